Context: an optimization exercise on an open-source flow, tuned for a short achievable clock period and few clock cycles. The choices shown serve that exercise and are no tape-out recipe. Function was checked by simulation only, so behaviour that the tests miss may differ from the original. Order is by start time. A run may have started before the one above it ended, and the first run may already hold edits. Not every run is shown, and edits may drop behaviour that the tests do not exercise.

==> design.v <==
package rv32i_types;
typedef enum bit [6:0] {
    op_lui   = 7'b0110111,  
    op_auipc = 7'b0010111,  
    op_jal   = 7'b1101111,  
    op_jalr  = 7'b1100111,  
    op_br    = 7'b1100011,  
    op_load  = 7'b0000011,  
    op_store = 7'b0100011,  
    op_imm   = 7'b0010011,  
    op_reg   = 7'b0110011,  
    op_csr   = 7'b1110011   
} rv32i_opcode;
typedef enum bit [2:0] {
    beq  = 3'b000,
    bne  = 3'b001,
    blt  = 3'b100,
    bge  = 3'b101,
    bltu = 3'b110,
    bgeu = 3'b111
} branch_funct3_t;
typedef enum bit [2:0] {
    lb  = 3'b000,
    lh  = 3'b001,
    lw  = 3'b010,
    lbu = 3'b100,
    lhu = 3'b101
} load_funct3_t;
typedef enum bit [2:0] {
    sb = 3'b000,
    sh = 3'b001,
    sw = 3'b010
} store_funct3_t;
typedef enum bit [2:0] {
    add  = 3'b000,  
    sll  = 3'b001,
    slt  = 3'b010,
    sltu = 3'b011,
    axor = 3'b100,
    sr   = 3'b101,  
    aor  = 3'b110,
    aand = 3'b111
} arith_funct3_t;
typedef enum bit [2:0] {
    alu_add = 3'b000,
    alu_sll = 3'b001,
    alu_sra = 3'b010,
    alu_sub = 3'b011,
    alu_xor = 3'b100,
    alu_srl = 3'b101,
    alu_or  = 3'b110,
    alu_and = 3'b111
} alu_ops;
typedef logic [31:0] rv32i_word;
typedef logic [4:0] rv32i_reg;
typedef logic [3:0] rv32i_mem_wmask;
typedef struct packed {
    rv32i_word curr_pc;
    rv32i_word pc_plus4;
    rv32i_opcode opcode;
	 logic [2:0] funct3;
    alu_ops aluop;
    branch_funct3_t cmpop;
    logic [2:0] regfilemux_sel;
    logic alumux1_sel;
    logic [2:0] alumux2_sel;
    logic marmux_sel;
    logic [2:0] mdrmux_sel;
    logic cmpmux_sel;
	logic [1:0] pc_branch_jump_sel;
    logic load_regfile;
    logic mem_read;
    logic mem_write;
    logic [2:0] mem_byte_enable;
    logic [4:0] source_reg1;
    logic [4:0] source_reg2;
    logic [4:0] dest_reg;
} rv32i_ctrl_word;
endpackage : rv32i_types
module alu
(
    input rv32i_types::alu_ops aluop,
    input [31:0] a, b,
    output logic [31:0] f
);
always_comb
begin
    case (aluop)
        rv32i_types::alu_add:  f = a + b;
        rv32i_types::alu_sll:  f = a << b[4:0];
        rv32i_types::alu_sra:  f = $signed(a) >>> b[4:0];
        rv32i_types::alu_sub:  f = a - b;
        rv32i_types::alu_xor:  f = a ^ b;
        rv32i_types::alu_srl:  f = a >> b[4:0];
        rv32i_types::alu_or:   f = a | b;
        rv32i_types::alu_and:  f = a & b;
    endcase
end
endmodule
module cmp
(
	input logic[2:0] cmpop,
	input logic[31:0] a, b,
	output logic cmp_out
);
logic eq_bit, lt_bit, ltu_bit, cmpinternalmux_out;
always_comb
begin
	eq_bit = (a==b);
	lt_bit = ($signed(a)<$signed(b));
	ltu_bit = (a<b);
end
mux4 #(.width(1)) cmpinternalmux
(
	.sel(cmpop[2:1]),
	.a  (eq_bit),
	.b  (1'b0),  
	.c  (lt_bit),
	.d  (ltu_bit),
	.f  (cmpinternalmux_out)
);
assign cmp_out = cmpinternalmux_out ^ cmpop[0];
endmodule
module mux2 #(parameter width = 32)
(
	input sel,
	input [width-1:0] a,b,
	output logic [width-1:0] f
);
always_comb
begin
	if(sel == 0)
		f = a;
	else
		f = b;
end
endmodule
module mux4 #(parameter width = 32)
(
	input logic[1:0] sel,
	input logic[width-1:0] a,b,c,d,
	output logic[width-1:0] f
);
always_comb
begin
	case(sel)
		0 : f = a;
		1 : f = b;
		2 : f = c;
		3 : f = d;
	endcase  
end
endmodule
module mux8 #(parameter width = 32)
(
	input logic[2:0] sel,
	input logic[width-1:0] a,b,c,d,e,f,g,h,
	output logic[width-1:0] res
);
always_comb
begin
	case(sel)
		0: res = a;
		1: res = b;
		2: res = c;
		3: res = d;
		4: res = e;
		5: res = f;
		6: res = g;
		7: res = h;
	endcase
end
endmodule
module zext #(parameter width = 32)
(
	input logic in,
	output logic [width-1:0] out
);
assign out = {{(width-1){1'b0}}, in};
endmodule
module zext_32 #(parameter in_width = 16)
(
	input logic[in_width-1 :0] in,
	output logic[31:0] out
);
assign out = {{(32-in_width){1'b0}}, in};
endmodule
module register #(parameter width = 32)
(
    input clk,
    input rst,
    input load,
	input flush,
    input [width-1:0] in,
    output logic [width-1:0] out
);
logic [width-1:0] data;
always_ff @(posedge clk)
begin
	if (rst | flush)
	begin
		data <= 0;
	end
    else if (load)
    begin
        data <= in;
    end
	else 
	begin
		 ;
	end
end
always_comb
begin
    out = flush ? {width{1'b0}} : data;
end
endmodule
module control_reg
(
	input logic clk,
	input logic rst,
	input logic load,
    input logic flush,
	input rv32i_types::rv32i_ctrl_word in,
	output rv32i_types::rv32i_ctrl_word out
);
rv32i_types::rv32i_ctrl_word data;
always_ff @(posedge clk)
begin
    if(rst | flush)
        data <= 0;
	else if(load)
		data <= in;
	else  ;
end
always_comb
begin
    out = flush ? rv32i_types::rv32i_ctrl_word'(0) : data;
end
endmodule 
module ir
(
    input clk,
    input rst,
	input flush,
    input load,
    input [31:0] in,
    output [2:0] funct3,
    output [6:0] funct7,
    output rv32i_types::rv32i_opcode opcode,
    output [31:0] i_imm,
    output [31:0] s_imm,
    output [31:0] b_imm,
    output [31:0] u_imm,
    output [31:0] j_imm,
    output [4:0] rs1,
    output [4:0] rs2,
    output [4:0] rd
);
logic [31:0] data, q;
assign q = flush ? 32'h0 : data;
assign funct3 = q[14:12];
assign funct7 = q[31:25];
assign opcode = rv32i_types::rv32i_opcode'(q[6:0]);
assign i_imm = {{21{q[31]}}, q[30:20]};
assign s_imm = {{21{q[31]}}, q[30:25], q[11:7]};
assign b_imm = {{20{q[31]}}, q[7], q[30:25], q[11:8], 1'b0};
assign u_imm = {q[31:12], 12'h000};
assign j_imm = {{12{q[31]}}, q[19:12], q[20], q[30:21], 1'b0};
assign rs1 = q[19:15];
assign rs2 = q[24:20];
assign rd = q[11:7];
always_ff @(posedge clk)
begin
	if(rst | flush)
	begin
		data <= 0;
	end
    else if (load == 1)
    begin
        data <= in;
    end
	else 
	begin
		 ;
	end
end
endmodule
module pc_register #(parameter width = 32)
(
    input clk,
    input rst,
    input load,
    input [width-1:0] in,
    output logic [width-1:0] out
);
logic [width-1:0] data;
always_ff @(posedge clk)
begin
    if (rst)
    begin
        data <= 32'h00000060;
    end
    else if (load)
    begin
        data <= in;
    end
	else  ;
end
always_comb
begin
    out = data;
end
endmodule
module regfile
(
    input clk,
    input load,
    input [31:0] in,
    input [4:0] src_a, src_b, dest,
    output logic [31:0] reg_a, reg_b
);
logic [31:0] data [32]  ;
always_ff @(posedge clk)
begin
    if (load && dest)
    begin
        data[dest] <= in;
    end
	else
	begin
		 ;
	end
end
always_comb
begin
    reg_a = src_a ? data[src_a] : 0;
    reg_b = src_b ? data[src_b] : 0;
end
endmodule
module fetch_latch
(
	input logic clk,
	input logic rst,
	input logic flush,
	input logic latch_enable,
	input rv32i_types::rv32i_word pc_plus4_in,
	input rv32i_types::rv32i_word pc_in, 
	output rv32i_types::rv32i_word curr_pc_out,
	output rv32i_types::rv32i_word pc_plus4_out,
	input rv32i_types::rv32i_word i_rdata,
	output [2:0] funct3,
    output [6:0] funct7,
    output rv32i_types::rv32i_opcode opcode,
    output [31:0] i_imm,
    output [31:0] s_imm,
    output [31:0] b_imm,
    output [31:0] u_imm,
    output [31:0] j_imm,
    output [4:0] rs1,
    output [4:0] rs2,
    output [4:0] rd 
);
logic load_ir;
logic load_pc;
logic load_pcp4;
assign load_ir = latch_enable;
assign load_pc = latch_enable;
assign load_pcp4 = latch_enable;
register PC_Plus4
(
	.clk  (clk),
	.rst  (rst),
	.flush(flush),
	.load (load_pcp4),
	.in   (pc_plus4_in),
	.out  (pc_plus4_out)
);
register PC
(
	.clk  (clk),
	.rst  (rst),
	.flush(flush),
	.load (load_pc),
	.in   (pc_in),
	.out  (curr_pc_out)
);
ir IR
(
	.clk   (clk),
	.rst  (rst),
	.flush (flush),
	.load  (load_ir),
	.in    (i_rdata),
	.funct3(funct3),
	.funct7(funct7),
	.opcode(opcode),
	.i_imm (i_imm),
	.s_imm (s_imm),
	.b_imm (b_imm),
	.u_imm (u_imm),
	.j_imm (j_imm),
	.rs1   (rs1),
	.rs2   (rs2),
	.rd    (rd)
);
endmodule 
module decode_latch
(
	input logic clk,
	input logic rst,
				latch_enable,
                flush,
	input rv32i_types::rv32i_word rs1_data,
					 rs2_data,
	input rv32i_types::rv32i_word i_imm,
					 b_imm,
					 u_imm,
					 j_imm,
					 s_imm,
	input rv32i_types::rv32i_ctrl_word ctrl_word,
	output rv32i_types::rv32i_ctrl_word ctrl_word_out,
	output rv32i_types::rv32i_word rs1_data_out,
					  rs2_data_out,
	output rv32i_types::rv32i_word i_imm_out,
					  b_imm_out,
					  u_imm_out,
					  j_imm_out,
					  s_imm_out
);
register I_imm
(
	.clk  (clk),
	.rst  (rst),
	.flush(flush),
	.load (latch_enable),
	.in   (i_imm),
	.out  (i_imm_out)
);
register B_imm
(
	.clk (clk),
	.rst  (rst),
	.flush(flush),
	.load(latch_enable),
	.in  (b_imm),
	.out (b_imm_out)
);
register U_imm
(
	.clk (clk),
	.rst  (rst),
	.flush(flush),
	.load(latch_enable),
	.in  (u_imm),
	.out (u_imm_out)
);
register J_imm
(
	.clk (clk),
	.rst  (rst),
	.flush(flush),
	.load(latch_enable),
	.in  (j_imm),
	.out (j_imm_out)
);
register S_imm
(
	.clk (clk),
	.rst  (rst),
	.flush(flush),
	.load(latch_enable),
	.in  (s_imm),
	.out (s_imm_out)
);
register RS1_data
(
	.clk (clk),
	.rst  (rst),
	.flush(flush),
	.load(latch_enable),
	.in  (rs1_data),
	.out (rs1_data_out)
);
register RS2_data
(
	.clk (clk),
	.rst  (rst),
	.flush(flush),
	.load(latch_enable),
	.in  (rs2_data),
	.out (rs2_data_out)
);
control_reg ctrl_reg
(
	.clk (clk),
	.rst  (rst),
	.load(latch_enable),
    .flush(flush),
	.in  (ctrl_word),
	.out (ctrl_word_out)
);
endmodule 
module exec_latch
(
	input logic clk,
	input logic rst,
				latch_enable,
                flush,
	input rv32i_types::rv32i_word rs2_data,
					 alu_data,
	input logic [2:0] control_sel_br_en, 
	input rv32i_types::rv32i_word u_imm,
	input rv32i_types::rv32i_ctrl_word ctrl_word,
	output rv32i_types::rv32i_ctrl_word ctrl_word_out,
	output rv32i_types::rv32i_word rs2_data_out,
	output rv32i_types::rv32i_word u_imm_out,
	output rv32i_types::rv32i_word alu_data_out,
	output logic [2:0] control_sel_br_en_out
);
register RS2_data
(
	.clk (clk),
	.rst  (rst),
	.flush(1'b0),
	.load(latch_enable),
	.in  (rs2_data),
	.out (rs2_data_out)
);
register ALU_data
(
	.clk (clk),
	.rst  (rst),
	.flush(1'b0),
	.load(latch_enable),
	.in  (alu_data),
	.out (alu_data_out)
);
register U_imm
(
	.clk (clk),
	.rst  (rst),
	.flush(1'b0),
	.load(latch_enable),
	.in  (u_imm),
	.out (u_imm_out)
);
register #(3) Control_sel_br_en
(
	.clk (clk),
	.rst  (rst),
	.flush(1'b0),
	.load(latch_enable),
	.in  (control_sel_br_en),
	.out (control_sel_br_en_out)
);
control_reg ctrl_reg
(
	.clk (clk),
	.rst  (rst),
	.load(latch_enable),
    .flush(flush),
	.in  (ctrl_word),
	.out (ctrl_word_out)
);
endmodule
module mem_latch
(
	input logic clk,
	input logic rst,
	input logic latch_enable,
	input rv32i_types::rv32i_ctrl_word ctrl_word,
	input rv32i_types::rv32i_word mdr_in,
					 u_imm,
					 br_en_zext,
					 alu_data,
	output rv32i_types::rv32i_word mdr_out,
					  u_imm_out,
					  br_en_zext_out,
					  alu_data_out,
	output rv32i_types::rv32i_ctrl_word ctrl_word_out
);
register U_imm
(
	.clk (clk),
	.rst  (rst),
	.flush(1'b0),
	.load(latch_enable),
	.in  (u_imm),
	.out (u_imm_out)
);
register BR_en_zext
(
	.clk (clk),
	.rst  (rst),
	.flush(1'b0),
	.load(latch_enable),
	.in  (br_en_zext),
	.out (br_en_zext_out)
);
register mdr
(
	.clk (clk),
	.rst  (rst),
	.flush(1'b0),
	.load(latch_enable),
	.in  (mdr_in),
	.out (mdr_out)
);
control_reg ctrl_reg
(
	.clk (clk),
	.rst  (rst),
	.load(latch_enable),
    .flush(1'b0),
	.in  (ctrl_word),
	.out (ctrl_word_out)
);
register ALU_data
(
	.clk (clk),
	.rst  (rst),
	.flush(1'b0),
	.load(latch_enable),
	.in  (alu_data),
	.out (alu_data_out)
);
endmodule 
module staller
(
    input logic exec_regld,
                mem_regld,
					 decode_regld,
    input logic [4:0] decode_rs1,
                      decode_rs2,
							 fetch_rs1,
							 fetch_rs2,
                      exec_rd,
                      mem_rd,
							 decode_rd,
    input rv32i_types::rv32i_opcode fetch_opcode,
					   decode_opcode,
					   exec_opcode,
                       mem_opcode,
	input logic[2:0] exec_funct3,
					 mem_funct3,
    input logic [31:0] exec_alu_out,
					   exec_zext_br_en_out,
					   exec_u_imm_out,
                       mem_alu_out,
					   mem_zext_br_en_out,
                       mem_rdata_out,
					   mem_u_imm_out,
    output logic rs2_fwd_sel,
                 rs1_fwd_sel,
                 hazard_stall_signal,
					  regwr_hazard_signal,
    output logic [31:0] rs1_data_forward,
                        rs2_data_forward
);
always_comb begin
hazard_stall_signal = 1'b1;
regwr_hazard_signal = 1'b1;
rs1_fwd_sel = 1'b0;
rs2_fwd_sel = 1'b0;
rs1_data_forward = 32'b0;
rs2_data_forward = 32'b0;
	if ((fetch_rs1 == mem_rd) 
	    & ((fetch_rs1 != exec_rd) | !exec_regld)
		& ((fetch_rs1 != decode_rd) | !decode_regld)
		& mem_rd != 5'd0 & mem_regld == 1'b1)
	begin
		 regwr_hazard_signal = 0;
	end
	else  ;
	if ((fetch_rs2 == mem_rd) 
	    & ((fetch_rs2 != exec_rd) | !exec_regld)
		& ((fetch_rs2 != decode_rd) | !decode_regld)
		& mem_rd != 5'd0 & mem_regld == 1'b1 & fetch_opcode != rv32i_types::op_imm)
	begin	
		regwr_hazard_signal = 0;
	end
	else  ;
	if (((fetch_rs1 == exec_rd & fetch_rs2 == decode_rd) |
	    (fetch_rs1 == decode_rd & fetch_rs2 == exec_rd)) 
		& (decode_rd != exec_rd) & exec_regld & decode_regld 
		& decode_opcode == rv32i_types::op_load & exec_rd != 5'b0)
	begin
		regwr_hazard_signal = 0;
	end
	else  ;
    if (exec_opcode == rv32i_types::op_load & (decode_rs1 == exec_rd | decode_rs2 == exec_rd ) & exec_rd != 5'd0)
        hazard_stall_signal = 0;
	else  ;
    if (exec_regld & decode_rs1 == exec_rd & exec_rd != 5'd0 
		& ((exec_opcode == rv32i_types::op_imm & exec_funct3 != 3'b010 & exec_funct3 != 3'b011)
		| (exec_opcode == rv32i_types::op_reg & exec_funct3 != 3'b010 & exec_funct3 != 3'b011)
        | exec_opcode == rv32i_types::op_auipc)) 
	begin
        rs1_data_forward = exec_alu_out;
        rs1_fwd_sel = 1;
    end
	else  ;
    if (exec_regld & decode_rs1 == exec_rd & exec_rd != 5'd0 & exec_opcode == rv32i_types::op_lui) 
	begin
        rs1_data_forward = exec_u_imm_out;
        rs1_fwd_sel = 1;
    end
	else  ;
    if (exec_regld & decode_rs2 == exec_rd & exec_rd != 5'd0
		& ((exec_opcode == rv32i_types::op_imm & exec_funct3 != 3'b010 & exec_funct3 != 3'b011)
		| (exec_opcode == rv32i_types::op_reg & exec_funct3 != 3'b010 & exec_funct3 != 3'b011)
        | exec_opcode == rv32i_types::op_lui | exec_opcode == rv32i_types::op_auipc) 
		& decode_opcode != rv32i_types::op_imm) 
	begin
        rs2_data_forward = exec_alu_out;
        rs2_fwd_sel = 1;
    end
	else  ;
    if (exec_regld & decode_rs2 == exec_rd & exec_rd != 5'd0 & exec_opcode == rv32i_types::op_lui & decode_opcode != rv32i_types::op_imm) 
	begin
        rs2_data_forward = exec_u_imm_out;
        rs2_fwd_sel = 1;
	end
	else  ;
    if (exec_regld & decode_rs1 == exec_rd & exec_rd != 5'd0 
		& ((exec_opcode == rv32i_types::op_imm & (exec_funct3 == 3'b010 | exec_funct3 == 3'b011))
		| (exec_opcode == rv32i_types::op_reg & (exec_funct3 == 3'b010 | exec_funct3 == 3'b011)))) 
	begin
        rs1_data_forward = exec_zext_br_en_out;
        rs1_fwd_sel = 1;
    end
	else  ;
    if (exec_regld & decode_rs2 == exec_rd & exec_rd != 5'd0 
		& ((exec_opcode == rv32i_types::op_imm & (exec_funct3 == 3'b010 | exec_funct3 == 3'b011))
		| (exec_opcode == rv32i_types::op_reg & (exec_funct3 == 3'b010 | exec_funct3 == 3'b011)))
		& decode_opcode != rv32i_types::op_imm) 
	begin
        rs2_data_forward = exec_zext_br_en_out;
        rs2_fwd_sel = 1;
    end
	else  ;
    if (mem_regld & decode_rs1 == mem_rd & mem_rd != 5'd0 & (mem_opcode == rv32i_types::op_load | mem_opcode == rv32i_types::op_store)
        & (decode_rs1 != exec_rd | ~exec_regld)) 
	begin
        rs1_data_forward = mem_rdata_out;
        rs1_fwd_sel = 1;
    end
	else  ;
    if (mem_regld & decode_rs2 == mem_rd & mem_rd != 5'd0 & (mem_opcode == rv32i_types::op_load | mem_opcode == rv32i_types::op_store)
        & (decode_rs2 != exec_rd | ~exec_regld)) 
	begin
        rs2_data_forward = mem_rdata_out;
        rs2_fwd_sel = 1;
    end
	else  ;
    if (mem_regld & decode_rs1 == mem_rd & mem_rd != 5'd0 
		& ((mem_opcode == rv32i_types::op_imm & mem_funct3 != 3'b010 & mem_funct3 != 3'b011) 
		| (mem_opcode == rv32i_types::op_reg & mem_funct3 != 3'b010 & mem_funct3 != 3'b011)
        | mem_opcode == rv32i_types::op_lui | mem_opcode == rv32i_types::op_auipc) 
		& (decode_rs1 != exec_rd | ~exec_regld)) 
	begin
        rs1_data_forward = mem_alu_out;
        rs1_fwd_sel = 1;
    end
	else  ;
    if (mem_regld & decode_rs1 == mem_rd & mem_rd != 5'd0 & mem_opcode == rv32i_types::op_lui 
		& (decode_rs1 != exec_rd | ~exec_regld)) 
	begin
        rs1_data_forward = mem_u_imm_out;
        rs1_fwd_sel = 1;
    end
	else  ;
    if (mem_regld & decode_rs2 == mem_rd & mem_rd != 5'd0 
		& ((mem_opcode == rv32i_types::op_imm & mem_funct3 != 3'b010 & mem_funct3 != 3'b011) 
		| (mem_opcode == rv32i_types::op_reg & mem_funct3 != 3'b010 & mem_funct3 != 3'b011)
        | mem_opcode == rv32i_types::op_lui | mem_opcode == rv32i_types::op_auipc) 
		& (decode_rs2 != exec_rd | ~exec_regld) & decode_opcode != rv32i_types::op_imm) 
	begin
        rs2_data_forward = mem_alu_out;
        rs2_fwd_sel = 1;
    end
	else  ;
    if (mem_regld & decode_rs2 == mem_rd & mem_rd != 5'd0 & mem_opcode == rv32i_types::op_lui 
		& (decode_rs2 != exec_rd | ~exec_regld) & decode_opcode != rv32i_types::op_imm) 
	begin
        rs2_data_forward = mem_u_imm_out;
        rs2_fwd_sel = 1;
    end
	else  ;
    if (mem_regld & decode_rs1 == mem_rd & mem_rd != 5'd0 
		& ((mem_opcode == rv32i_types::op_imm & (mem_funct3 == 3'b010 | mem_funct3 == 3'b011))
		| (mem_opcode == rv32i_types::op_reg & (mem_funct3 == 3'b010 | mem_funct3 == 3'b011)))
		& (decode_rs1 != exec_rd | ~exec_regld)) 
	begin
        rs1_data_forward = mem_zext_br_en_out;
        rs1_fwd_sel = 1;
    end
	else  ;
    if (mem_regld & decode_rs2 == mem_rd & mem_rd != 5'd0 
		& ((mem_opcode == rv32i_types::op_imm & (mem_funct3 == 3'b010 | mem_funct3 == 3'b011))
		| (mem_opcode == rv32i_types::op_reg & (mem_funct3 == 3'b010 | mem_funct3 == 3'b011)))
		& (decode_rs2 != exec_rd | ~exec_regld) & decode_opcode != rv32i_types::op_imm) 
	begin
        rs2_data_forward = mem_zext_br_en_out;
        rs2_fwd_sel = 1;
    end
	else  ;
end
endmodule
module control_rom
(
	input rv32i_types::rv32i_opcode opcode,
	input logic[2:0] funct3,
	input logic[6:0] funct7,
	input logic[4:0] src_reg1,
					 src_reg2,
					 dest_reg,
	input rv32i_types::rv32i_word curr_pc,
					 pc_plus4,
	output rv32i_types::rv32i_ctrl_word ctrl_word
);
always_comb
begin
	ctrl_word.curr_pc = curr_pc;
    ctrl_word.pc_plus4 = pc_plus4;
    ctrl_word.opcode = opcode;
	 ctrl_word.funct3 = funct3;
    ctrl_word.aluop = rv32i_types::alu_ops'(funct3);
    ctrl_word.cmpop = rv32i_types::branch_funct3_t'(funct3);
    ctrl_word.regfilemux_sel = 3'b0;
    ctrl_word.alumux1_sel = 1'b0;
    ctrl_word.alumux2_sel = 3'b0;
    ctrl_word.marmux_sel = 1'b0;
    ctrl_word.mdrmux_sel = 3'b0;
    ctrl_word.cmpmux_sel = 1'b0;
	 ctrl_word.pc_branch_jump_sel = 2'b00;
    ctrl_word.load_regfile = 1'b0;
    ctrl_word.mem_read = 1'b0;
    ctrl_word.mem_write = 1'b0;
    ctrl_word.mem_byte_enable = 2'b00;
    ctrl_word.source_reg1 = src_reg1;
    ctrl_word.source_reg2 = src_reg2;
    ctrl_word.dest_reg = dest_reg;
    case(opcode)
    	rv32i_types::op_auipc :
    		begin
    			ctrl_word.load_regfile = 1'b1;
    			ctrl_word.alumux1_sel = 1'b1;
    			ctrl_word.alumux2_sel = 3'b001;
    			ctrl_word.aluop = rv32i_types::alu_add;
				ctrl_word.source_reg1 = 5'h0;
				ctrl_word.source_reg2 = 5'h0;
    		end
    	rv32i_types::op_lui :
    		begin 
    			ctrl_word.load_regfile = 1'b1;
    			ctrl_word.regfilemux_sel = 3'd2;
				ctrl_word.source_reg1 = 5'h0;
				ctrl_word.source_reg2 = 5'h0;
    		end
    	rv32i_types::op_imm :
    		begin
    			if(funct3 == 3'b010)  
    			begin : SLTI
    				ctrl_word.load_regfile = 1'b1;
    				ctrl_word.cmpop = rv32i_types::branch_funct3_t'(rv32i_types::blt);
    				ctrl_word.regfilemux_sel = 3'b001;
    				ctrl_word.cmpmux_sel = 1'b1;
					ctrl_word.source_reg2 = 5'h0;
    			end
    			else if(funct3 == 3'b011)  
    			begin : SLTIU
    				ctrl_word.load_regfile = 1'b1;
    				ctrl_word.cmpop = rv32i_types::branch_funct3_t'(rv32i_types::bltu);
    				ctrl_word.regfilemux_sel = 3'b001;
    				ctrl_word.cmpmux_sel = 1'b1;
					ctrl_word.source_reg2 = 5'h0;
    			end
    			else if ((funct3 == 3'b101) &&(funct7[5] == 1'b1))  
    			begin : SRAI
    				ctrl_word.load_regfile = 1'b1;
    				ctrl_word.aluop = rv32i_types::alu_sra; 
					ctrl_word.source_reg2 = 5'h0;
    			end
    			else  
    			begin : OTHER_IMM
    				ctrl_word.load_regfile = 1'b1;
    				ctrl_word.aluop = rv32i_types::alu_ops'(funct3);
					ctrl_word.source_reg2 = 5'h0;
    			end
    		end
    	rv32i_types::op_reg :
    		begin
    			if((funct3 == 3'b000) && (funct7[5] == 1'b1))  
    			begin : SUB
    				ctrl_word.load_regfile = 1'b1;
    				ctrl_word.alumux2_sel = 3'd5;
    				ctrl_word.aluop = rv32i_types::alu_sub;
    			end
    			else if((funct3 == 3'b101) && (funct7[5] == 1'b1))  
    			begin : SRA
    				ctrl_word.load_regfile = 1'b1;
    				ctrl_word.alumux2_sel = 3'd5;
    				ctrl_word.aluop = rv32i_types::alu_sra;
    			end
    			else if(funct3 == 3'b010)  
    			begin : SLT
    				ctrl_word.load_regfile = 1'b1;
    				ctrl_word.cmpop = rv32i_types::branch_funct3_t'(rv32i_types::blt);
    				ctrl_word.regfilemux_sel = 3'b001;
    			end
    			else if(funct3 == 3'b011)  
    			begin : SLTU
    				ctrl_word.load_regfile = 1'b1;
    				ctrl_word.cmpop = rv32i_types::branch_funct3_t'(rv32i_types::bltu);
    				ctrl_word.regfilemux_sel = 3'b001;
    			end
    			else  
    			begin : OTHER_REG
    				ctrl_word.load_regfile = 1'b1;
    				ctrl_word.alumux2_sel = 3'd5;
    				ctrl_word.aluop = rv32i_types::alu_ops'(funct3);
    			end
    		end
    	rv32i_types::op_load :
    		begin
				if(funct3 == rv32i_types::load_funct3_t'(rv32i_types::lw))  
				begin : LW
					ctrl_word.aluop = rv32i_types::alu_add;
					ctrl_word.marmux_sel = 1'b1;
					ctrl_word.mem_read = 1'b1;
					ctrl_word.regfilemux_sel = 3'd3;
					ctrl_word.load_regfile = 1'b1;
				end
				else if(funct3 == rv32i_types::load_funct3_t'(rv32i_types::lh))  
				begin : LH
					ctrl_word.aluop = rv32i_types::alu_add;
					ctrl_word.marmux_sel = 1'b1;
					ctrl_word.mem_read = 1'b1;
					ctrl_word.regfilemux_sel = 3'd3;
					ctrl_word.load_regfile = 1'b1;
					ctrl_word.mdrmux_sel = 3'd1;
				end
            else if(funct3 == rv32i_types::load_funct3_t'(rv32i_types::lhu))  
				begin : LHU
					ctrl_word.aluop = rv32i_types::alu_add;
					ctrl_word.marmux_sel = 1'b1;
					ctrl_word.mem_read = 1'b1;
					ctrl_word.regfilemux_sel = 3'd3;
					ctrl_word.load_regfile = 1'b1;
					ctrl_word.mdrmux_sel = 3'd2;
				end
            else if(funct3 == rv32i_types::load_funct3_t'(rv32i_types::lb))  
				begin : LB
					ctrl_word.aluop = rv32i_types::alu_add;
					ctrl_word.marmux_sel = 1'b1;
					ctrl_word.mem_read = 1'b1;
					ctrl_word.regfilemux_sel = 3'd3;
					ctrl_word.load_regfile = 1'b1;
					ctrl_word.mdrmux_sel = 3'd3;
				end
            else 
				begin : LBU  
					ctrl_word.aluop = rv32i_types::alu_add;
					ctrl_word.marmux_sel = 1'b1;
					ctrl_word.mem_read = 1'b1;
					ctrl_word.regfilemux_sel = 3'd3;
					ctrl_word.load_regfile = 1'b1;
					ctrl_word.mdrmux_sel = 3'd4;
				end
    		end
    	rv32i_types::op_store :
    		begin
				if(funct3 == rv32i_types::store_funct3_t'(rv32i_types::sw))  
            begin : SW
					ctrl_word.aluop = rv32i_types::alu_add;
					ctrl_word.marmux_sel = 1'b1;
					ctrl_word.alumux2_sel = 3'd3;
					ctrl_word.mem_write = 1'b1;
					ctrl_word.mem_byte_enable = 2'b00;
				end
            else if(funct3 == rv32i_types::store_funct3_t'(rv32i_types::sh))  
            begin : SH
					ctrl_word.aluop = rv32i_types::alu_add;
					ctrl_word.marmux_sel = 1'b1;
					ctrl_word.alumux2_sel = 3'd3;
					ctrl_word.mem_write = 1'b1;
					ctrl_word.mem_byte_enable = 2'b01;
				end
            else  
            begin : SB
					ctrl_word.aluop = rv32i_types::alu_add;
					ctrl_word.marmux_sel = 1'b1;
					ctrl_word.alumux2_sel = 3'd3;
					ctrl_word.mem_write = 1'b1;
					ctrl_word.mem_byte_enable = 2'b10;
				end	
    		end
    	rv32i_types::op_br : 
    		begin
				ctrl_word.pc_branch_jump_sel = 2'b11;
    			ctrl_word.alumux1_sel = 1'b1;
    			ctrl_word.alumux2_sel = 3'd2;
    			ctrl_word.aluop = rv32i_types::alu_add;
				ctrl_word.dest_reg = 5'h0;
    		end
    	rv32i_types::op_jal : 
    		begin
    			ctrl_word.alumux1_sel = 1'b1;
    			ctrl_word.alumux2_sel = 3'd4;
    			ctrl_word.pc_branch_jump_sel = 2'b01;
    			ctrl_word.load_regfile = 1'b1;
    			ctrl_word.aluop = rv32i_types::alu_add;
    			ctrl_word.regfilemux_sel = 3'd4;
				ctrl_word.source_reg1 = 5'h0;
				ctrl_word.source_reg2 = 5'h0;
    		end
    	rv32i_types::op_jalr : 
    		begin
    			ctrl_word.pc_branch_jump_sel = 2'd2;
    			ctrl_word.load_regfile = 1'b1;
    			ctrl_word.aluop = rv32i_types::alu_add;
    			ctrl_word.regfilemux_sel = 3'd4;
				ctrl_word.source_reg2 = 5'h0;
    		end
    	default : 
    			begin
    				ctrl_word = 0;
    			end
    endcase
end
endmodule  
module cpu_datapath
(
	input logic clk,
	input logic rst,
	input logic mem_resp_i,
				mem_resp_d,
	input logic [31:0] mem_rdata_i,
					   mem_rdata_d,
	output logic mem_read_i,
				 mem_read_d,
				 mem_write_i,
				 mem_write_d,
	output logic [3:0] mem_byte_enable_i,
					   mem_byte_enable_d,
	output logic [31:0] mem_wdata_i,
					    mem_wdata_d,
						mem_address_i,
						mem_address_d
);
rv32i_types::rv32i_word alumux1_out, alumux2_out, regfilemux_out, cmpmux_out, marmux_out, alu_out, mdrmux_out, br_en_zext_out;
logic cmp_out,exec_br_en_out, reserved_addr_space;
logic latch_en, fetch_latch_en, decode_latch_en, exec_latch_en, mem_latch_en;
logic flush_fetch, flush_decode, flush_exec;
logic [2:0] exec_control_sel_br_en_out, execbubbleflushmux_out;
logic[2:0] funct3;
logic[6:0] funct7;
logic [1:0] pcmux_sel, alignment;
logic [31:0] rs2_data;
logic [31:0] rs1_data_forward, rs2_data_forward, fwdrs1mux_out, fwdrs2mux_out;
logic fwd_rs1_mux_sel, fwd_rs2_mux_sel;
rv32i_types::rv32i_word reg1_data_out, reg2_data_out, 
		   decode_rs1_data_out, decode_rs2_data_out,
		   exec_rs2_data_out, exec_alu_data_out,
		   mem_mdr_out, mem_br_en_zext_out, mem_alu_data_out;
rv32i_types::rv32i_word pc_out, pc_plus4, pcmux_out;
rv32i_types::rv32i_word fetch_curr_pc_out, fetch_pc_plus4_out;
rv32i_types::rv32i_word mem_rdata_d_lh, mem_rdata_d_lhu, mem_rdata_d_lb, mem_rdata_d_lbu;
rv32i_types::rv32i_opcode fetch_opcode;
rv32i_types::rv32i_ctrl_word decode_ctrl, decode_ctrl_out, exec_ctrl_out, mem_ctrl_out, execbubblemux_out, decodebubblemux_out;
logic[4:0] fetch_source_reg1, fetch_source_reg2, fetch_dest_reg;
rv32i_types::rv32i_word fetch_i_imm,fetch_j_imm, fetch_b_imm, fetch_s_imm, fetch_u_imm,
		   decode_i_imm, decode_j_imm, decode_b_imm, decode_s_imm, decode_u_imm,
		   decode_i_imm_out, decode_j_imm_out, decode_b_imm_out, decode_s_imm_out, decode_u_imm_out,
		   exec_u_imm_out,
		   mem_u_imm_out;
logic hazard_stall_signal, regwr_hazard_signal;
staller staller
(
	.decode_regld		(decode_ctrl_out.load_regfile),
    .exec_regld			(exec_ctrl_out.load_regfile),
    .mem_regld			(mem_ctrl_out.load_regfile),
    .decode_rs1			(decode_ctrl_out.source_reg1),
    .decode_rs2			(decode_ctrl_out.source_reg2),
	.fetch_rs1			(fetch_source_reg1),
	.fetch_rs2			(fetch_source_reg2),
	.decode_rd			(decode_ctrl_out.dest_reg),
    .exec_rd			(exec_ctrl_out.dest_reg),
    .mem_rd				(mem_ctrl_out.dest_reg),
	.fetch_opcode		(fetch_opcode),
	.decode_opcode		(decode_ctrl_out.opcode),
    .exec_opcode		(exec_ctrl_out.opcode),
    .mem_opcode			(mem_ctrl_out.opcode),
	.exec_funct3		(exec_ctrl_out.funct3),
	.mem_funct3			(mem_ctrl_out.funct3),
    .exec_alu_out		(exec_alu_data_out),
	.exec_zext_br_en_out(br_en_zext_out),
	.exec_u_imm_out		(exec_u_imm_out),
    .mem_alu_out		(mem_alu_data_out),
	.mem_zext_br_en_out(mem_br_en_zext_out),
    .mem_rdata_out		(mem_mdr_out),
	.mem_u_imm_out		(mem_u_imm_out),
    .rs2_fwd_sel		(fwd_rs2_mux_sel),
    .rs1_fwd_sel		(fwd_rs1_mux_sel),
    .hazard_stall_signal(hazard_stall_signal),
	.regwr_hazard_signal(regwr_hazard_signal),
    .rs1_data_forward	(rs1_data_forward),
    .rs2_data_forward	(rs2_data_forward)
);
assign mem_read_d = exec_ctrl_out.mem_read;  
assign mem_write_d = exec_ctrl_out.mem_write;  
assign latch_en = ~((mem_read_d | mem_write_d) & ~mem_resp_d);
assign fetch_latch_en = mem_resp_i & latch_en & hazard_stall_signal & regwr_hazard_signal;
assign pc_plus4 = pc_out + 4;
assign mem_address_i = pc_out;
assign mem_write_i = 1'b0;
assign mem_read_i = 1'b1;
assign mem_byte_enable_i = 4'b0000;
assign mem_wdata_i = 32'h0;
assign flush_fetch = (pcmux_sel != 2'b00);
mux4 pcmux
(
	.sel(pcmux_sel), 
	.a  (pc_plus4),
	.b  (exec_alu_data_out),  
	.c  ((exec_alu_data_out & 32'hFFFFFFFE)),  
	.d  (32'h0),
	.f  (pcmux_out)
);
mux4 #(.width(2)) pcmuxselmux 
(
	.sel(exec_control_sel_br_en_out[2:1]),
	.a(2'b00),
	.b(2'b01),
	.c(2'b10),
	.d({1'b0,exec_control_sel_br_en_out[0]}),
	.f(pcmux_sel)
);
pc_register PC
(
	.clk (clk),
	.rst (rst),
	.load(fetch_latch_en),
	.in  (pcmux_out),
	.out (pc_out)
);
fetch_latch REG_fetch
(
	.clk         (clk),
	.rst (rst),
	.flush		 (flush_fetch),
	.latch_enable(fetch_latch_en),
	.pc_plus4_in (pc_plus4),
	.pc_in       (pc_out),
	.curr_pc_out (fetch_curr_pc_out),
	.pc_plus4_out(fetch_pc_plus4_out),
	.i_rdata     (mem_rdata_i),
	.funct3      (funct3),
	.funct7      (funct7),
	.opcode      (fetch_opcode),
	.i_imm       (fetch_i_imm),
	.s_imm       (fetch_s_imm),
	.b_imm       (fetch_b_imm),
	.u_imm       (fetch_u_imm),
	.j_imm       (fetch_j_imm),
	.rs1         (fetch_source_reg1),
	.rs2         (fetch_source_reg2),
	.rd          (fetch_dest_reg)
);
assign decode_latch_en = mem_resp_i & latch_en & hazard_stall_signal;
assign flush_decode = (pcmux_sel != 2'b00);
control_rom decode_block
(
	.opcode   (fetch_opcode),
	.funct3   (funct3),
	.funct7   (funct7),
	.src_reg1 (fetch_source_reg1),
	.src_reg2 (fetch_source_reg2),
	.dest_reg (fetch_dest_reg),
	.curr_pc  (fetch_curr_pc_out),
	.pc_plus4 (fetch_pc_plus4_out),
	.ctrl_word(decode_ctrl)
);
regfile Regfile
(
	.clk  (clk),
	.load (mem_ctrl_out.load_regfile), 
	.in   (regfilemux_out),
	.src_a(fetch_source_reg1),
	.src_b(fetch_source_reg2),
	.dest (mem_ctrl_out.dest_reg), 
	.reg_a(reg1_data_out),
	.reg_b(reg2_data_out)
);
mux2 #(.width($bits(decode_ctrl))) decodebubblemux
(
	.sel(regwr_hazard_signal),
	.a  (0),
	.b  (decode_ctrl),
	.f  (decodebubblemux_out)
);
decode_latch REG_decode
(
	.clk          (clk),
	.rst (rst),
	.latch_enable (decode_latch_en),
    .flush        (flush_decode),
	.rs1_data     (reg1_data_out),
	.rs2_data     (reg2_data_out),
	.i_imm        (fetch_i_imm),
	.b_imm        (fetch_b_imm),
	.u_imm        (fetch_u_imm),
	.j_imm        (fetch_j_imm),
	.s_imm        (fetch_s_imm),
	.ctrl_word    (decodebubblemux_out),
	.ctrl_word_out(decode_ctrl_out),
	.rs1_data_out (decode_rs1_data_out),
	.rs2_data_out (decode_rs2_data_out),
	.i_imm_out    (decode_i_imm_out),
	.b_imm_out    (decode_b_imm_out),
	.u_imm_out    (decode_u_imm_out),
	.j_imm_out    (decode_j_imm_out),
	.s_imm_out    (decode_s_imm_out)
);
assign exec_latch_en = mem_resp_i & latch_en;
assign flush_exec = 0;
mux2 fwdrs1mux
(
    .sel(fwd_rs1_mux_sel),
    .a  (decode_rs1_data_out),
    .b  (rs1_data_forward),
    .f  (fwdrs1mux_out)
);
mux2 fwdrs2mux
(
    .sel(fwd_rs2_mux_sel),
    .a  (decode_rs2_data_out),
    .b  (rs2_data_forward),
    .f  (fwdrs2mux_out)
);
mux2 alumux1
(
	.sel(decode_ctrl_out.alumux1_sel),
	.a  (fwdrs1mux_out),
	.b  (decode_ctrl_out.curr_pc),
	.f  (alumux1_out)
);
mux8 alumux2
(
	.sel(decode_ctrl_out.alumux2_sel),
	.a  (decode_i_imm_out),
	.b  (decode_u_imm_out),
	.c  (decode_b_imm_out),
	.d  (decode_s_imm_out),
	.e  (decode_j_imm_out),
	.f  (fwdrs2mux_out),
	.g  (32'h0),
	.h  (32'h0),
	.res(alumux2_out)
);
mux2 cmpmux
(
	.sel(decode_ctrl_out.cmpmux_sel),
	.a  (fwdrs2mux_out),
	.b  (decode_i_imm_out),
	.f  (cmpmux_out)
);
alu ALU
(
	.aluop(decode_ctrl_out.aluop),
	.a    (alumux1_out),
	.b    (alumux2_out),
	.f    (alu_out)
);
cmp CMP
(
	.cmpop  (decode_ctrl_out.cmpop),
	.a      (fwdrs1mux_out),
	.b      (cmpmux_out),
	.cmp_out(cmp_out)
);
mux2 #(.width($bits(decode_ctrl))) execbubblemux
(
	.sel(hazard_stall_signal),
	.a  (0),
	.b  (decode_ctrl_out),
	.f  (execbubblemux_out)
);
mux2 #(3) execbubbleflushmux
(
	.sel(hazard_stall_signal),
	.a	(3'b000),
	.b	({decode_ctrl_out.pc_branch_jump_sel, cmp_out}),
	.f	(execbubbleflushmux_out)
);
exec_latch REG_exec
(
	.clk          (clk),
	.rst (rst),
	.latch_enable (exec_latch_en),
    .flush        (flush_exec),
	.rs2_data     (fwdrs2mux_out),
	.alu_data     (alu_out),
	.control_sel_br_en        (execbubbleflushmux_out),
	.u_imm        (decode_u_imm_out),
	.ctrl_word    (execbubblemux_out),
	.ctrl_word_out(exec_ctrl_out),
	.rs2_data_out (exec_rs2_data_out),
	.u_imm_out    (exec_u_imm_out),
	.alu_data_out (exec_alu_data_out),
	.control_sel_br_en_out	  (exec_control_sel_br_en_out)
);
assign mem_latch_en = mem_resp_i & latch_en;  
assign mem_wdata_d = exec_rs2_data_out;
assign mem_byte_enable_d = exec_ctrl_out.mem_byte_enable;  
assign alignment = mem_address_d[1:0];
mux2 marmux
(
	.sel(exec_ctrl_out.marmux_sel),
	.a  (exec_ctrl_out.curr_pc),
	.b  (exec_alu_data_out),
	.f  (mem_address_d)
);
mux2 lh_align_mux
(
	.sel(alignment != 0),
	.a	({{16{mem_rdata_d[15]}}, mem_rdata_d[15:0]}),
	.b	({{16{mem_rdata_d[31]}}, mem_rdata_d[31:16]}),
	.f	(mem_rdata_d_lh)
);
mux2 lhu_align_mux
(
	.sel(alignment != 0),
	.a	({{16{1'b0}}, mem_rdata_d[15:0]}),
	.b	({{16{1'b0}}, mem_rdata_d[31:16]}),
	.f	(mem_rdata_d_lhu)
);
mux4 lb_align_mux
(
	.sel(alignment),
	.a	({{24{mem_rdata_d[7]}}, mem_rdata_d[7:0]}),
	.b	({{24{mem_rdata_d[15]}}, mem_rdata_d[15:8]}),
	.c	({{24{mem_rdata_d[23]}}, mem_rdata_d[23:16]}),
	.d	({{24{mem_rdata_d[31]}}, mem_rdata_d[31:24]}),
	.f	(mem_rdata_d_lb)
);
mux4 lbu_align_mux
(
	.sel(alignment),
	.a	({{24{1'b0}}, mem_rdata_d[7:0]}),
	.b	({{24{1'b0}}, mem_rdata_d[15:8]}),
	.c	({{24{1'b0}}, mem_rdata_d[23:16]}),
	.d	({{24{1'b0}}, mem_rdata_d[31:24]}),
	.f	(mem_rdata_d_lbu)
);
mux8 mdrmux 
(
	.sel(exec_ctrl_out.mdrmux_sel),
	.a  (mem_rdata_d),
	.b	(mem_rdata_d_lh),
	.c  (mem_rdata_d_lhu),
	.d  (mem_rdata_d_lb),
	.e  (mem_rdata_d_lbu),
	.f  (32'h0),
	.g  (32'h0),
	.h  (32'h0),
	.res(mdrmux_out)
);
zext #(.width(32)) br_en_zext
(
	.in(exec_control_sel_br_en_out[0]),
	.out(br_en_zext_out)
);
mem_latch REG_mem
(
	.clk           (clk),
	.rst (rst),
	.latch_enable	(mem_latch_en),
	.ctrl_word     (exec_ctrl_out),
	.mdr_in        (mdrmux_out),
	.u_imm         (exec_u_imm_out),
	.alu_data      (exec_alu_data_out),
	.br_en_zext    (br_en_zext_out),
	.mdr_out       (mem_mdr_out),
	.u_imm_out     (mem_u_imm_out),
	.br_en_zext_out(mem_br_en_zext_out),
	.alu_data_out  (mem_alu_data_out),
	.ctrl_word_out (mem_ctrl_out)
);
mux8 regfilemux
(
	.sel(mem_ctrl_out.regfilemux_sel),
	.a  (mem_alu_data_out),
	.b  (mem_br_en_zext_out),
	.c  (mem_u_imm_out),
	.d  (mem_mdr_out),
	.e  (mem_ctrl_out.pc_plus4),
	.f  (32'h0),
	.g  (32'h0),
	.h  (32'h0),
	.res(regfilemux_out)
);
endmodule
==> run.sh <==
#!/bin/bash
# synth_recipe.tcl (not shown) runs the flow's synth.tcl, then flattens the netlist and writes it again
# the make line also repeats each setting of config.mk as NAME=value (left out here)
make -C /OpenROAD-flow-scripts/flow DESIGN_CONFIG=/design/flow/config.mk WORK_HOME=/design/flow/orfs CLKGATE_MAP_FILE= SYNTH_SCRIPT=/design/flow/synth_recipe.tcl finish
==> config.mk <==
export PLATFORM = sky130hd
export DESIGN_NAME = cpu_datapath
export DESIGN_NICKNAME = cpu_datapath
export VERILOG_FILES = /design/flow/design.v
export SDC_FILE = /design/flow/constraint.sdc
export NUM_CORES = 4
export LEC_CHECK = 0
export CAP_MARGIN = 20
export CORE_MARGIN = 2
export CORE_UTILIZATION = 40
export SLEW_MARGIN = 20
==> constraint.sdc <==
create_clock -name core_clock -period 9.0 [get_ports {clk}]
set_input_delay 1.8000 -clock core_clock [delete_from_list [all_inputs] [get_ports {clk}]]
set_output_delay 1.8000 -clock core_clock [all_outputs]
set_load 0.01 [all_outputs]
==> out/metrics.csv, run 1 <==
stage,metric,value,unit
yosys,share of flip-flops with an asynchronous set or reset,0,
cts,clk root buf,clkbuf_16,
grt,initial antenna violation count,21,
yosys,Synth Register Bits,1660,
yosys,most frequent cells after synthesis,"nor2_1 (1077), edfxtp_1 (1024), a21oi_1 (914)",
cts,Worst-path clk slew,70,ps
timing,Tmin final,8418,ps
setup_path,Critical Path Stages,26,
floorplanning,# IOs,208,
yosys,Synth Cell Area,0.09085,mm2
cts,postcts setup bufs,0,
layout,final layout net count,9354,
cts,Skew-Pair Late Insertion Delay,890,ps
setup_path,kind of critical path,flip-flop to flip-flop,
outcome,run status,timing/DRC/antenna clean,
timing,period utilization,0.9353,
cts,CTS Hold Buffers Added,0,
setup_path,Required @ worst endpoint,9760,ps
routing,Wirelength per Cell,35.68,um
setup_path,reg2reg path depth,26,
setup_path,worst setup path start,REG_exec.Control_sel_br_en.data[1],
timing,relative slew slack,0.1561,
grt,gr usage total,0.3662,
yosys,"area leader, netlist",edfxtp_1,
yosys,largest cells by area after synthesis,"edfxtp_1 (34%), dfxtp_1 (14%), mux2i_1 (9.3%), a21oi_1 (5.0%), nor2_1 (4.4%)",
timing,post-route setup TNS,0,ps
layout,synthesis-to-layout area growth,12.98,%
run,max-cap violations,0,
routing,Via density,6.714,
setup_path,crit path max-delay cell type,dfxtp_1,
timing,Max Clk Rate,118.8,MHz
setup_path,Critical path destination,REG_exec.ALU_data.data[31],
yosys,Unique masters post-synth,113,
layout,FILL cells,21076,
routing,ANT nets after route,0,
grt,vias in the first global route,77804,
yosys,post-synthesis sequential area ratio,0.4786,
grt,first-pass GRT wire length,604600,um
routing,DRT iter0 DRCs,12326,
cts,Num CTS Buffers,181,
timing,count of pins over their slew limit,0,
cts,TritonCTS clock tree,yes,
timing,hold_ws,452.7,ps
setup_path,Top delay family on crit path,compound AO/OA/AOI/OAI gates,
cts,H-tree depth,4,
setup_path,reg2reg end,REG_exec.ALU_data.data[31],
routing,total routed wirelength,439600,um
yosys,Post-synth EDFFs,1024,
grt,GR Overflow Total,0,
cts,CTS Sinks,1660,
yosys,Mapped Cells,9285,
timing,final hold vios,0,
layout,layout cells sized above 1,0.1032,
grt,largest net degree at the start of global routing,145,
layout,multi-input logic area,0.04427,mm2
floorplanning,starting density of the core,0.4032,
yosys,top cell type's share of synthesized area,0.3385,
setup_path,crit path capture type,flip-flop,
placed_design,Post-DP HPWL,288500,um
worst_hold_path,hold depth,2,
timing,worst slew pin tran,1263,ps
floorplanning,row cnt,174,
cts,CTS resizes,0,
floorplanning,die height,480.6,um
timing,RSZ-0062 raised after global routing,no,
timing,Finish-stage setup viols,0,
routing,first drt pass iteration count,9,
setup_path,"Buf+Inv Stages, Crit Path",1,
setup_path,Setup crit start kind,flip-flop,
setup_path,"reg-to-reg slack, setup",580,ps
floorplanning,die width,480.6,um
layout,register area,0.04351,mm2
routing,Vias,82712,
setup_path,Critical Path Max Stage Delay,710,ps
setup_path,Critical Path AT,9180,ps
timing,Clock Skews,80.22,ps
setup_path,Crit Path Max Fanout,28,
placed_design,PortBufs,167,
floorplanning,Die Area,0.2309,mm2
yosys,synth warn,19,
setup_path,Reg2Reg Launch Point,REG_exec.Control_sel_br_en.data[1],
yosys,Main synth FF type,edfxtp_1,
yosys,"Avg Cell Area, Syn",9.784,um2
floorplanning,Core Box Area,0.2253,mm2
placed_design,GPL Wtd Cong,1.067,
worst_hold_path,Hold WC Path Type,flip-flop to flip-flop,
cts,Clock Path Buffers,3,
yosys,most instantiated library cell after synthesis,nor2_1,
routing,# DRC,0,
[tightest hold or removal path, cell delays in order (launching register included)]
cell,delay (ps)
dfxtp_1,310
nand2_1,60
a21oi_1,50
[per-stage QoR]
stage	area, um2	util	std cells	setup WS, ps
final	102600	0.4555	12320	581.9
after global routing	102600	0.4554	12310	97.98
after global placement	96290	0.4273	11961	788.6
after detailed placement	96310	0.4274	11962	768.3
after CTS	102600	0.4552	12304	743.2
after floorplan	91110	-	9355	2076
[layer usage]
metal	part of all wire	global-route usage	vias up
li1	-	-	34882
met1	0.38	0.4657	41078
met2	0.44	0.5607	5429
met3	0.10	0.07923	1307
met5	0.00048	0.003935	-
met4	0.076	0.2400	16
[cell families (layout without fill, tap and decap cells)]
| logic type | after synthesis | in the layout | share of synthesized area |
|---|---|---|---|
| AO/OA/AOI/OAI | 2749 | 2749 | 0.2075 |
| multiplexers | 982 | 982 | 0.1116 |
| buffers and inverters | 1004 | 963 | 0.04469 |
| XOR/XNOR | 123 | 123 | 0.01194 |
| other | 2 | 86 | 0.00008267 |
| AND/OR/NAND/NOR | 2633 | 2633 | 0.1273 |
| flip-flops | 1660 | 1660 | 0.4786 |
| adder cells (fa/ha/maj) | 132 | 132 | 0.01823 |
[layout make-up]
type | instances | share of cell area
multi-input combinational | 6691 | 0.4313
sequential | 1660 | 0.4239
clock buffer | 241 | 0.04913
timing repair buffer | 498 | 0.04250
tap | 2992 | 0.03647
clock inverter | 101 | 0.01181
inverter | 123 | 0.004510
antenna | 14 | 0.0003413
[flip-flops by register name, indices dropped and copies added (netlist names), 50 cells and up]
| register | cells |
|---|---|
| REG_decode.ctrl_reg.data | 111 |
| Regfile.data | 1024 |
| REG_exec.ctrl_reg.data | 89 |
| REG_mem.ctrl_reg.data | 50 |
[worst min path at each step]
stage | startpoint | to | slack, ps
2_1_floorplan | REG_decode.ctrl_reg.data[16] | REG_decode.ctrl_reg.data[16] | 430
3_3_place_gp | REG_fetch.PC.data[29] | REG_fetch.PC.data[29] | 440
3_5_place_dp | REG_exec.ctrl_reg.data[55] | REG_mem.ctrl_reg.data[55] | 440
4_1_cts | REG_exec.ctrl_reg.data[62] | REG_mem.ctrl_reg.data[62] | 450
5_1_grt | REG_fetch.IR.data[28] | REG_decode.S_imm.data[8] | 460
6_report | REG_exec.ctrl_reg.data[33] | REG_mem.ctrl_reg.data[33] | 450
[layout by cell type (no fill, tap or decap), types with 224 or more instances in the layout]
cell / n
a21oi_1: 913
a22oi_1: 244
buf_4: 315
dfxtp_1: 628
edfxtp_1: 1024
mux2i_1: 842
nand2_1: 757
nand3_1: 224
nor2_1: 1017
o21ai_0: 266
Testbench counts, summed over its fixed seeds: cycles 141,862.
Power of run 1 is not shown: the default activity estimate is doubtful for this run.
==> run 2, diff against run 1 <==
==> design.v (replaced) <==
module cpu_datapath
(
	input  logic        clk,
	input  logic        rst,
	input  logic        mem_resp_i,
	                    mem_resp_d,
	input  logic [31:0] mem_rdata_i,
	                    mem_rdata_d,
	output logic        mem_read_i,
	                    mem_read_d,
	                    mem_write_i,
	                    mem_write_d,
	output logic [3:0]  mem_byte_enable_i,
	                    mem_byte_enable_d,
	output logic [31:0] mem_wdata_i,
	                    mem_wdata_d,
	                    mem_address_i,
	                    mem_address_d
);
localparam int QD = 4;           
localparam int QW = 2;           
localparam int IC = 16;          
localparam int ICW = 4;
localparam logic [4:0] OP_LUI   = 5'b01101;
localparam logic [4:0] OP_AUIPC = 5'b00101;
localparam logic [4:0] OP_JAL   = 5'b11011;
localparam logic [4:0] OP_JALR  = 5'b11001;
localparam logic [4:0] OP_BR    = 5'b11000;
localparam logic [4:0] OP_LOAD  = 5'b00000;
localparam logic [4:0] OP_STORE = 5'b01000;
localparam logic [4:0] OP_IMM   = 5'b00100;
localparam logic [4:0] OP_REG   = 5'b01100;
assign mem_read_i        = 1'b1;
assign mem_write_i       = 1'b0;
assign mem_byte_enable_i = 4'b0000;
assign mem_wdata_i       = 32'h0;
logic        e_redirect;
logic [31:0] e_target;
logic        adv;
logic [31:0] pc_f;
assign mem_address_i = pc_f;
logic [31:0]  ic_data [IC];
logic [7:0]   ic_tag  [IC];
logic [IC-1:0] ic_valid;
logic [ICW-1:0] ic_idx;
logic         ic_hit;
assign ic_idx = pc_f[ICW+1:2];
assign ic_hit = ic_valid[ic_idx] && (ic_tag[ic_idx] == pc_f[13:6]);
logic [31:0] f_word;
logic        f_got, f_pred;
assign f_word = ic_hit ? ic_data[ic_idx] : mem_rdata_i;
assign f_got  = ic_hit | mem_resp_i;
assign f_pred = (f_word[6:2] == OP_JAL) | ((f_word[6:2] == OP_BR) & f_word[31]);
logic [31:0] q_instr [QD];
logic [31:0] q_pc    [QD];
logic        q_pred  [QD];
logic [QW-1:0] q_head, q_tail;
logic [QW:0]   q_count;
logic          q_full;
assign q_full = (q_count == QD[QW:0]);
logic        pd_pending;
logic [31:0] pd_pc, pd_instr, pd_target, pd_imm;
assign pd_imm = (pd_instr[6:2] == OP_JAL)
              ? {{12{pd_instr[31]}}, pd_instr[19:12], pd_instr[20], pd_instr[30:21], 1'b0}
              : {{20{pd_instr[31]}}, pd_instr[7], pd_instr[30:25], pd_instr[11:8], 1'b0};
assign pd_target = pd_pc + pd_imm;
logic pd_redirect, push, pop;
assign pd_redirect = pd_pending & ~e_redirect;
assign push = f_got & ~q_full & ~e_redirect & ~pd_redirect;
always_ff @(posedge clk) begin
	if (rst) begin
		pc_f <= 32'h0000_0060;
		pd_pending <= 1'b0;
	end else begin
		if (e_redirect)        pc_f <= e_target;
		else if (pd_redirect)  pc_f <= pd_target;
		else if (push)         pc_f <= pc_f + 32'd4;
		pd_pending <= push & f_pred;
	end
	if (push) begin
		pd_pc <= pc_f;
		pd_instr <= f_word;
	end
end
always_ff @(posedge clk) begin
	if (rst) ic_valid <= '0;
	else if (mem_resp_i & ~ic_hit) ic_valid[ic_idx] <= 1'b1;
	if (mem_resp_i & ~ic_hit) begin
		ic_data[ic_idx] <= mem_rdata_i;
		ic_tag[ic_idx]  <= pc_f[13:6];
	end
end
always_ff @(posedge clk) begin
	if (rst | e_redirect) begin
		q_head <= '0;
		q_tail <= '0;
		q_count <= '0;
	end else begin
		if (push) q_tail <= q_tail + 1'b1;
		if (pop)  q_head <= q_head + 1'b1;
		q_count <= q_count + {{QW{1'b0}}, push} - {{QW{1'b0}}, pop};
	end
	if (push) begin
		q_instr[q_tail] <= f_word;
		q_pc[q_tail]    <= pc_f;
		q_pred[q_tail]  <= f_pred;
	end
end
logic        d_valid;
logic [31:0] d_instr, d_pc;
logic        d_pred;
assign d_valid = (q_count != '0);
assign d_instr = q_instr[q_head];
assign d_pc    = q_pc[q_head];
assign d_pred  = q_pred[q_head];
logic [4:0] d_op, d_rd, d_rs1, d_rs2;
logic [2:0] d_f3;
assign d_op  = d_instr[6:2];
assign d_rd  = d_instr[11:7];
assign d_f3  = d_instr[14:12];
assign d_rs1 = d_instr[19:15];
assign d_rs2 = d_instr[24:20];
logic d_lui, d_auipc, d_jal, d_jalr, d_br, d_load, d_store, d_imm_op, d_reg_op;
assign d_lui    = d_op == OP_LUI;
assign d_auipc  = d_op == OP_AUIPC;
assign d_jal    = d_op == OP_JAL;
assign d_jalr   = d_op == OP_JALR;
assign d_br     = d_op == OP_BR;
assign d_load   = d_op == OP_LOAD;
assign d_store  = d_op == OP_STORE;
assign d_imm_op = d_op == OP_IMM;
assign d_reg_op = d_op == OP_REG;
logic d_use1, d_use2, d_wr;
assign d_use1 = d_jalr | d_br | d_load | d_store | d_imm_op | d_reg_op;
assign d_use2 = d_br | d_store | d_reg_op;
assign d_wr   = (d_lui | d_auipc | d_jal | d_jalr | d_load | d_imm_op | d_reg_op) & (d_rd != 5'd0);
logic [31:0] d_i_imm, d_s_imm, d_b_imm, d_u_imm;
assign d_i_imm = {{21{d_instr[31]}}, d_instr[30:20]};
assign d_s_imm = {{21{d_instr[31]}}, d_instr[30:25], d_instr[11:7]};
assign d_b_imm = {{20{d_instr[31]}}, d_instr[7], d_instr[30:25], d_instr[11:8], 1'b0};
assign d_u_imm = {d_instr[31:12], 12'h000};
logic [31:0] rf [1:31];
logic [31:0] rf_a, rf_b;
assign rf_a = (d_rs1 == 5'd0) ? 32'h0 : rf[d_rs1];
assign rf_b = (d_rs2 == 5'd0) ? 32'h0 : rf[d_rs2];
logic        e_valid, e_wr, e_load, e_store, e_br, e_jalr, e_pred, e_done;
logic [4:0]  e_rd;
logic [2:0]  e_f3;
logic        e_alt, e_bimm, e_const_sel;
logic [31:0] e_a, e_b, e_imm, e_const, e_alt_target;
logic        e_fa_m, e_fa_w, e_fb_m, e_fb_w;
logic        m_valid, m_wr, m_load, m_store;
logic [4:0]  m_rd;
logic [2:0]  m_f3;
logic [31:0] m_result, m_wdata;
logic        w_valid, w_wr;
logic [4:0]  w_rd;
logic [31:0] w_result;
logic [31:0] d_a, d_b;
assign d_a = (w_valid & w_wr & (w_rd == d_rs1)) ? w_result : rf_a;
assign d_b = (w_valid & w_wr & (w_rd == d_rs2)) ? w_result : rf_b;
logic d_stall;
assign d_stall = e_valid & e_load & e_wr &
                 ((d_use1 & (e_rd == d_rs1)) | (d_use2 & (e_rd == d_rs2)));
assign pop = d_valid & adv & ~d_stall & ~e_redirect;
logic [31:0] d_pc4, d_br_target;
assign d_pc4 = d_pc + 32'd4;
assign d_br_target = d_pc + d_b_imm;
always_ff @(posedge clk) begin
	if (rst) begin
		e_valid <= 1'b0;
		e_done  <= 1'b0;
	end else if (adv) begin
		e_valid <= pop;
		e_done  <= 1'b0;
	end else if (e_redirect) begin
		e_done  <= 1'b1;
	end
	if (adv) begin
		e_wr    <= d_wr & pop;
		e_load  <= d_load & pop;
		e_store <= d_store & pop;
		e_br    <= d_br & pop;
		e_jalr  <= d_jalr & pop;
		e_pred  <= d_pred;
		e_rd    <= d_rd;
		e_f3    <= (d_imm_op | d_reg_op | d_br | d_load | d_store) ? d_f3 : 3'b000;
		e_alt   <= (d_reg_op & d_instr[30] & ((d_f3 == 3'b000) | (d_f3 == 3'b101)))
		         | (d_imm_op & d_instr[30] & (d_f3 == 3'b101));
		e_bimm  <= ~(d_reg_op | d_br);
		e_imm   <= d_store ? d_s_imm : d_i_imm;
		e_const_sel <= d_lui | d_auipc | d_jal | d_jalr;
		e_const <= d_lui ? d_u_imm : d_auipc ? (d_pc + d_u_imm) : d_pc4;
		e_alt_target <= d_pred ? d_pc4 : d_br_target;
		e_a     <= d_a;
		e_b     <= d_b;
		e_fa_m  <= e_valid & e_wr & (e_rd == d_rs1);
		e_fb_m  <= e_valid & e_wr & (e_rd == d_rs2);
		e_fa_w  <= m_valid & m_wr & (m_rd == d_rs1);
		e_fb_w  <= m_valid & m_wr & (m_rd == d_rs2);
	end
end
logic [31:0] x_a, x_b_reg, x_b;
assign x_a     = e_fa_m ? m_result : e_fa_w ? w_result : e_a;
assign x_b_reg = e_fb_m ? m_result : e_fb_w ? w_result : e_b;
assign x_b     = e_bimm ? e_imm : x_b_reg;
logic [31:0] x_sum, x_diff, x_res, x_alu;
logic        x_eq, x_lt, x_ltu;
logic [31:0] x_sra;
assign x_sra = $signed(x_a) >>> x_b[4:0];
assign x_sum  = x_a + x_b;
assign x_diff = x_a - x_b;
assign x_eq   = (x_a == x_b);
assign x_lt   = ($signed(x_a) < $signed(x_b));
assign x_ltu  = (x_a < x_b);
always_comb begin
	case (e_f3)
		3'b000: x_alu = e_alt ? x_diff : x_sum;
		3'b001: x_alu = x_a << x_b[4:0];
		3'b010: x_alu = {31'b0, x_lt};
		3'b011: x_alu = {31'b0, x_ltu};
		3'b100: x_alu = x_a ^ x_b;
		3'b101: x_alu = e_alt ? x_sra : (x_a >> x_b[4:0]);
		3'b110: x_alu = x_a | x_b;
		default: x_alu = x_a & x_b;
	endcase
end
assign x_res = e_const_sel ? e_const : x_alu;
logic x_taken;
always_comb begin
	case (e_f3[2:1])
		2'b00:   x_taken = x_eq ^ e_f3[0];
		2'b10:   x_taken = x_lt ^ e_f3[0];
		2'b11:   x_taken = x_ltu ^ e_f3[0];
		default: x_taken = 1'b0;
	endcase
end
assign e_redirect = e_valid & ~e_done & (e_jalr | (e_br & (x_taken != e_pred)));
assign e_target   = e_jalr ? {x_sum[31:1], 1'b0} : e_alt_target;
always_ff @(posedge clk) begin
	if (rst) m_valid <= 1'b0;
	else if (adv) m_valid <= e_valid;
	if (adv) begin
		m_wr     <= e_wr;
		m_load   <= e_load;
		m_store  <= e_store;
		m_rd     <= e_rd;
		m_f3     <= e_f3;
		m_result <= (e_load | e_store) ? x_sum : x_res;
		m_wdata  <= x_b_reg;
	end
end
assign mem_read_d  = m_valid & m_load;
assign mem_write_d = m_valid & m_store;
assign mem_address_d = m_result;
assign mem_wdata_d = m_wdata;
assign mem_byte_enable_d = {2'b00, (m_f3[1:0] == 2'b00), (m_f3[1:0] == 2'b01)};
assign adv = ~((mem_read_d | mem_write_d) & ~mem_resp_d);
logic [31:0] m_load_data;
logic [7:0]  m_byte;
logic [15:0] m_half;
always_comb begin
	case (m_result[1:0])
		2'b00:   m_byte = mem_rdata_d[7:0];
		2'b01:   m_byte = mem_rdata_d[15:8];
		2'b10:   m_byte = mem_rdata_d[23:16];
		default: m_byte = mem_rdata_d[31:24];
	endcase
	m_half = (m_result[1:0] != 2'b00) ? mem_rdata_d[31:16] : mem_rdata_d[15:0];
	case (m_f3)
		3'b000:  m_load_data = {{24{m_byte[7]}}, m_byte};
		3'b001:  m_load_data = {{16{m_half[15]}}, m_half};
		3'b100:  m_load_data = {24'h0, m_byte};
		3'b101:  m_load_data = {16'h0, m_half};
		default: m_load_data = mem_rdata_d;
	endcase
end
always_ff @(posedge clk) begin
	if (rst) w_valid <= 1'b0;
	else if (adv) w_valid <= m_valid;
	if (adv) begin
		w_wr     <= m_wr;
		w_rd     <= m_rd;
		w_result <= m_load ? m_load_data : m_result;
	end
end
always_ff @(posedge clk) begin
	if (w_valid & w_wr)
		rf[w_rd] <= w_result;
end
endmodule
==> run 2 against run 1 <==
  * Highest routed layer unchanged
  * Critical path depth shrank 4
  * Die area increased by 23%
  * Count of clock-buffer cells in the layout up 47
  * Area after synthesis up 23%
  * First-iteration DRC count shrank 25%
  * Via count fell by 12%
  * Hold slack worse by 4.8 ps
  * Global-route usage fell by 12 points
  * Utilization shrank 0.47 points
  * Sequential share of layout area rose by 11 points
  * Setup slack better by 1400 ps
  * Synthesized cell count decreased by 16%
  * Still clean
==> out/metrics.csv, run 2 <==
stage,metric,value,unit
setup_path,kind of critical path,flip-flop to flip-flop,
layout,top flop regs,"rf x992, ic_data x480",
layout,"commonest non-fill, non-tap cell in the layout",edfxtp_1,
setup_path,Setup crit start kind,flip-flop,
timing,RSZ-0062 raised after global routing,no,
placed_design,Post-DP HPWL,226000,um
grt,vias in the first global route,71346,
routing,Vias,73128,
routing,total routed wirelength,356100,um
cts,Skew-Pair Late Insertion Delay,920,ps
yosys,most frequent cells after synthesis,"edfxtp_1 (2188), nand2_1 (850), mux4_2 (700)",
setup_path,Critical Path AT,7810,ps
setup_path,crit path capture type,flip-flop,
yosys,most instantiated library cell after synthesis,edfxtp_1,
routing,# DRC,0,
setup_path,Required @ worst endpoint,9760,ps
routing,Wirelength per Cell,30.09,um
placed_design,PortBufs,165,
cts,CTS Sinks,2254,
routing,Via density,6.180,
cts,clk root buf,clkbuf_16,
timing,worst slew pin tran,1271,ps
timing,count of pins over their slew limit,0,
setup_path,reg2reg end,q_count[2],
setup_path,Top delay family on crit path,compound AO/OA/AOI/OAI gates,
timing,Max Clk Rate,141.8,MHz
layout,layout cells sized above 1,0.1785,
floorplanning,die width,532.5,um
setup_path,crit path max-delay cell type,edfxtp_1,
layout,synthesis-to-layout area growth,12.43,%
cts,CTS resizes,0,
cts,Num CTS Buffers,236,
worst_hold_path,Hold Path End,w_wr,
yosys,largest cells by area after synthesis,"edfxtp_1 (59%), mux4_2 (14%), nand2_1 (2.9%), ha_1 (2.1%), mux2i_1 (2.0%)",
outcome,run status,timing/DRC/antenna clean,
yosys,Synth Register Bits,2254,
routing,first drt pass iteration count,6,
floorplanning,starting density of the core,0.4010,
setup_path,"Buf+Inv Stages, Crit Path",5,
worst_hold_path,Hold WC Path Type,flip-flop to flip-flop,
yosys,share of flip-flops with an asynchronous set or reset,0,
timing,final hold vios,0,
yosys,Unique masters post-synth,94,
timing,post-route setup TNS,0,ps
yosys,"area leader, netlist",edfxtp_1,
run,max-cap violations,0,
timing,Tmin final,7052,ps
timing,Finish-stage setup viols,0,
grt,first-pass GRT wire length,508200,um
grt,initial antenna violation count,25,
floorplanning,# IOs,208,
timing,Clock Skews,90.31,ps
routing,DRT iter0 DRCs,9299,
setup_path,Crit Path Max Fanout,14,
cts,postcts setup bufs,0,
layout,most frequent cells in the layout,"edfxtp_1 (2188), nand2_1 (850), mux4_2 (696)",
setup_path,Reg2Reg Launch Point,e_fa_w,
layout,final layout net count,8183,
yosys,Post-synth EDFFs,2188,
placed_design,GPL Wtd Cong,0.9748,
cts,TritonCTS clock tree,yes,
yosys,synth warn,1,
yosys,"Avg Cell Area, Syn",14.26,um2
grt,gr usage total,0.2445,
layout,FILL cells,24452,
floorplanning,Core Box Area,0.2787,mm2
timing,relative slew slack,0.1524,
grt,largest net degree at the start of global routing,110,
setup_path,reg2reg path depth,22,
timing,period utilization,0.7836,
yosys,post-synthesis sequential area ratio,0.5999,
cts,H-tree depth,4,
layout,register with the most flip-flops,rf,
floorplanning,row cnt,194,
floorplanning,Die Area,0.2836,mm2
yosys,Synth Cell Area,0.1117,mm2
setup_path,CP Cell Sequence,buf_4 > mux2i_1 > o21ai_1 > ha_1 > nand4_1 > or3_1 > or4_1 > clkinv_1 > o211ai_1 > a221o_1 > o221ai_2 > nor2_4 > or2_2 > inv_1 > ha_1 > inv_1 > ha_1 > inv_1 > fa_1 > xor2_1 > xnor2_1 > nor2_1,
worst_hold_path,hold depth,0,
yosys,top cell type's share of synthesized area,0.5881,
setup_path,Critical Path Max Stage Delay,970,ps
cts,CTS Hold Buffers Added,0,
setup_path,"reg-to-reg slack, setup",1950,ps
grt,GR Overflow Total,0,
yosys,Main synth FF type,edfxtp_1,
layout,max FFs per register,992,
floorplanning,die height,532.5,um
cts,Worst-path clk slew,70,ps
yosys,Mapped Cells,7836,
routing,ANT nets after route,0,
cts,Clock Path Buffers,4,
worst_hold_path,hold wc startpoint,m_wr,
run 2: cell count changes after synthesis, moves of 498 or more:
cell	before	now
dfxtp_1	636	66
nor2_1	1077	500
mux4_2	12	700
edfxtp_1	1024	2188
mux2i_1	843	228
a21oi_1	914	416
run 2: how the worst max path moves through the flow:
stage | start | end | depth (start not counted)
4_1_cts | e_fb_w | q_count[2] | 24
2_1_floorplan | mem_resp_d | q_count[2] | 13
3_5_place_dp | e_fb_w | q_count[2] | 24
3_3_place_gp | e_fa_w | q_count[2] | 22
6_report | e_fa_w | q_count[2] | 22
5_1_grt | e_fb_w | q_count[2] | 24
run 2: cells by family after synthesis:
group | after synthesis | share of synthesized area
and+or+nand+nor | 1823 | 0.07075
DFF | 2254 | 0.5999
xor gates and xnor gates | 200 | 0.01568
other | 2 | 0.00006722
muxes | 1002 | 0.1691
buffers and inverters | 779 | 0.02945
AOI/OAI and AO/OA | 1581 | 0.09285
adders and majority gates | 195 | 0.02224
run 2: metal layers:
metal / up-vias / track usage / routed length (um)
li1: 30889 / - / -
met1: 37717 / 0.3405 / 144600
met2: 3815 / 0.3777 / 162300
met3: 679 / 0.04236 / 32380
met4: 28 / 0.1053 / 16590
met5: - / 0 / 173
run 2: metrics by stage:
step | hold WS, ps | instance area (um2) | std cells | worst slack (ps) | util
global placement | 430.6 | 117900 | 11393 | 1888 | 0.4229
finish | 447.9 | 125600 | 11833 | 1948 | 0.4508
global route | 462.3 | 125600 | 11831 | 1714 | 0.4508
CTS | 447.5 | 125400 | 11819 | 2128 | 0.4501
detailed placement | 432.5 | 117900 | 11395 | 2131 | 0.4231
floorplan | 424.4 | 111900 | 7874 | 909.7 | -
run 2: area by class of cell:
class / instances / area [um2] / area share
inverters: 198 / 777.0 / 0.006186
clock buffers: 288 / 6142 / 0.04890
flip-flops and latches: 2254 / 67050 / 0.5337
multi-input cells: 4841 / 42060 / 0.3348
diodes: 3 / 7.507 / 0.00005976
well taps: 3724 / 4659 / 0.03709
repair buffers: 389 / 3531 / 0.02811
clock inverters: 136 / 1398 / 0.01113
Testbench counts for the RTL of run 2, summed over its fixed seeds: cycles 96,917.
Power of run 2 is not shown: the default activity estimate is doubtful for this run.
==> run 3, diff against run 2 <==
==> design.v (replaced) <==
module cpu_datapath
(
	input  logic        clk,
	input  logic        rst,
	input  logic        mem_resp_i,
	                    mem_resp_d,
	input  logic [31:0] mem_rdata_i,
	                    mem_rdata_d,
	output logic        mem_read_i,
	                    mem_read_d,
	                    mem_write_i,
	                    mem_write_d,
	output logic [3:0]  mem_byte_enable_i,
	                    mem_byte_enable_d,
	output logic [31:0] mem_wdata_i,
	                    mem_wdata_d,
	                    mem_address_i,
	                    mem_address_d
);
localparam int QD = 4;           
localparam int QW = 2;           
localparam int IC = 32;          
localparam int ICW = 5;
localparam int AHEAD = 18;      
function automatic logic [1:0] cmp_tree(input logic [31:0] a, input logic [31:0] b);
	logic [31:0] lt, eq;
	lt = ~a & b;
	eq = ~(a ^ b);
	for (int w = 1; w < 32; w = w * 2)
		for (int i = 0; i < 32; i = i + 2 * w) begin
			lt[i] = lt[i+w] | (eq[i+w] & lt[i]);
			eq[i] = eq[i+w] & eq[i];
		end
	cmp_tree = {lt[0], eq[0]};
endfunction
function automatic logic [31:0] ks_add(input logic [31:0] a, input logic [31:0] b, input logic cin);
	logic [31:0] g, p, t, gn, pn;
	g = a & b;
	p = a ^ b;
	t = p;
	g[0] = g[0] | (p[0] & cin);
	for (int d = 1; d < 32; d = d * 2) begin
		gn = g;
		pn = p;
		for (int i = d; i < 32; i = i + 1) begin
			gn[i] = g[i] | (p[i] & g[i-d]);
			pn[i] = p[i] & p[i-d];
		end
		g = gn;
		p = pn;
	end
	ks_add = t ^ {g[30:0], cin};
endfunction
localparam logic [4:0] OP_LUI   = 5'b01101;
localparam logic [4:0] OP_AUIPC = 5'b00101;
localparam logic [4:0] OP_JAL   = 5'b11011;
localparam logic [4:0] OP_JALR  = 5'b11001;
localparam logic [4:0] OP_BR    = 5'b11000;
localparam logic [4:0] OP_LOAD  = 5'b00000;
localparam logic [4:0] OP_STORE = 5'b01000;
localparam logic [4:0] OP_IMM   = 5'b00100;
localparam logic [4:0] OP_REG   = 5'b01100;
assign mem_read_i        = 1'b1;
assign mem_write_i       = 1'b0;
assign mem_byte_enable_i = 4'b0000;
assign mem_wdata_i       = 32'h0;
logic        e_redirect;
logic [31:0] e_target;
logic        adv;
logic [31:0] pc_f, pf;
assign mem_address_i = pf;
localparam int TGW = 13 - ICW - 1;        
logic [31:0]  ic_data [IC];
logic [TGW-1:0] ic_tag [IC];
logic [IC-1:0] ic_valid;
logic [11:0]  ic_tgt [IC];
logic [IC-1:0] ic_tk;      
logic [ICW-1:0] ic_idx, pf_idx;
logic         ic_hit, pf_hit, pf_same, pf_go;
assign ic_idx = pc_f[ICW+1:2];
assign pf_idx = pf[ICW+1:2];
logic [IC-1:0] ic_m, pf_m;
always_comb
	for (int i = 0; i < IC; i++) begin
		ic_m[i] = ic_valid[i] & (ic_tag[i] == pc_f[13:ICW+2]) & (ic_idx == i[ICW-1:0]);
		pf_m[i] = ic_valid[i] & (ic_tag[i] == pf[13:ICW+2]) & (pf_idx == i[ICW-1:0]);
	end
assign ic_hit = |ic_m;
assign pf_hit = |pf_m;
assign pf_same = (pf[31:2] == pc_f[31:2]);
logic [11:0] pf_dist;
assign pf_dist = pf[13:2] - pc_f[13:2];
assign pf_go = (pf_dist < AHEAD[11:0]);
logic pf_fill;
assign pf_fill = mem_resp_i & ~pf_hit;
logic [31:0] f_word;
logic        f_got, f_pred;
assign f_word = ic_hit ? ic_data[ic_idx] : mem_rdata_i;
assign f_got  = ic_hit | (mem_resp_i & pf_same);
logic f_tk;
assign f_tk = ic_hit & ic_tk[ic_idx];
assign f_pred = (f_word[6:2] == OP_JAL) | ((f_word[6:2] == OP_BR) & f_word[31]);
logic [31:0] e_alt_target;
logic [ICW-1:0] alt_idx;
logic        alt_hit, alt_tk, alt_pred, alt_use;
logic [31:0] alt_word, alt_next;
assign alt_idx  = e_alt_target[ICW+1:2];
logic [IC-1:0] alt_m;
always_comb
	for (int i = 0; i < IC; i++)
		alt_m[i] = ic_valid[i] & (ic_tag[i] == e_alt_target[13:ICW+2]) & (alt_idx == i[ICW-1:0]);
assign alt_hit  = |alt_m;
assign alt_word = ic_data[alt_idx];
assign alt_tk   = ic_tk[alt_idx];
assign alt_pred = (alt_word[6:2] == OP_JAL) | ((alt_word[6:2] == OP_BR) & alt_word[31]);
assign alt_next = alt_tk ? {e_alt_target[31:14], ic_tgt[alt_idx], 2'b00} : e_alt_target + 32'd4;
logic [31:0] q_instr [QD];
logic [31:0] q_pc    [QD];
logic        q_pred  [QD];
logic [QW-1:0] q_head, q_tail;
logic [QW:0]   q_count;
logic          q_full;
assign q_full = (q_count == QD[QW:0]);
logic        pd_pending;
logic [31:0] pd_pc, pd_instr, pd_target, pd_imm;
logic [QW-1:0] pd_slot;
assign pd_slot  = q_tail - 1'b1;       
assign pd_instr = q_instr[pd_slot];
assign pd_pc    = q_pc[pd_slot];
assign pd_imm = (pd_instr[6:2] == OP_JAL)
              ? {{12{pd_instr[31]}}, pd_instr[19:12], pd_instr[20], pd_instr[30:21], 1'b0}
              : {{20{pd_instr[31]}}, pd_instr[7], pd_instr[30:25], pd_instr[11:8], 1'b0};
logic        pd_seq, pd_is_jalr, f_fuse;
logic [31:0] au_val, pd_dest;
assign pd_is_jalr = (pd_instr[6:2] == OP_JALR);
assign f_fuse = (f_word[6:2] == OP_JALR) & pd_seq & (pd_instr[6:2] == OP_AUIPC)
              & (pd_instr[11:7] == f_word[19:15]) & (pd_instr[11:7] != 5'd0);
logic [31:0] pd_jalr_sum;
assign pd_jalr_sum = au_val + {{21{pd_instr[31]}}, pd_instr[30:20]};
assign pd_dest = pd_is_jalr ? {pd_jalr_sum[31:1], 1'b0} : pd_pc + pd_imm;
assign pd_target = pd_dest;
logic pd_redirect, push, pop;
assign pd_redirect = pd_pending & ~e_redirect;
assign push = f_got & ~q_full & ~pd_pending;
always_ff @(posedge clk) begin
	if (rst) begin
		pc_f <= 32'h0000_0060;
		pf <= 32'h0000_0060;
		pd_pending <= 1'b0;
		pd_seq <= 1'b0;
	end else begin
		if (e_redirect)        pc_f <= alt_use ? alt_next : e_target;
		else if (pd_redirect)  pc_f <= pd_target;
		else if (push)         pc_f <= f_tk ? {pc_f[31:14], ic_tgt[ic_idx], 2'b00} : pc_f + 32'd4;
		pd_pending <= e_redirect ? (alt_use & alt_pred & ~alt_tk) : (push & ((f_pred & ~f_tk) | f_fuse));
		pd_seq <= e_redirect ? alt_use : (push | pd_seq);
		if (~ic_hit & ~pf_same)           pf <= pc_f;
		else if (pf_go & (pf_hit | mem_resp_i)) pf <= pf + 32'd4;
	end
	au_val <= pd_pc + {pd_instr[31:12], 12'h000};
end
logic           ts_v;
logic [ICW-1:0] ts_idx;
logic [TGW-1:0] ts_tag;
logic [17:0]    ts_p;
logic [31:0]    ts_t;
always_ff @(posedge clk) begin
	if (rst) ic_valid <= '0;
	else if (pf_fill) ic_valid[pf_idx] <= 1'b1;
	if (pf_fill) begin
		ic_data[pf_idx] <= mem_rdata_i;
		ic_tag[pf_idx]  <= pf[13:ICW+2];
	end
	if (rst) ic_tk <= '0;
	else begin
		if (e_valid && e_br && ic_valid[e_pc_lo[ICW-1:0]] && ic_tag[e_pc_lo[ICW-1:0]] == e_pc_lo[11:ICW])
			ic_tk[e_pc_lo[ICW-1:0]] <= x_taken & e_brt_ok;
		if (ts_v && (ts_t[31:14] == ts_p) && (ts_t[1:0] == 2'b00) && ic_valid[ts_idx] && ic_tag[ts_idx] == ts_tag
		    && !(pf_fill && pf_idx == ts_idx))
			ic_tk[ts_idx] <= 1'b1;
		if (pf_fill) ic_tk[pf_idx] <= 1'b0;
	end
	if (e_valid && e_br) ic_tgt[e_pc_lo[ICW-1:0]] <= e_brt_lo;
	if (ts_v) ic_tgt[ts_idx] <= ts_t[13:2];
	if (rst) ts_v <= 1'b0;
	else ts_v <= pd_pending & ~pd_is_jalr;
	ts_idx <= pd_pc[ICW+1:2];
	ts_tag <= pd_pc[13:ICW+2];
	ts_p   <= pd_pc[31:14];
	ts_t   <= pd_target;
end
always_ff @(posedge clk) begin
	if (rst | e_redirect) begin
		q_head <= '0;
		q_tail <= {{(QW-1){1'b0}}, alt_use & ~rst};
		q_count <= {{QW{1'b0}}, alt_use & ~rst};
	end else begin
		if (push) q_tail <= q_tail + 1'b1;
		if (pop)  q_head <= q_head + 1'b1;
		q_count <= q_count + {{QW{1'b0}}, push} - {{QW{1'b0}}, pop};
	end
	if (e_redirect) begin
		q_instr[0] <= alt_word;
		q_pc[0]    <= e_alt_target;
		q_pred[0]  <= alt_pred | alt_tk;
	end else if (~q_full) begin
		q_instr[q_tail] <= f_word;
		q_pc[q_tail]    <= pc_f;
		q_pred[q_tail]  <= f_pred | f_tk | f_fuse;
	end
end
logic        d_valid;
logic [31:0] d_instr, d_pc;
logic        d_pred;
assign d_valid = (q_count != '0);
assign d_instr = q_instr[q_head];
assign d_pc    = q_pc[q_head];
assign d_pred  = q_pred[q_head];
logic [4:0] d_op, d_rd, d_rs1, d_rs2;
logic [2:0] d_f3;
assign d_op  = d_instr[6:2];
assign d_rd  = d_instr[11:7];
assign d_f3  = d_instr[14:12];
assign d_rs1 = d_instr[19:15];
assign d_rs2 = d_instr[24:20];
logic d_lui, d_auipc, d_jal, d_jalr, d_br, d_load, d_store, d_imm_op, d_reg_op;
assign d_lui    = d_op == OP_LUI;
assign d_auipc  = d_op == OP_AUIPC;
assign d_jal    = d_op == OP_JAL;
assign d_jalr   = d_op == OP_JALR;
assign d_br     = d_op == OP_BR;
assign d_load   = d_op == OP_LOAD;
assign d_store  = d_op == OP_STORE;
assign d_imm_op = d_op == OP_IMM;
assign d_reg_op = d_op == OP_REG;
logic d_use1, d_use2, d_wr;
assign d_use1 = d_jalr | d_br | d_load | d_store | d_imm_op | d_reg_op;
assign d_use2 = d_br | d_store | d_reg_op;
assign d_wr   = (d_lui | d_auipc | d_jal | d_jalr | d_load | d_imm_op | d_reg_op) & (d_rd != 5'd0);
logic [31:0] d_i_imm, d_s_imm, d_b_imm, d_u_imm;
assign d_i_imm = {{21{d_instr[31]}}, d_instr[30:20]};
assign d_s_imm = {{21{d_instr[31]}}, d_instr[30:25], d_instr[11:7]};
assign d_b_imm = {{20{d_instr[31]}}, d_instr[7], d_instr[30:25], d_instr[11:8], 1'b0};
assign d_u_imm = {d_instr[31:12], 12'h000};
logic [31:0] rf [1:31];
logic [31:0] rf_a, rf_b;
assign rf_a = (d_rs1 == 5'd0) ? 32'h0 : rf[d_rs1];
assign rf_b = (d_rs2 == 5'd0) ? 32'h0 : rf[d_rs2];
logic        e_valid, e_wr, e_load, e_store, e_br, e_jalr, e_pred, e_done;
logic [4:0]  e_rd;
logic [2:0]  e_f3;
logic        e_alt, e_const_sel;
logic        s_sum, s_diff, s_sll, s_srl, s_sra, s_slt, s_sltu, s_xor, s_or, s_and;
logic [31:0] e_a, e_b, e_sd, e_const;      
logic [31:0] x_res;
logic [11:0] e_pc_lo, e_brt_lo;
logic        e_brt_ok;
logic        m_valid, m_wr, m_load, m_store;
logic [4:0]  m_rd;
logic [2:0]  m_f3;
logic [31:0] m_result, m_wdata;
logic        m_done, lu_valid, luw_valid, lu_done;
logic [31:0] ld_data;
logic [4:0]  lu_rd, luw_rd;
logic [31:0] luw_data;
logic        w_valid, w_wr;
logic [4:0]  w_rd;
logic [31:0] w_result;
function automatic logic [31:0] d_operand(input logic [4:0] r, input logic [31:0] rfv,
	input logic e_v, input logic [4:0] e_r, input logic [31:0] e_res,
	input logic m_v, input logic [4:0] m_r, input logic [31:0] m_res,
	input logic w_v, input logic [4:0] w_r, input logic [31:0] w_res,
	input logic l_v, input logic [4:0] l_r, input logic [31:0] l_res,
	input logic lw_v, input logic [4:0] lw_r, input logic [31:0] lw_res);
	if (e_v && e_r == r)        d_operand = e_res;
	else if (m_v && m_r == r)   d_operand = m_res;
	else if (w_v && w_r == r)   d_operand = w_res;
	else if (l_v && l_r == r)   d_operand = l_res;
	else if (lw_v && lw_r == r) d_operand = lw_res;
	else                        d_operand = rfv;
endfunction
logic [31:0] m_fwd, d_a, d_b;
assign m_fwd = m_load ? ld_data : m_result;
logic [31:0] d_a_rest, d_b_rest;
logic        d_a_e, d_b_e;
assign d_a_e = e_valid & e_wr & (e_rd == d_rs1);
assign d_b_e = e_valid & e_wr & (e_rd == d_rs2);
assign d_a = d_a_e ? x_res : d_a_rest;
assign d_b = d_b_e ? x_res : d_b_rest;
assign d_a_rest = d_operand(d_rs1, rf_a, 1'b0, e_rd, x_res, m_valid & m_wr, m_rd, m_fwd,
                       w_valid & w_wr, w_rd, w_result, lu_done, lu_rd, ld_data,
                       luw_valid & (d_rs1 != 5'd0), luw_rd, luw_data);
assign d_b_rest = d_operand(d_rs2, rf_b, 1'b0, e_rd, x_res, m_valid & m_wr, m_rd, m_fwd,
                       w_valid & w_wr, w_rd, w_result, lu_done, lu_rd, ld_data,
                       luw_valid & (d_rs2 != 5'd0), luw_rd, luw_data);
logic d_stall;
assign d_stall = (e_valid & e_load & e_wr &
                  ((d_use1 & (e_rd == d_rs1)) | (d_use2 & (e_rd == d_rs2))))
               | (m_valid & m_load & m_wr & ~m_done &
                  ((d_use1 & (m_rd == d_rs1)) | (d_use2 & (m_rd == d_rs2)) | (d_wr & (m_rd == d_rd))))
               | (lu_valid & ~lu_done &
                  ((d_use1 & (lu_rd == d_rs1)) | (d_use2 & (lu_rd == d_rs2)) | (d_wr & (lu_rd == d_rd))));
assign pop = d_valid & adv & ~d_stall;
logic [31:0] d_pc4, d_br_target;
assign d_pc4 = d_pc + 32'd4;
assign d_br_target = d_pc + d_b_imm;
logic [14:0] d_br_lo;
assign d_br_lo = {1'b0, d_pc[13:0]} + {1'b0, d_b_imm[13:0]};
always_ff @(posedge clk) begin
	if (rst) begin
		e_valid <= 1'b0;
		e_done  <= 1'b0;
	end else if (adv) begin
		e_valid <= pop & ~e_redirect;
		e_done  <= 1'b0;
	end else if (e_redirect) begin
		e_done  <= 1'b1;
	end
	if (adv) begin
		e_wr    <= d_wr;
		e_load  <= d_load;
		e_store <= d_store;
		e_br    <= d_br;
		e_jalr  <= d_jalr;
		e_pred  <= d_pred;
		e_rd    <= d_rd;
		e_f3    <= (d_imm_op | d_reg_op | d_br | d_load | d_store) ? d_f3 : 3'b000;
		e_alt   <= (d_reg_op & d_instr[30] & ((d_f3 == 3'b000) | (d_f3 == 3'b101)))
		         | (d_imm_op & d_instr[30] & (d_f3 == 3'b101));
		e_const_sel <= d_lui | d_auipc | d_jal | d_jalr;
		s_sum  <= d_load | d_store | ((d_imm_op | d_reg_op) & (d_f3 == 3'b000) & ~(d_reg_op & d_instr[30]));
		s_diff <= d_reg_op & (d_f3 == 3'b000) & d_instr[30];
		s_sll  <= (d_imm_op | d_reg_op) & (d_f3 == 3'b001);
		s_slt  <= (d_imm_op | d_reg_op) & (d_f3 == 3'b010);
		s_sltu <= (d_imm_op | d_reg_op) & (d_f3 == 3'b011);
		s_xor  <= (d_imm_op | d_reg_op) & (d_f3 == 3'b100);
		s_srl  <= (d_imm_op | d_reg_op) & (d_f3 == 3'b101) & ~d_instr[30];
		s_sra  <= (d_imm_op | d_reg_op) & (d_f3 == 3'b101) & d_instr[30];
		s_or   <= (d_imm_op | d_reg_op) & (d_f3 == 3'b110);
		s_and  <= (d_imm_op | d_reg_op) & (d_f3 == 3'b111);
		e_const <= d_lui ? d_u_imm : d_auipc ? (d_pc + d_u_imm) : d_pc4;
		e_alt_target <= d_pred ? d_pc4 : d_br_target;
		e_pc_lo <= d_pc[13:2];
		e_brt_lo <= d_br_target[13:2];
		e_brt_ok <= (d_br_lo[14] == d_b_imm[31]) & (d_br_lo[1:0] == 2'b00);
		e_a     <= d_a;
		e_b     <= ((d_reg_op | d_br) & d_b_e) ? x_res : (d_reg_op | d_br) ? d_b_rest : d_store ? d_s_imm : d_i_imm;
		e_sd    <= d_b;
	end
end
logic [31:0] x_a, x_b;
assign x_a = e_a;
assign x_b = e_b;
logic [31:0] x_sum, x_diff, x_alu;
logic        x_eq, x_lt, x_ltu;
logic [31:0] x_sra;
assign x_sra = $signed(x_a) >>> x_b[4:0];
assign x_sum  = ks_add(x_a, x_b, 1'b0);
assign x_diff = ks_add(x_a, ~x_b, 1'b1);
logic [1:0] x_cu, x_cs;
assign x_cu   = cmp_tree(x_a, x_b);
assign x_cs   = cmp_tree({~x_a[31], x_a[30:0]}, {~x_b[31], x_b[30:0]});
assign x_eq   = x_cu[0];
assign x_ltu  = x_cu[1];
assign x_lt   = x_cs[1];
assign x_alu = ({32{s_sum}}  & x_sum)
             | ({32{s_diff}} & x_diff)
             | ({32{s_sll}}  & (x_a << x_b[4:0]))
             | ({32{s_srl}}  & (x_a >> x_b[4:0]))
             | ({32{s_sra}}  & x_sra)
             | ({32{s_xor}}  & (x_a ^ x_b))
             | ({32{s_or}}   & (x_a | x_b))
             | ({32{s_and}}  & (x_a & x_b))
             | {31'b0, (s_slt & x_lt) | (s_sltu & x_ltu)};
assign x_res = x_alu | ({32{e_const_sel}} & e_const);
logic x_taken;
always_comb begin
	case (e_f3[2:1])
		2'b00:   x_taken = x_eq ^ e_f3[0];
		2'b10:   x_taken = x_lt ^ e_f3[0];
		2'b11:   x_taken = x_ltu ^ e_f3[0];
		default: x_taken = 1'b0;
	endcase
end
assign e_redirect = e_valid & ~e_done & ((e_jalr & ~e_pred) | (e_br & (x_taken != e_pred)));
assign e_target   = e_jalr ? {x_sum[31:1], 1'b0} : e_alt_target;
assign alt_use    = ~e_jalr & alt_hit;
always_ff @(posedge clk) begin
	if (rst) m_valid <= 1'b0;
	else if (adv) m_valid <= e_valid;
	if (adv) begin
		m_wr     <= e_wr;
		m_load   <= e_load;
		m_store  <= e_store;
		m_rd     <= e_rd;
		m_f3     <= e_f3;
		m_result <= x_res;
		m_wdata  <= e_sd;
	end
end
localparam int SBD = 2;
logic [31:0] sb_addr [SBD];
logic [31:0] sb_data [SBD];
logic [1:0]  sb_be   [SBD];
logic [1:0]  sb_count;
logic        sb_busy, sb_full, sb_pop, sb_push;
assign sb_full = (sb_count == SBD[1:0]);
logic [31:0] lu_addr;
logic [2:0]  lu_f3;
logic [1:0]  lu_older;       
logic        lu_port, m_port, m_to_lu;
logic [1:0]  sb_count_n, lu_older_n;
logic        lu_valid_n;
assign sb_count_n = sb_count + {1'b0, sb_push} - {1'b0, sb_pop};
assign lu_valid_n = m_to_lu ? (m_wr & ~(e_valid & e_wr & (e_rd == m_rd))) : lu_done ? 1'b0 : lu_valid;
assign lu_older_n = m_to_lu ? (sb_count - {1'b0, sb_pop}) : (lu_valid & sb_pop) ? (lu_older - 2'd1) : lu_older;
assign m_port  = ~lu_valid & ~sb_busy & m_valid & m_load;
assign mem_read_d  = lu_port | m_port;
assign mem_write_d = sb_busy & ~lu_port;
assign mem_address_d = lu_port ? lu_addr : sb_busy ? sb_addr[0] : m_result;
assign mem_wdata_d = sb_data[0];
assign mem_byte_enable_d = {2'b00, sb_be[0]};
assign sb_pop  = mem_write_d & mem_resp_d;
assign lu_done = lu_port & mem_resp_d;
assign m_done  = m_port & mem_resp_d;
assign adv = ~((m_valid & m_load & ~m_done & lu_valid) |
               (m_valid & m_store & sb_full & ~sb_pop));
assign sb_push = m_valid & m_store & adv;
assign m_to_lu = m_valid & m_load & ~m_done & ~lu_valid;
always_ff @(posedge clk) begin
	if (rst) begin
		sb_count <= 2'd0;
		sb_busy  <= 1'b0;
		lu_port  <= 1'b0;
	end else begin
		sb_count <= sb_count_n;
		sb_busy  <= (sb_count_n != 2'd0);
		lu_port  <= lu_valid_n & (lu_older_n == 2'd0);
	end
	for (int i = 0; i < SBD; i++) begin
		if (sb_push && ((sb_count == i[1:0] && !sb_pop) || (sb_count == i[1:0] + 2'd1 && sb_pop))) begin
			sb_addr[i] <= m_result;
			sb_data[i] <= m_wdata;
			sb_be[i]   <= {(m_f3[1:0] == 2'b00), (m_f3[1:0] == 2'b01)};
		end else if (sb_pop && i < SBD - 1) begin
			sb_addr[i] <= sb_addr[i+1];
			sb_data[i] <= sb_data[i+1];
			sb_be[i]   <= sb_be[i+1];
		end
	end
end
logic [1:0]  ld_off;
logic [2:0]  ld_f3;
logic [7:0]  ld_byte;
logic [15:0] ld_half;
assign ld_off = lu_valid ? lu_addr[1:0] : m_result[1:0];
assign ld_f3  = lu_valid ? lu_f3 : m_f3;
always_comb begin
	case (ld_off)
		2'b00:   ld_byte = mem_rdata_d[7:0];
		2'b01:   ld_byte = mem_rdata_d[15:8];
		2'b10:   ld_byte = mem_rdata_d[23:16];
		default: ld_byte = mem_rdata_d[31:24];
	endcase
	ld_half = (ld_off != 2'b00) ? mem_rdata_d[31:16] : mem_rdata_d[15:0];
	case (ld_f3)
		3'b000:  ld_data = {{24{ld_byte[7]}}, ld_byte};
		3'b001:  ld_data = {{16{ld_half[15]}}, ld_half};
		3'b100:  ld_data = {24'h0, ld_byte};
		3'b101:  ld_data = {16'h0, ld_half};
		default: ld_data = mem_rdata_d;
	endcase
end
always_ff @(posedge clk) begin
	if (rst) begin
		lu_valid <= 1'b0;
		luw_valid <= 1'b0;
	end else begin
		lu_valid <= lu_valid_n;
		luw_valid <= lu_done;
	end
	lu_older <= lu_older_n;
	if (m_to_lu) begin
		lu_addr  <= m_result;
		lu_f3    <= m_f3;
		lu_rd    <= m_rd;
	end
	if (lu_done) begin
		luw_rd   <= lu_rd;
		luw_data <= ld_data;
	end
end
always_ff @(posedge clk) begin
	if (rst) w_valid <= 1'b0;
	else if (adv) w_valid <= m_valid;
	if (adv) begin
		w_wr     <= m_wr & ~m_to_lu;
		w_rd     <= m_rd;
		w_result <= m_load ? ld_data : m_result;
	end
end
always_ff @(posedge clk) begin
	if (w_valid & w_wr)
		rf[w_rd] <= w_result;
	if (luw_valid)
		rf[luw_rd] <= luw_data;
end
endmodule
--- a/config.mk
+++ b/config.mk
@@ -7,2 +7,3 @@
 export LEC_CHECK = 0
+export ABC_CLOCK_PERIOD_IN_PS = 3000
 export CAP_MARGIN = 20
@@ -10,2 +11,3 @@
 export CORE_UTILIZATION = 40
+export SETUP_SLACK_MARGIN = 5
 export SLEW_MARGIN = 20
==> run 3 against run 2 <==
  * Final area grew 110%
  * Wire length grew to 2.6 times the previous value
  * Sequential cell count grew 1341
  * Critical endpoint is now pc_f[29]
  * Clock skew grew 17 ps
  * Sequential share of layout area shrank 14 points
  * Die area grew 87%
  * Critical path depth shrank 3
  * Global-route usage grew 8.1 points
  * Hold slack lost 33 ps
  * Synthesized cell count grew 91%
  * Non-clock buffer count grew 1891
  * Cell count grew 100%
==> out/metrics.csv, run 3 <==
stage,metric,value,unit
outcome,run status,timing/DRC/antenna clean,
routing,DRT iter0 DRCs,25145,
floorplanning,row cnt,266,
routing,# DRC,0,
timing,post-route setup TNS,0,ps
grt,initial antenna violation count,45,
yosys,synthesized-area fraction occupied by adder cells,0.01893,
timing,relative slew slack,0.1173,
layout,max FFs per register,992,
setup_path,Setup crit start kind,flip-flop,
cts,TritonCTS clock tree,yes,
yosys,XOR/XNOR share of the synthesized area,0.04337,
yosys,simple-gate share of the synthesized area,0.06357,
cts,clk root buf,clkbuf_16,
routing,Vias,159109,
layout,final layout net count,16701,
layout,"commonest non-fill, non-tap cell in the layout",edfxtp_1,
yosys,Mapped Cells,14938,
layout,register with the most flip-flops,rf,
worst_hold_path,hold depth,0,
yosys,Unique masters post-synth,111,
yosys,top cell type's share of synthesized area,0.4787,
worst_hold_path,Hold Path End,m_wdata[15],
yosys,most instantiated library cell after synthesis,edfxtp_1,
grt,GR Overflow Total,0,
grt,vias in the first global route,149724,
floorplanning,Core Box Area,0.5235,mm2
yosys,multiplexer share of the synthesized area,0.2735,
yosys,Post-synth EDFFs,3345,
timing,Finish-stage setup viols,0,
timing,count of pins over their slew limit,0,
yosys,Synth Cell Area,0.2098,mm2
routing,total routed wirelength,917400,um
yosys,share of flip-flops with an asynchronous set or reset,0,
timing,final hold vios,0,
yosys,synth warn,4,
cts,Num CTS Buffers,402,
layout,synthesis-to-layout area growth,27.36,%
placed_design,placed cells,21263,
yosys,largest cells by area after synthesis,"edfxtp_1 (48%), mux4_2 (18%), mux2_2 (8.2%), xnor2_1 (3.1%), dfxtp_1 (2.4%)",
timing,Tmin final,5114,ps
floorplanning,die height,728.3,um
routing,Via density,6.726,
routing,first drt pass iteration count,9,
setup_path,crit path capture type,flip-flop,
yosys,Synth Register Bits,3595,
cts,CTS Hold Buffers Added,0,
floorplanning,# IOs,208,
floorplanning,Die Area,0.5304,mm2
yosys,"area leader, netlist",edfxtp_1,
grt,largest net degree at the start of global routing,142,
cts,Clock Path Buffers,4,
worst_hold_path,Hold WC Path Type,flip-flop to flip-flop,
grt,first-pass GRT wire length,1217000,um
yosys,Main synth FF type,edfxtp_1,
layout,"non-filler cells, final",23655,
setup_path,Reg2Reg Launch Point,q_tail[0],
timing,hold_ws,414.6,ps
yosys,Compound-Gate Fraction of Synth Area,0.06582,
timing,period utilization,0.5682,
layout,layout cells sized above 1,0.4470,
placed_design,GPL Wtd Cong,1.006,
setup_path,kind of critical path,flip-flop to flip-flop,
yosys,post-synthesis sequential area ratio,0.5026,
placed_design,Post-DP HPWL,502400,um
routing,ANT nets after route,0,
floorplanning,starting density of the core,0.4008,
yosys,main combinational cell family by area after synthesis,multiplexers,
routing,Wirelength per Cell,38.78,um
grt,gr usage total,0.3257,
layout,most frequent cells in the layout,"edfxtp_1 (3345), mux4_2 (1660), mux2_2 (1528)",
timing,Max Clk Rate,195.6,MHz
timing,worst slew pin tran,1320,ps
yosys,most frequent cells after synthesis,"edfxtp_1 (3345), mux4_2 (1664), mux2_2 (1537)",
placed_design,PortBufs,165,
cts,Worst-path clk slew,60,ps
timing,final setup margin,3886,ps
yosys,"Avg Cell Area, Syn",14.05,um2
placed_design,dpl ws,2230,ps
setup_path,worst setup path start,q_tail[0],
cts,CTS Sinks,3595,
setup_path,"reg-to-reg slack, setup",3890,ps
timing,Clock Skews,106.9,ps
setup_path,Crit Path Max Fanout,7,
timing,RSZ-0062 raised after global routing,yes,
cts,H-tree depth,5,
floorplanning,die width,728.3,um
setup_path,reg2reg path depth,19,
run,max-cap violations,0,
layout,top flop regs,"rf x992, ic_data x960, ic_tgt x384",
setup_path,Critical Path AT,5980,ps
cts,Skew-Pair Late Insertion Delay,1100,ps
worst_hold_path,hold wc startpoint,e_sd[15],
setup_path,Required @ worst endpoint,9870,ps
setup_path,reg2reg end,pc_f[29],
run 3: critical path, stage by stage, from the launching register on:
cell and delay (ps):
edfxtp_1 440, buf_4 170, buf_6 120, buf_12 140
mux4_2 570, mux2_4 380, ha_4 170, fa_2 360
a211o_1 300, a2111o_1 420, nand3_2 140, o211ai_1 200
nand3_1 170, a21oi_2 90, a221o_1 330, and3_1 160
or4_1 390, a22o_1 240, nand2_2 80, a311oi_2 80
run 3: cell families after synthesis:
group,after synthesis
AO/OA/AOI/OAI,2107
XOR/XNOR,1039
adder cells (fa/ha/maj),312
buffers and inverters,1617
flip-flops,3595
multiplexers,3461
other,2
AND/OR/NAND/NOR,2805
run 3: metal layers:
metal | global-route usage | up-vias | wire, um
met4 | 0.2247 | 32 | 83230
met3 | 0.08973 | 3158 | 118700
met1 | 0.4130 | 81568 | 318300
met5 | 0 | - | 439
li1 | - | 62113 | -
met2 | 0.4855 | 12238 | 396700
run 3: cell type report:
type                            instances  area, um2
Fill cell                           42919     256300
Multi-Input combinational cell       9796     107800
Sequential cell                      3595     105600
Timing Repair Buffer                 2280      30630
Clock buffer                          491      10620
Tap cell                             6968       8718
Clock inverter                        255       2619
Inverter                              242       1081
Timing Repair inverter                  4      67.56
Antenna cell                           24      60.06
run 3: timing repair:
| action | 4_1_cts | 5_1_grt |
|---|---|---|
| resized for setup | 2409 | 965 |
| buffers inserted | 946 | 360 |
| setup endpoints to repair | 2369 | 2176 |
| cloned | 230 | 74 |
| pin swaps | 477 | 551 |
run 3: worst max path at each step:
stage | to | cells past startpoint
final | pc_f[29] | 19
after global routing | pc_f[31] | 20
after CTS | pc_f[29] | 20
after detailed placement | pc_f[30] | 17
after global placement | pc_f[28] | 17
after floorplan | q_instr[1][10] | 17
run 3: stage by stage:
stage                     utilization  cell area, um2
after floorplan                     -          210400
after global placement         0.4202          220000
after detailed placement       0.4205          220100
after CTS                      0.4926          257900
after global routing           0.5103          267200
final                          0.5104          267200
Testbench counts for the RTL of run 3, summed over its fixed seeds: cycles 80,735.
Power of run 3 is not shown: the default activity estimate is doubtful for this run.
==> run 4, diff against run 3 <==
--- a/design.v
+++ b/design.v
@@ -125,6 +125,3 @@
 logic [31:0] pd_pc, pd_instr, pd_target, pd_imm;
-logic [QW-1:0] pd_slot;
-assign pd_slot  = q_tail - 1'b1;       
-assign pd_instr = q_instr[pd_slot];
-assign pd_pc    = q_pc[pd_slot];
+logic        pushed_q;
 assign pd_imm = (pd_instr[6:2] == OP_JAL)
@@ -132,7 +129,7 @@
               : {{20{pd_instr[31]}}, pd_instr[7], pd_instr[30:25], pd_instr[11:8], 1'b0};
-logic        pd_seq, pd_is_jalr, f_fuse;
+logic        lp_auipc, pd_is_jalr, f_fuse;
+logic [4:0]  lp_rd;          
 logic [31:0] au_val, pd_dest;
 assign pd_is_jalr = (pd_instr[6:2] == OP_JALR);
-assign f_fuse = (f_word[6:2] == OP_JALR) & pd_seq & (pd_instr[6:2] == OP_AUIPC)
-              & (pd_instr[11:7] == f_word[19:15]) & (pd_instr[11:7] != 5'd0);
+assign f_fuse = (f_word[6:2] == OP_JALR) & lp_auipc & (lp_rd == f_word[19:15]);
 logic [31:0] pd_jalr_sum;
@@ -149,3 +146,4 @@
 		pd_pending <= 1'b0;
-		pd_seq <= 1'b0;
+		lp_auipc <= 1'b0;
+		pushed_q <= 1'b0;
 	end else begin
@@ -155,3 +153,5 @@
 		pd_pending <= e_redirect ? (alt_use & alt_pred & ~alt_tk) : (push & ((f_pred & ~f_tk) | f_fuse));
-		pd_seq <= e_redirect ? alt_use : (push | pd_seq);
+		pushed_q <= e_redirect ? alt_use : push;
+		if (e_redirect) lp_auipc <= alt_use & (alt_word[6:2] == OP_AUIPC) & (alt_word[11:7] != 5'd0);
+		else if (push)  lp_auipc <= (f_word[6:2] == OP_AUIPC) & (f_word[11:7] != 5'd0);
 		if (~ic_hit & ~pf_same)           pf <= pc_f;
@@ -159,3 +159,12 @@
 	end
-	au_val <= pd_pc + {pd_instr[31:12], 12'h000};
+	if (pushed_q) au_val <= pd_pc + {pd_instr[31:12], 12'h000};
+	if (e_redirect) begin
+		pd_pc    <= e_alt_target;
+		pd_instr <= alt_word;
+	end else begin
+		pd_pc    <= pc_f;
+		pd_instr <= f_word;
+	end
+	if (e_redirect)  lp_rd <= alt_word[11:7];
+	else if (push)   lp_rd <= f_word[11:7];
 end
==> run 4 against run 3 <==
  * Clock skew is 3.0 ps higher
  * Fmax is 15% higher
  * Sequential share of layout area is 1.4 points higher
  * Critical endpoint is now e_b[5]
  * Final area is 1.6% lower
  * Highest routed layer unchanged
  * Sequential cell count is 78 higher
  * First-iteration DRC count is 3.0% lower
  * Wire length is 2.1% lower
  * Largest cell class is now flip-flops and latches
  * Register-to-register slack better by 670 ps
  * Still clean on timing, DRC and antenna
  * Hold slack worse by 36 ps
  * Critical path depth is 5 lower
  * Utilization is 0.90 points lower
  * Cell count is 0.69% lower
==> out/metrics.csv, run 4 <==
stage,metric,value,unit
routing,ANT nets after route,0,
routing,Wirelength per Cell,38.23,um
routing,# DRC,0,
grt,first-pass GRT wire length,1180000,um
yosys,post-synthesis sequential area ratio,0.5100,
setup_path,CP Cell Sequence,buf_12 > buf_6 > mux4_4 > buf_12 > buf_12 > buf_16 > buf_6 > mux4_2 > mux4_2 > a21oi_4 > o21ai_2 > o211ai_1 > a31oi_2 > mux2_4,
yosys,top cell type's share of synthesized area,0.4823,
setup_path,reg2reg end,e_b[5],
yosys,share of flip-flops with an asynchronous set or reset,0,
grt,met2 usage,0.4706,
setup_path,crit-path most repeated cell,buf_12,
cts,Skew-Pair Late Insertion Delay,1080,ps
setup_path,crit path max-delay cell type,mux4_4,
timing,worst slew pin tran,1302,ps
yosys,most frequent cells after synthesis,"edfxtp_1 (3382), mux4_2 (1586), mux2_2 (1538)",
grt,GR Util met3,0.08630,
placed_design,GPL Wtd Cong,1.024,
floorplanning,row cnt,266,
floorplanning,Die Area,0.5322,mm2
yosys,"Avg Cell Area, Syn",14.05,um2
floorplanning,# IOs,208,
layout,synthesis-to-layout area growth,24.92,%
cts,CTS Sinks,3673,
grt,met1 Usage GRT,0.4022,
setup_path,"reg-to-reg slack, setup",4550,ps
floorplanning,die width,729.5,um
setup_path,kind of critical path,flip-flop to flip-flop,
setup_path,Critical Path AT,5180,ps
layout,max FFs per register,992,
setup_path,Critical Path Max Stage Delay,680,ps
timing,Clock Skews,109.9,ps
yosys,Post-synth EDFFs,3382,
timing,final hold vios,0,
timing,Finish-stage setup viols,0,
routing,first drt pass iteration count,10,
outcome,run status,timing/DRC/antenna clean,
layout,final layout net count,16527,
cts,Clock Path Buffers,4,
worst_hold_path,hold wc startpoint,pd_pc[8],
cts,clk root buf,clkbuf_16,
timing,post-route setup TNS,0,ps
routing,Via density,6.714,
yosys,"area leader, netlist",edfxtp_1,
layout,"commonest non-fill, non-tap cell in the layout",edfxtp_1,
yosys,Unique masters post-synth,98,
timing,count of pins over their slew limit,0,
floorplanning,die height,729.5,um
worst_hold_path,Hold WC Path Type,flip-flop to flip-flop,
routing,DRT iter0 DRCs,24397,
yosys,Mapped Cells,14987,
yosys,Synth Cell Area,0.2106,mm2
cts,CTS Hold Buffers Added,0,
cts,Num CTS Buffers,408,
timing,Tmin final,4445,ps
grt,gr usage total,0.3132,
setup_path,Setup crit start kind,flip-flop,
yosys,largest cells by area after synthesis,"edfxtp_1 (48%), mux4_2 (17%), mux2_2 (8.2%), xnor2_1 (3.4%), dfxtp_1 (2.8%)",
placed_design,PortBufs,165,
timing,period utilization,0.4939,
layout,register with the most flip-flops,rf,
yosys,Main synth FF type,edfxtp_1,
timing,Max Clk Rate,224.9,MHz
grt,largest net degree at the start of global routing,169,
layout,top flop regs,"rf x992, ic_data x960, ic_tgt x384",
worst_hold_path,Hold Path End,ts_tag[1],
timing,RSZ-0062 raised after global routing,yes,
layout,most frequent cells in the layout,"edfxtp_1 (3382), mux4_2 (1585), mux2_2 (1494)",
setup_path,reg2reg path depth,14,
floorplanning,Core Box Area,0.5245,mm2
cts,H-tree depth,5,
layout,layout cells sized above 1,0.4263,
floorplanning,starting density of the core,0.4014,
setup_path,crit path capture type,flip-flop,
yosys,synth warn,4,
setup_path,Required @ worst endpoint,9730,ps
placed_design,Post-DP HPWL,512200,um
grt,vias in the first global route,146731,
grt,Top Usage Layer GRT,met2,
timing,relative slew slack,0.1251,
yosys,Synth Register Bits,3673,
cts,TritonCTS clock tree,yes,
layout,FILL cells,43752,
grt,GR Overflow Total,0,
setup_path,Crit Path Max Fanout,7,
run,max-cap violations,0,
yosys,most instantiated library cell after synthesis,edfxtp_1,
layout,final core occ,0.5015,
routing,total routed wirelength,898000,um
routing,Vias,157715,
cts,Worst-path clk slew,60,ps
grt,initial antenna violation count,52,
worst_hold_path,hold depth,0,
[run 4: cell count changes after synthesis, sizes merged, moves of 37 or more]
| cell | before | now |
|---|---|---|
| a21oi | 450 | 554 |
| dfxtp | 250 | 291 |
| edfxtp | 3345 | 3382 |
| mux2i | 259 | 363 |
| mux4 | 1664 | 1586 |
| nor3 | 236 | 194 |
| o21ai | 494 | 413 |
| xnor2 | 735 | 809 |
| xor2 | 304 | 232 |
[run 4: worst max path at each step]
stage	startpoint	end	slack, ps	cells after the start
2_1_floorplan	e_a[10]	q_instr[2][10]	3140	16
3_3_place_gp	mem_resp_d	e_b[20]	2210	13
3_5_place_dp	mem_resp_d	e_b[20]	2200	13
4_1_cts	e_a[0]	e_b[30]	4450	17
5_1_grt	e_a[11]	q_instr[1][6]	4530	20
6_report	flip-flop	e_b[5]	4550	14
[run 4: repair_timing]
item / CTS / global route
resized for setup: 1732 / 1174
pin swaps: 284 / 417
gates cloned: 110 / 134
hold endpoints to repair: 0 / 0
setup endpoints to repair: 2357 / 2137
buffers inserted: 676 / 410
[run 4: critical path: cells and delay by family, from the launching register on]
kind                   cells  cell delay [ps]
buffers and inverters      6              910
DFF                        1              370
AOI/OAI and AO/OA          4              950
muxes                      4             1910
[run 4: cells by family after synthesis]
family / synth area share
buf+inv: 0.03134
mux: 0.2692
other cells: 0.00003567
xor+xnor: 0.04330
fa+ha+maj: 0.01886
simple gates: 0.06123
flops: 0.5100
compound gates: 0.06602
[run 4: cell type report]
class,instances,area (um2),share of cell area
timing repair inverter,8,86.33,0.0003282
inverter,239,1054,0.004005
tap,6968,8718,0.03314
timing repair buffer,2050,25940,0.09863
clock inverter,261,2751,0.01046
sequential,3673,107500,0.4089
clock buffer,498,10810,0.04108
multi-input combinational,9767,106100,0.4032
antenna,27,67.56,0.0002569
[run 4: routing by layer]
metal | vias up | part of all wire
met5 | - | 0.00039
met4 | 34 | 0.086
met3 | 3018 | 0.13
met2 | 12020 | 0.43
met1 | 80824 | 0.35
li1 | 61819 | -
[run 4: metrics by stage]
stage,worst slack [ps],std cells,hold WS [ps],instance area (um2)
after CTS,4446,22910,378.7,251400
after global placement,2211,21356,364.8,221200
final,4555,23491,379.0,263000
after global routing,4527,23468,383.7,263000
after detailed placement,2201,21365,366.7,221400
after floorplan,3136,15025,352.3,210800
Testbench counts for the RTL of run 4, summed over its fixed seeds: cycles 80,735.
Power of run 4 is not shown: the default activity estimate is doubtful for this run.
==> run 5, diff against run 4 <==
--- a/design.v
+++ b/design.v
@@ -19,4 +19,4 @@
 );
-localparam int QD = 4;           
-localparam int QW = 2;           
+localparam int QD = 2;           
+localparam int QW = 1;           
 localparam int IC = 32;          
@@ -24,6 +24,6 @@
 localparam int AHEAD = 18;      
-function automatic logic [1:0] cmp_tree(input logic [31:0] a, input logic [31:0] b);
+function automatic logic [1:0] cmp_tree(input logic [30:0] a, input logic [30:0] b);
 	logic [31:0] lt, eq;
-	lt = ~a & b;
-	eq = ~(a ^ b);
+	lt = {1'b0, ~a & b};
+	eq = {1'b1, ~(a ^ b)};
 	for (int w = 1; w < 32; w = w * 2)
@@ -170,2 +170,7 @@
 end
+logic           fq_v;
+logic [31:0]    fq_addr, fq_word, fq_imm;
+assign fq_imm = (fq_word[6:2] == OP_JAL)
+              ? {{12{fq_word[31]}}, fq_word[19:12], fq_word[20], fq_word[30:21], 1'b0}
+              : {{20{fq_word[31]}}, fq_word[7], fq_word[30:25], fq_word[11:8], 1'b0};
 logic           ts_v;
@@ -175,2 +180,7 @@
 logic [31:0]    ts_t;
+logic           e_upd, ts_upd;
+assign e_upd  = e_valid && e_br && ic_valid[e_pc_lo[ICW-1:0]] && (ic_tag[e_pc_lo[ICW-1:0]] == e_pc_lo[11:ICW])
+                && !(pf_fill && pf_idx == e_pc_lo[ICW-1:0]);
+assign ts_upd = ts_v && (ts_t[31:14] == ts_p) && (ts_t[1:0] == 2'b00) && ic_valid[ts_idx] && (ic_tag[ts_idx] == ts_tag)
+                && !(pf_fill && pf_idx == ts_idx) && !(e_upd && e_pc_lo[ICW-1:0] == ts_idx);
 always_ff @(posedge clk) begin
@@ -184,17 +194,21 @@
 	else begin
-		if (e_valid && e_br && ic_valid[e_pc_lo[ICW-1:0]] && ic_tag[e_pc_lo[ICW-1:0]] == e_pc_lo[11:ICW])
-			ic_tk[e_pc_lo[ICW-1:0]] <= x_taken & e_brt_ok;
-		if (ts_v && (ts_t[31:14] == ts_p) && (ts_t[1:0] == 2'b00) && ic_valid[ts_idx] && ic_tag[ts_idx] == ts_tag
-		    && !(pf_fill && pf_idx == ts_idx))
-			ic_tk[ts_idx] <= 1'b1;
+		if (e_upd)  ic_tk[e_pc_lo[ICW-1:0]] <= x_taken & e_brt_ok;
+		if (ts_upd) ic_tk[ts_idx] <= 1'b1;
 		if (pf_fill) ic_tk[pf_idx] <= 1'b0;
 	end
-	if (e_valid && e_br) ic_tgt[e_pc_lo[ICW-1:0]] <= e_brt_lo;
-	if (ts_v) ic_tgt[ts_idx] <= ts_t[13:2];
-	if (rst) ts_v <= 1'b0;
-	else ts_v <= pd_pending & ~pd_is_jalr;
-	ts_idx <= pd_pc[ICW+1:2];
-	ts_tag <= pd_pc[13:ICW+2];
-	ts_p   <= pd_pc[31:14];
-	ts_t   <= pd_target;
+	if (e_upd)  ic_tgt[e_pc_lo[ICW-1:0]] <= e_brt_lo;
+	if (ts_upd) ic_tgt[ts_idx] <= ts_t[13:2];
+	if (rst) begin
+		fq_v <= 1'b0;
+		ts_v <= 1'b0;
+	end else begin
+		fq_v <= pf_fill & ((mem_rdata_i[6:2] == OP_JAL) | ((mem_rdata_i[6:2] == OP_BR) & mem_rdata_i[31]));
+		ts_v <= fq_v;
+	end
+	fq_addr <= pf;
+	fq_word <= mem_rdata_i;
+	ts_idx <= fq_addr[ICW+1:2];
+	ts_tag <= fq_addr[13:ICW+2];
+	ts_p   <= fq_addr[31:14];
+	ts_t   <= fq_addr + fq_imm;
 end
@@ -203,4 +217,4 @@
 		q_head <= '0;
-		q_tail <= {{(QW-1){1'b0}}, alt_use & ~rst};
-		q_count <= {{QW{1'b0}}, alt_use & ~rst};
+		q_tail <= QW'(alt_use & ~rst);
+		q_count <= (QW+1)'(alt_use & ~rst);
 	end else begin
@@ -362,3 +376,3 @@
 assign x_b = e_b;
-logic [31:0] x_sum, x_diff, x_alu;
+logic [31:0] x_sum, x_alu;
 logic        x_eq, x_lt, x_ltu;
@@ -366,13 +380,12 @@
 assign x_sra = $signed(x_a) >>> x_b[4:0];
-assign x_sum  = ks_add(x_a, x_b, 1'b0);
-assign x_diff = ks_add(x_a, ~x_b, 1'b1);
-logic [1:0] x_cu, x_cs;
-assign x_cu   = cmp_tree(x_a, x_b);
-assign x_cs   = cmp_tree({~x_a[31], x_a[30:0]}, {~x_b[31], x_b[30:0]});
-assign x_eq   = x_cu[0];
-assign x_ltu  = x_cu[1];
-assign x_lt   = x_cs[1];
-assign x_alu = ({32{s_sum}}  & x_sum)
-             | ({32{s_diff}} & x_diff)
-             | ({32{s_sll}}  & (x_a << x_b[4:0]))
+assign x_sum  = ks_add(x_a, x_b ^ {32{s_diff}}, s_diff);
+logic [1:0] x_c;
+logic       x_msb_eq;
+assign x_c      = cmp_tree(x_a[30:0], x_b[30:0]);
+assign x_msb_eq = (x_a[31] == x_b[31]);
+assign x_eq     = x_c[0] & x_msb_eq;
+assign x_ltu    = (~x_a[31] & x_b[31]) | (x_msb_eq & x_c[1]);
+assign x_lt     = (x_a[31] & ~x_b[31]) | (x_msb_eq & x_c[1]);
+logic [31:0] x_oth;
+assign x_oth = ({32{s_sll}}  & (x_a << x_b[4:0]))
              | ({32{s_srl}}  & (x_a >> x_b[4:0]))
@@ -382,4 +395,6 @@
              | ({32{s_and}}  & (x_a & x_b))
-             | {31'b0, (s_slt & x_lt) | (s_sltu & x_ltu)};
-assign x_res = x_alu | ({32{e_const_sel}} & e_const);
+             | {31'b0, (s_slt & x_lt) | (s_sltu & x_ltu)}
+             | ({32{e_const_sel}} & e_const);
+assign x_alu = x_oth;
+assign x_res = (s_sum | s_diff) ? x_sum : x_oth;
 logic x_taken;
==> run 5 against run 4 <==
  * Still clean
  * Sequential share of layout area is 0.70 points lower
  * Global-route usage is 2.6 points higher
  * Critical path depth is 1 higher
  * Area after synthesis hardly changed
  * Synthesized cell count is 15% higher
  * Via count is 8.8% higher
  * Register-to-register slack worse by 70 ps
  * Sequential cell count is 67 lower
  * Critical endpoint is now ic_tgt[11][2]
==> out/metrics.csv, run 5 <==
stage,metric,value,unit
outcome,run status,timing/DRC/antenna clean,
setup_path,Critical Path AT,5280,ps
layout,"commonest non-fill, non-tap cell in the layout",edfxtp_1,
grt,vias in the first global route,158805,
yosys,"Avg Cell Area, Syn",12.22,um2
layout,top flop regs,"rf x992, ic_data x960, ic_tgt x384",
routing,top layer in use,met5,
layout,register with the most flip-flops,rf,
cts,Num CTS Buffers,399,
yosys,post-synthesis sequential area ratio,0.4974,
layout,layout cells sized above 1,0.3438,
layout,max FFs per register,992,
yosys,Main synth FF type,edfxtp_1,
routing,WL met3,141800,um
run,max-cap violations,0,
layout,final layout net count,18470,
routing,routed wl met2,402300,um
floorplanning,die width,729.7,um
yosys,Unique masters post-synth,94,
yosys,Post-synth EDFFs,3256,
timing,count of pins over their slew limit,0,
routing,total routed wirelength,963400,um
grt,largest net degree at the start of global routing,184,
layout,most frequent cells in the layout,"edfxtp_1 (3256), nand2_1 (2223), mux2_2 (1263)",
cts,CTS Hold Buffers Added,0,
routing,DRT iter0 DRCs,27885,
timing,post-route setup TNS,0,ps
timing,final hold vios,0,
layout,synthesis-to-layout area growth,23.96,%
layout,FILL cells,44969,
routing,metal1 wirelength,333700,um
yosys,most frequent cells after synthesis,"edfxtp_1 (3256), nand2_1 (2284), mux2_2 (1496)",
yosys,synth warn,4,
cts,TritonCTS clock tree,yes,
floorplanning,# IOs,208,
yosys,most instantiated library cell after synthesis,edfxtp_1,
routing,Vias,171555,
routing,ANT nets after route,0,
timing,relative slew slack,0.1164,
placed_design,Post-DP HPWL,542300,um
yosys,"area leader, netlist",edfxtp_1,
setup_path,Required @ worst endpoint,9760,ps
timing,period utilization,0.5022,
timing,RSZ-0062 raised after global routing,yes,
timing,worst slew pin tran,1325,ps
worst_hold_path,Hold WC Path Type,flip-flop to flip-flop,
yosys,top cell type's share of synthesized area,0.4642,
cts,Clock Path Buffers,4,
routing,first drt pass iteration count,19,
cts,Worst-path clk slew,60,ps
floorplanning,Core Box Area,0.5245,mm2
yosys,largest cells by area after synthesis,"edfxtp_1 (46%), mux4_2 (12%), mux2_2 (8.0%), nand2_1 (4.1%), dfxtp_1 (3.3%)",
routing,# DRC,0,
yosys,Synth Cell Area,0.2106,mm2
floorplanning,row cnt,266,
floorplanning,Die Area,0.5324,mm2
yosys,Synth Register Bits,3606,
timing,Finish-stage setup viols,0,
grt,initial antenna violation count,62,
timing,Clock Skews,131.9,ps
placed_design,GPL Wtd Cong,1.021,
cts,clk root buf,clkbuf_16,
timing,Max Clk Rate,221.2,MHz
setup_path,Crit Path Max Fanout,14,
setup_path,crit path capture type,flip-flop,
setup_path,Setup crit start kind,flip-flop,
cts,H-tree depth,5,
grt,gr usage total,0.3396,
yosys,Mapped Cells,17236,
cts,Skew-Pair Late Insertion Delay,1090,ps
setup_path,kind of critical path,flip-flop to flip-flop,
floorplanning,die height,729.7,um
grt,GR Overflow Total,0,
routing,Via density,6.752,
routing,Wirelength per Cell,37.92,um
grt,first-pass GRT wire length,1276000,um
placed_design,PortBufs,165,
floorplanning,starting density of the core,0.4016,
timing,Tmin final,4520,ps
cts,CTS Sinks,3606,
yosys,share of flip-flops with an asynchronous set or reset,0,
-- run 5: cell types whose count changed after synthesis, sizes merged, moves of 114 or more --
cell,before,now
a21oi,554,439
a311oi,39,277
and3,81,195
edfxtp,3382,3256
mux4,1586,1096
nand2,852,2284
nand3,285,1061
-- run 5: cell type report --
type                            count  area, um2  share of cell area
Antenna cell                       43      107.6           0.0004121
Clock buffer                      533      10910             0.04180
Clock inverter                    203       1851            0.007087
Inverter                          305       1391            0.005329
Multi-Input combinational cell  11879     109600              0.4196
Sequential cell                  3606     104900              0.4019
Tap cell                         6968       8718             0.03339
Timing Repair Buffer             1856      23460             0.08986
Timing Repair inverter             15      165.2           0.0006325
-- run 5: worst max-delay path: stages (launching register included) --
cell and delay [ps]:
edfxtp_1 1010, nor2b_2 790, a22oi_1 140, nor2_1 130, a21oi_1 50, a21o_1 250, nor4_2 300, o211ai_1 200
nor2_2 190, nor2_4 60, buf_12 150, buf_6 120, buf_12 120, buf_16 140, nand3_4 220, mux2_4 330
-- run 5: path summary, 6_finish.rpt --
| kind | end | cells after the start | slack (ps) | from |
|---|---|---|---|---|
| worst max-delay path | ic_tgt[11][2] | 15 | 4480 | e_pc_lo[3] |
| worst min-delay path | ts_t[0] | 0 | 330 | fq_addr[0] |
| worst max register to register | ic_tgt[11][2] | 15 | 4480 | e_pc_lo[3] |
| worst min register to register | ts_t[0] | 0 | 330 | fq_addr[0] |
-- run 5: per-stage QoR --
stage	util	instances	hold slack [ps]	worst slack [ps]	area [um2]
after global routing	0.4976	25370	344.9	4497	261000
after detailed placement	0.4218	23441	322.9	2667	221200
after floorplan	-	17274	309.6	4497	211300
after CTS	0.4808	24964	333.1	4659	252200
after global placement	0.4214	23432	327.6	2493	221000
final	0.4978	25408	332.2	4480	261100
-- run 5: repair_timing --
item                                    in CTS  in global routing
pin swaps                                  293                370
endpoints found under the setup margin    2903               2228
gates cloned                               176                 64
buffers inserted                           611                320
gates resized for setup                   2061                964
-- run 5: logic make-up (layout without fill, tap and decap cells) --
| group | count (synthesis) | after routing | synth area share |
|---|---|---|---|
| AO/OA/AOI/OAI | 2254 | 2260 | 0.07343 |
| XOR/XNOR | 1106 | 1106 | 0.04599 |
| adder cells (fa/ha/maj) | 340 | 340 | 0.02048 |
| buffers and inverters | 1845 | 2912 | 0.03574 |
| flip-flops | 3606 | 3606 | 0.4974 |
| multiplexers | 3046 | 3046 | 0.2191 |
| other | 2 | 83 | 0.00003565 |
| AND/OR/NAND/NOR | 5037 | 5087 | 0.1078 |
-- run 5: per-layer routing --
| metal | global-route usage | vias up |
|---|---|---|
| li1 | - | 67713 |
| met1 | 0.4248 | 85975 |
| met2 | 0.4929 | 14135 |
| met3 | 0.1168 | 3688 |
| met4 | 0.2355 | 44 |
| met5 | 0.003084 | - |
Testbench counts for the RTL of run 5, summed over its fixed seeds: cycles 80,611.
Power of run 5 is not shown: the default activity estimate is doubtful for this run.
==> run 6, diff against run 5 <==
--- a/design.v
+++ b/design.v
@@ -181,6 +181,8 @@
 logic           e_upd, ts_upd;
-assign e_upd  = e_valid && e_br && ic_valid[e_pc_lo[ICW-1:0]] && (ic_tag[e_pc_lo[ICW-1:0]] == e_pc_lo[11:ICW])
-                && !(pf_fill && pf_idx == e_pc_lo[ICW-1:0]);
+logic           u_v, u_tk;
+logic [11:0]    u_pc, u_tgt;
+assign e_upd  = u_v && ic_valid[u_pc[ICW-1:0]] && (ic_tag[u_pc[ICW-1:0]] == u_pc[11:ICW])
+                && !(pf_fill && pf_idx == u_pc[ICW-1:0]);
 assign ts_upd = ts_v && (ts_t[31:14] == ts_p) && (ts_t[1:0] == 2'b00) && ic_valid[ts_idx] && (ic_tag[ts_idx] == ts_tag)
-                && !(pf_fill && pf_idx == ts_idx) && !(e_upd && e_pc_lo[ICW-1:0] == ts_idx);
+                && !(pf_fill && pf_idx == ts_idx) && !(e_upd && u_pc[ICW-1:0] == ts_idx);
 always_ff @(posedge clk) begin
@@ -194,3 +196,3 @@
 	else begin
-		if (e_upd)  ic_tk[e_pc_lo[ICW-1:0]] <= x_taken & e_brt_ok;
+		if (e_upd)  ic_tk[u_pc[ICW-1:0]] <= u_tk;
 		if (ts_upd) ic_tk[ts_idx] <= 1'b1;
@@ -198,3 +200,8 @@
 	end
-	if (e_upd)  ic_tgt[e_pc_lo[ICW-1:0]] <= e_brt_lo;
+	if (e_upd)  ic_tgt[u_pc[ICW-1:0]] <= u_tgt;
+	if (rst) u_v <= 1'b0;
+	else u_v <= e_valid & e_br;
+	u_pc  <= e_pc_lo;
+	u_tk  <= x_taken & e_brt_ok;
+	u_tgt <= e_brt_lo;
 	if (ts_upd) ic_tgt[ts_idx] <= ts_t[13:2];
==> run 6 against run 5 <==
  * Still clean on timing, DRC and antenna
  * Die area increased by 0.21%
  * Wire length fell by 2.0%
  * Register-to-register slack worse by 350 ps
  * Critical path depth unchanged
  * Hold slack got worse by 5.7 ps
  * Setup slack got worse by 350 ps
  * Final area down 0.45%
  * Sequential share of layout area is 0.35 points higher
  * Count of clock-buffer cells in the layout increased by 4
  * Utilization shrank 0.29 points
==> out/metrics.csv, run 6 <==
stage,metric,value,unit
outcome,run status,timing/DRC/antenna clean,
routing,total routed wirelength,943800,um
cts,H-tree depth,5,
worst_hold_path,hold depth,0,
yosys,synth warn,4,
grt,vias in the first global route,158932,
setup_path,Setup crit start kind,flip-flop,
routing,Via density,6.720,
yosys,most instantiated library cell after synthesis,edfxtp_1,
layout,most frequent cells in the layout,"edfxtp_1 (3256), nand2_1 (2397), mux2_2 (1102)",
yosys,Post-synth EDFFs,3256,
layout,final layout net count,18502,
yosys,top cell type's share of synthesized area,0.4632,
timing,Clock Skews,149.5,ps
yosys,Main synth FF type,edfxtp_1,
grt,initial antenna violation count,55,
setup_path,kind of critical path,flip-flop to flip-flop,
setup_path,Critical Path Max Stage Delay,520,ps
cts,Clock Path Buffers,4,
layout,"commonest non-fill, non-tap cell in the layout",edfxtp_1,
yosys,largest cells by area after synthesis,"edfxtp_1 (46%), mux4_2 (11%), mux2_2 (8.1%), nand2_1 (4.4%), dfxtp_1 (3.5%)",
routing,DRT iter0 DRCs,27364,
layout,register with the most flip-flops,rf,
routing,# DRC,0,
yosys,"area leader, netlist",edfxtp_1,
timing,count of pins over their slew limit,0,
setup_path,Critical Path Stages,15,
setup_path,crit-path most repeated cell,buf_12,
setup_path,CP Cell Sequence,buf_12 > buf_16 > mux4_2 > mux2_4 > a22oi_2 > nor2_2 > or4_4 > a2111oi_4 > o311ai_4 > or2_4 > buf_12 > o211a_4 > buf_12 > nand2_8 > mux2_4,
yosys,Unique masters post-synth,94,
placed_design,Post-DP HPWL,537400,um
timing,relative slew slack,0.1542,
grt,largest net degree at the start of global routing,157,
layout,layout cells sized above 1,0.3327,
timing,hold_ws,326.4,ps
yosys,most frequent cells after synthesis,"edfxtp_1 (3256), nand2_1 (2453), mux2_2 (1518)",
yosys,Synth Cell Area,0.2111,mm2
timing,Finish-stage setup viols,0,
timing,Tmin final,4867,ps
setup_path,Required @ worst endpoint,9760,ps
placed_design,GPL Wtd Cong,1.026,
cts,Skew-Pair Late Insertion Delay,1160,ps
layout,Finished Cell Area,0.2599,mm2
timing,final hold vios,0,
grt,first-pass GRT wire length,1266000,um
placed_design,PortBufs,165,
layout,FILL cells,44727,
layout,top flop regs,"rf x992, ic_data x960, ic_tgt x384",
yosys,Synth Register Bits,3627,
timing,worst slew pin tran,1233,ps
setup_path,Reg2Reg Launch Point,u_pc[0],
worst_hold_path,Hold WC Path Type,flip-flop to flip-flop,
floorplanning,Core Box Area,0.5252,mm2
grt,GR Overflow Total,0,
cts,CTS Sinks,3627,
cts,clk root buf,clkbuf_16,
setup_path,"Buf+Inv Stages, Crit Path",4,
timing,Max Clk Rate,205.5,MHz
timing,period utilization,0.5408,
routing,ANT nets after route,0,
floorplanning,# IOs,208,
routing,Vias,170904,
setup_path,Critical Path AT,5630,ps
layout,multi-input logic area,0.1095,mm2
layout,register area,0.1054,mm2
layout,max FFs per register,992,
yosys,share of flip-flops with an asynchronous set or reset,0,
cts,CTS Hold Buffers Added,0,
cts,TritonCTS clock tree,yes,
setup_path,Crit Path Max Fanout,8,
floorplanning,starting density of the core,0.4019,
routing,first drt pass iteration count,9,
floorplanning,die height,730.4,um
yosys,Mapped Cells,17418,
setup_path,crit path max-delay cell type,dfxtp_4,
yosys,post-synthesis sequential area ratio,0.4984,
routing,Wirelength per Cell,37.11,um
placed_design,cell area after placement,0.2221,mm2
yosys,"Avg Cell Area, Syn",12.12,um2
cts,Num CTS Buffers,403,
setup_path,Top delay family on crit path,compound AO/OA/AOI/OAI gates,
floorplanning,die width,730.4,um
floorplanning,row cnt,266,
worst_hold_path,hold wc startpoint,fq_addr[0],
run,max-cap violations,0,
timing,RSZ-0062 raised after global routing,yes,
grt,gr usage total,0.3356,
cts,Worst-path clk slew,60,ps
timing,post-route setup TNS,0,ps
setup_path,reg2reg path depth,15,
setup_path,worst setup path start,u_pc[0],
floorplanning,Die Area,0.5335,mm2
layout,synthesis-to-layout area growth,23.15,%
setup_path,crit path capture type,flip-flop,
==> run 6: cell types whose count changed after synthesis, moves of 33 or more <==
cell,previous run,this run
o21ai_0,410,477
mux4_2,1096,1063
clkbuf_1,997,1052
buf_2,211,109
mux2i_1,399,353
nor2_1,672,630
nand2_1,2284,2453
xnor2_1,783,816
buf_1,243,304
xor2_1,323,282
a21oi_1,439,402
a311oi_1,277,318
==> run 6: repair_timing <==
item                                    in CTS  in global routing
gates resized for setup                   2189                824
cloned                                     181                 42
endpoints found under the setup margin    2961               2188
pin swaps                                  263                314
buffers inserted                           560                255
==> run 6: area by class of cell <==
type                       count  share of cell area
antenna                       32           0.0003081
clock buffer                 537             0.04207
clock inverter               207            0.008265
inverter                     278            0.004934
multi-input combinational  12039              0.4212
sequential                  3627              0.4054
tap                         6968             0.03354
timing repair buffer        1728             0.08348
timing repair inverter        16           0.0007220
==> run 6: layer usage <==
metal  vias up  track usage  wire length [um]
met5         -            0               169
met4        24       0.2366             82990
met3      3416       0.1075            132400
met2     13655       0.4870            397700
met1     85854       0.4242            330500
li1      67955            -                 -
==> run 6: logic make-up after synthesis <==
| family | count (synthesis) | share of synthesized area |
|---|---|---|
| buffers and inverters | 1837 | 0.03528 |
| DFF | 3627 | 0.4984 |
| muxes | 2968 | 0.2130 |
| AOI/OAI and AO/OA | 2326 | 0.07572 |
| xor gates and xnor gates | 1098 | 0.04556 |
| adders and majority gates | 341 | 0.02050 |
| other | 2 | 0.00003558 |
| and+or+nand+nor | 5219 | 0.1115 |
==> run 6: stage by stage <==
step | instances | utilization | setup WS (ps)
detailed placement | 23609 | 0.4228 | 2118
floorplan | 17456 | - | 3639
CTS | 25094 | 0.4816 | 4359
global route | 25403 | 0.4948 | 4204
global placement | 23602 | 0.4226 | 2131
finish | 25432 | 0.4949 | 4133
==> run 6: path summary, 6_finish.rpt <==
path / to / slack, ps
worst max-delay path: ic_tgt[27][1] / 4130
worst min-delay path: ts_t[0] / 330
worst max register to register: ic_tgt[27][1] / 4130
worst min register to register: ts_t[0] / 330
Testbench counts for the RTL of run 6, summed over its fixed seeds: cycles 80,611.
Power of run 6 is not shown: the default activity estimate is doubtful for this run.

==> what the ideal ports hide <==
Ports are ideal in the flow. The routed layouts listed here were re-timed in OpenROAD.
Step 1, drivers: a clkbuf_16 drives clk and a buf_2 each remaining input, both assumed.
Step 2 adds t to the input delays and takes it off the output delays; t is the mean of the earliest and latest rising clock arrival at the registers after step 1. Input paths then give back, and output paths get back, about the clock's delay inside the block.
a / b / c = ideal ports / drivers / drivers and shift; a / b = the first two.
run	t, ns	slack for setup (ns)	pins driven straight from the clock port
run 1	0.946	0.582 / 0.582 / 0.582	1
run 2	0.980	1.948 / 1.948 / 1.948	1
run 3	1.161	3.886 / 3.886 / 3.596	1
run 4	1.136	4.555 / 4.555 / 3.705	1
run 5	1.147	4.480 / 4.480 / 3.855	1
run 6	1.206	4.133 / 4.133 / 3.750	1
After both steps setup and hold are still met in every run listed. The setup slack of run 4, which loses most, moves by 0.000 ns with the drivers and by -0.850 ns with both steps.
